Background: an optimization exercise with open tools, aiming at small area. Do not read the settings as production practice. RTL that was checked went through simulation tests only; none was proved equivalent to the original. The runs stand in the order in which they began. Some may have run side by side, so a run need not build on the results above it, and the first need not be the original design. Some runs may be left out. An edit can pass the tests and still lose a function that they never use. Function not checked in run 1: the RTL went through the layout flow alone. No driver is modelled on the clock port, so clock power and skew are understated where the tree is cut down; a real chip needs a root buffer or a tree. Power is estimated from default activity; no workload was simulated.

$ cat flow/run.sh
#!/bin/bash
# synth_recipe.tcl (not shown) runs the flow's synth.tcl, then flattens the netlist and writes it again
# the make line also repeats each setting of config.mk as NAME=value (left out here)
make -C /OpenROAD-flow-scripts/flow DESIGN_CONFIG=/design/flow/config.mk WORK_HOME=/design/flow/orfs CLKGATE_MAP_FILE= SYNTH_SCRIPT=/design/flow/synth_recipe.tcl finish
$ cat flow/config.mk
export PLATFORM = sky130hd
export DESIGN_NAME = lab4_2
export DESIGN_NICKNAME = lab4_2
export VERILOG_FILES = /design/flow/design.v
export SDC_FILE = /design/flow/constraint.sdc
export NUM_CORES = 4
export LEC_CHECK = 0
export CAP_MARGIN = 20
export CORE_MARGIN = 2
export CORE_UTILIZATION = 40
export SLEW_MARGIN = 20
$ cat flow/constraint.sdc
create_clock -name core_clock -period 15.0 [get_ports {CLK}]
set_input_delay 3.0000 -clock core_clock [delete_from_list [all_inputs] [get_ports {CLK}]]
set_output_delay 3.0000 -clock core_clock [all_outputs]
set_load 0.01 [all_outputs]
$ cat flow/design.v
`timescale 1ns / 1ps
module lab4_2(
	input[3:0] userID, 
	input CLK, 
	input rst,
	input team,
	input [1:0] mode,
	output reg  [7:0] numPlyLP,
	output reg  [7:0] numPlyCF,
	output reg  teamWng,
	output reg capWngLP,
	output reg capWngCF,
	output reg findRes,
	output reg [3:0] listOut,
	output reg  listMode
    );
reg [3:0] logicPlayers [4:0]; 
reg [3:0] cengPlayers [4:0]; 
integer i; 
integer j;	 
integer flag;
integer index;
integer countLP;
integer countCF;
always@(posedge CLK)
begin
if(rst)
begin
	for(i=0;i<=4;i=i+1)
	begin
		logicPlayers[i]=4'b0000;
		cengPlayers[i]=4'b0000;
	end
	numPlyLP = 0;
	numPlyCF = 0;
	capWngLP = 1;
	capWngCF = 1;
	j = 0;
	listOut=0;
	countLP=0;
	countCF=0;
	findRes = 0;
	teamWng = 0;
	listMode = 0;
end
else
begin
index = -1;
flag = 0;
findRes = 0;	
teamWng = 0;
listMode=0;
numPlyLP=countLP;
numPlyCF=countCF;
	if(mode==2'b00)  
	begin
		j=0; 
		if(team == 0)  
		begin
			for(i = 0; i <= 4; i = i + 1) 
			begin
				if(logicPlayers[i] == userID && userID != 4'b0000) 
				begin
					logicPlayers[i] = 4'b0000;
					countLP = countLP- 1; 
					if(countLP == 0) 
					begin
						capWngLP = 1;
					end
				end
			end
		end
		else  
		begin
			for(i = 0; i <= 4; i = i + 1) 
			begin
				if(cengPlayers[i] == userID && userID != 4'b0000) 
				begin
					cengPlayers[i] = 4'b0000;
					countCF = countCF - 1; 
					if(countCF == 0) 
					begin
						capWngCF = 1;
					end
				end
			end
		end
	end
	else if(mode==2'b01)  
	begin
		j=0; 
		if(team != userID[3])  
		begin
			teamWng = 1;
		end
		else
		begin
			if(team == 0)  
			begin
				for(i = 0; i < 5; i = i + 1) 
				begin
					if(logicPlayers[i] == 4'b0000) 
					begin
						index = (index >= 0) ? index : i;
					end
				end
				for(i = 0; i < 5; i = i + 1) 
				begin
					if(logicPlayers[i] == userID)
					begin
						flag = 1;  
					end
				end
				if((flag == 0) && (index >= 0))  
				begin
					logicPlayers[index] = userID;
					countLP = countLP + 1;
					if((countLP == 5) || (countLP == 0))
					begin
						capWngLP = 1;
					end
					else if((countLP < 5) && (countLP > 0))
					begin
						capWngLP = 0;
					end
				end
			end
			else  
			begin
				for(i = 0; i <= 4; i = i + 1)
				begin
					if(cengPlayers[i] == 4'b0000)
					begin
						index = (index >= 0) ? index : i;
					end
				end
				for(i = 0; i <= 4; i = i + 1)
				begin
					if(cengPlayers[i] == userID)
					begin
						flag = 1;  
					end
				end
				if((flag == 0) && (index >= 0))  
				begin
					cengPlayers[index] = userID;
					countCF = countCF + 1;
					if((countCF == 5) || (countCF == 0))
					begin
						capWngCF = 1;
					end
					else if((countCF < 5) && (countCF > 0))
					begin
						capWngCF = 0;
					end
				end
			end
		end
	end
	else if(mode==2'b10)  
	begin
		j=0; 
		if(team==0)
		begin
			for(i=0;i<=4;i=i+1)
			begin
				if(logicPlayers[i]==userID)  
				begin
					findRes=1;
				end
			end
		end
		else
		begin
			for(i=0;i<=4;i=i+1)
			begin
				if(cengPlayers[i]==userID)  
				begin
					findRes=1;
				end
			end
		end
	end
	else if(mode == 2'b11)  
	begin
		listMode=1;
		if(team==0) 
		begin
			listOut = logicPlayers[j];
			j = (j == 4) ? 0: j + 1;
		end
		else 
		begin
			listOut = cengPlayers[j];
			j = (j == 4) ? 0: j + 1;
		end
	end
end
end
endmodule
==> summary.txt, run 1 <==
CTS Root Cell clkbuf_16; Static Leak 0.008524 uW; TNS Setup 0 ns; CTS Buffer Depth 2; Most used DFF post-synth dfxtp_1; starting density of the core 40.18%; DR vias/cell 6.575; number of setup violations in the final report 0; Die Width 249.5 um; top cell type's share of synthesized area 13.37%; initial detailed-routing violation count 3491; maximum capacitance violations 0; postcts setup bufs 0; first-pass GRT wire length 144200 um; Async SR Flop Fraction 0%; vias in the first global route 24690; CTS Sinks 161; DP Wirelength 71880 um; synthesized cell area 0.02411 mm^2; GRT Total Usage 28.71%; Max-slew headroom 27.41%; Avg WL per Cell 22.01 um; FF+latch area 0.003223 mm^2; largest net degree at the start of global routing 97; EDFF count, synth 0; Post-CTS Hold Buffers 0; R2R Setup Slk 6.51 ns; Buffers on Ports 33; Worst Setup End Kind register; GRT overflow 0; First-pass DRT Iterations 6; post-synth cell types 104; Synth warnings 3; antenna violation net count after detailed routing 0; Total Power 2034 uW; Critical Path AT 11.74 ns; total CTS buffers 17; Area Overhead vs Synth 5.355%; worst hold slack 0.5109 ns; Filler Cells Inserted 6372; layout cells sized above 1 5.231%; cells after synthesis 3552; Final Hold Viols 0; gpl congestion 0.9979; critical path class in -> reg; Worst Tran Pin Value 1.080 ns; Clock Latency Late Sink 0.48 ns; CTS clk-pin slew, worst paths 0.08 ns; Synth area leaders dfxtp_1, xnor2_1, nor2_1, xor2_1, nand2_1; nets 3452; Site Rows 90; area of the multi-input gates 0.01979 mm^2; worst-path fanout max 19; io pins 34; required time of the critical path 15.40 ns; Slew Viols, Final 0; Fmax 0.08819 GHz; # diodes 0; via count 27640; outcome timing/DRC/antenna clean; CTS tree done; Routed WL 92530 um; Worst Skew 0.01865 ns; Syn Area/Cell 6.789 um^2; die height 249.5 um; Max H-tree Level 4; Final period util 75.59%; final worst path period need 11.34 ns; register bit total from synthesis 161; Startpoint Class input port; Max VDD drop 0.09215 mV; core area 0.06002 mm^2; Yosys top cell by area dfxtp_1; sequential area share after synthesis 13.37%; DRC Markers 0; post-CTS sizing 0; unrepaired setup endpoints after global routing false; total power per unit cell area 80.06 mW/mm^2; Min-Delay Path Class reg -> reg; DIE AREA 0.06226 mm^2; initial antenna violation count 0
## final timing paths
check                                  startpoint  endpoint  cells after the start
worst max-delay path                    userID[0]  capWngCF                     24
worst min-delay path                        j[15]     j[15]                      2
worst max register to register  cengPlayers[0][0]  capWngCF                     22
worst min register to register              j[15]     j[15]                      2
## layout by cell type (no fill, tap or decap), types with 45 or more instances in the layout
| cell type | Yosys | layout |
|---|---|---|
| nor2_1 | 434 | 432 |
| xnor2_1 | 290 | 290 |
| nand2_1 | 257 | 257 |
| nand3_1 | 192 | 192 |
| nor3_1 | 181 | 180 |
| a21oi_1 | 177 | 177 |
| o21ai_0 | 165 | 165 |
| dfxtp_1 | 161 | 161 |
| nand4_1 | 141 | 141 |
| xor2_1 | 139 | 139 |
| nor4_1 | 122 | 122 |
| and3_1 | 69 | 69 |
| a31oi_1 | 59 | 59 |
| or3_1 | 56 | 56 |
| and2_1 | 53 | 53 |
| or4_1 | 51 | 51 |
| a22oi_1 | 46 | 46 |
| inv_1 | 46 | 45 |
## layout make-up
| type | count | area share [%] |
|---|---|---|
| Multi-Input combinational cell | 3106 | 77.88 |
| Sequential cell | 161 | 12.69 |
| Tap cell | 782 | 3.851 |
| Timing Repair Buffer | 74 | 2.502 |
| Clock buffer | 17 | 1.675 |
| Inverter | 49 | 0.7240 |
| Clock inverter | 15 | 0.6797 |
## sequential cells by signal (all words and copies together) (netlist names), 4 cells and up
register	count
cengPlayers	20
countCF	32
countLP	32
j	32
listOut	4
logicPlayers	20
numPlyCF	8
numPlyLP	8
## cells in the mapped netlist (26+ instances only)
cell / instances
a211oi_1: 32
a21oi_1: 177
a22oi_1: 46
a31oi_1: 59
and2_1: 53
and3_1: 69
and4_1: 32
clkbuf_1: 200
dfxtp_1: 161
ha_1: 34
inv_1: 46
mux2i_1: 38
nand2_1: 257
nand3_1: 192
nand4_1: 141
nor2_1: 434
nor2b_1: 26
nor3_1: 181
nor4_1: 122
o21ai_0: 165
o31ai_1: 35
or3_1: 56
or4_1: 51
xnor2_1: 290
xor2_1: 139
## metrics by stage
step                instance area [um^2]  utilization, %  std cells  setup slack (ns)
global placement                   24800           41.32       4172             3.667
floorplan                          24110               -       3552             5.062
detailed placement                 24800           41.32       4172             3.330
CTS                                25400           42.32       4204             3.848
finish                             25400           42.33       4204             3.661
global route                       25400           42.33       4204             2.940
## power by group
| group | switching (uW) | internal (uW) | leakage [uW] |
|---|---|---|---|
| logic | 763 | 366 | 0.00694 |
| clock network | 218 | 237 | 0.000289 |
| registers | 16.2 | 434 | 0.00130 |
| total | 997 | 1040 | 0.00852 |
## critical path: stages
cell and delay, ns:
clkdlybuf4s50_1 0.45, buf_4 0.29, xnor2_1 0.18, and4_1 0.68, a21oi_1 0.20, nor2_1 0.24, ha_1 0.29, inv_1 0.09
nor3_1 0.61, o21ai_0 0.37, o32ai_1 0.34, nor2_1 0.19, o211ai_1 0.37, nand4_1 0.40, or3_1 0.64, or4_1 0.59
a211oi_2 0.44, nand3_1 0.22, xnor2_1 0.19, a2111oi_0 0.85, nand4_1 0.16, a2111oi_0 0.50, o2111ai_1 0.19, o31ai_1 0.21
## per-layer routing
layer	track usage (%)	part of all wire [%]
met1	40.87	45
met5	0	0
met3	4.297	8.7
met2	43.40	43
met4	10.90	3.8
## kinds of logic (layout without fill, tap and decap cells)
kind of cell    after synthesis  count (layout)  synth area share, %
compound gates              808             808                22.78
mux                          47              47                1.998
xor+xnor                    436             436                16.21
buf+inv                     285             155                4.748
fa+ha+maj                    34              34                1.764
simple gates               1781            1781                39.13
flops                       161             161                13.37
==> inputs of run 2 (changes only) <==
==> flow/design.v (replaced) <==
`timescale 1ns / 1ps
module lab4_2(
	input [3:0] userID,
	input CLK,
	input rst,
	input team,
	input [1:0] mode,
	output reg [7:0] numPlyLP,
	output reg [7:0] numPlyCF,
	output reg teamWng,
	output reg capWngLP,
	output reg capWngCF,
	output reg findRes,
	output reg [3:0] listOut,
	output reg listMode
    );
reg [2:0] a [0:4];	 
reg [3:0] b [0:4];	 
reg [2:0] pos;		 
reg [2:0] cntA, cntB;	 
wire logout = (mode == 2'd0);
wire login  = (mode == 2'd1);
wire find   = (mode == 2'd2);
wire list   = (mode == 2'd3);
integer i;
reg [4:0] fullA, fullB, eqA, eqB, wrA, wrB;
reg [2:0] popA, popB;
reg anyA, anyB, freeA, freeB;
always @* begin
	for (i = 0; i < 5; i = i + 1) begin
		fullA[i] = |a[i];
		fullB[i] = b[i][3];
		eqA[i] = (a[i] == userID[2:0]) & ~userID[3];
		eqB[i] = (b[i] == userID);
	end
	anyA = |eqA;
	anyB = |eqB;
	freeA = ~&fullA;
	freeB = ~&fullB;
	popA = fullA[0] + fullA[1] + fullA[2] + fullA[3] + fullA[4];
	popB = fullB[0] + fullB[1] + fullB[2] + fullB[3] + fullB[4];
	wrA = ~fullA & {&fullA[3:0], &fullA[2:0], &fullA[1:0], fullA[0], 1'b1};
	wrB = ~fullB & {&fullB[3:0], &fullB[2:0], &fullB[1:0], fullB[0], 1'b1};
end
wire tOK   = (team == userID[3]);
wire addA  = login & tOK & ~team & ~anyA & freeA;
wire addB  = login & tOK &  team & ~anyB & freeB;
wire delA  = logout & ~team & (userID != 4'd0);
wire delB  = logout &  team & (userID != 4'd0);
reg [3:0] sel;
always @* begin
	sel = team ? b[0] : {1'b0, a[0]};
	case (pos)
		3'd1: sel = team ? b[1] : {1'b0, a[1]};
		3'd2: sel = team ? b[2] : {1'b0, a[2]};
		3'd3: sel = team ? b[3] : {1'b0, a[3]};
		3'd4: sel = team ? b[4] : {1'b0, a[4]};
		default: ;
	endcase
end
always @(posedge CLK) begin
	if (rst) begin
		for (i = 0; i < 5; i = i + 1) begin
			a[i] <= 3'd0;
			b[i] <= 4'd0;
		end
		pos <= 3'd0;
		cntA <= 3'd0;
		cntB <= 3'd0;
		capWngLP <= 1'b1;
		capWngCF <= 1'b1;
		listOut <= 4'd0;
		teamWng <= 1'b0;
		findRes <= 1'b0;
		listMode <= 1'b0;
	end else begin
		cntA <= popA;
		cntB <= popB;
		teamWng <= login & ~tOK;
		findRes <= find & (team ? anyB : anyA);
		listMode <= list;
		pos <= (list && pos != 3'd4) ? pos + 3'd1 : 3'd0;
		if (list)
			listOut <= sel;
		for (i = 0; i < 5; i = i + 1) begin
			if (addA & wrA[i])
				a[i] <= userID[2:0];
			else if (delA & eqA[i])
				a[i] <= 3'd0;
			if (addB & wrB[i])
				b[i] <= userID;
			else if (delB & eqB[i])
				b[i] <= 4'd0;
		end
		if (addA)
			capWngLP <= (popA == 3'd4);
		else if (delA & anyA & (popA == 3'd1))
			capWngLP <= 1'b1;
		if (addB)
			capWngCF <= (popB == 3'd4);
		else if (delB & anyB & (popB == 3'd1))
			capWngCF <= 1'b1;
	end
end
always @* begin
	numPlyLP = {5'd0, cntA};
	numPlyCF = {5'd0, cntB};
end
endmodule
==> run 2 against run 1 <==
Against the previous run: still clean on timing, DRC and antenna; synthesized cell count shrank 90%; maximum frequency grew 110%; clock-buffer cell count shrank 12; power shrank 87%; final area shrank 86%; combinational power shrank 97%; area after synthesis shrank 87%; non-clock buffer count shrank 50; sequential share of layout area grew 17 points; largest cell class unchanged.
==> summary.txt, run 2 <==
outcome timing/DRC/antenna clean; cells after synthesis 346 (-90%); Synth area leaders dfxtp_1, xor2_1, mux2i_1, ha_1, nand2_1; RR Startpoint a[0][0]; Most used DFF post-synth dfxtp_1; largest family of logic cells by synthesized area simple AND/OR/NAND/NOR gates; Startpoint Class input port; DP Wirelength 5804 um (-92%); starting density of the core 41.41% (+1.2 points); Static Leak 0.001438 uW (-83%); Met3 Wirelength 335 um (-96%); met2 WL post-DR 3837 um (-90%); Critical Path AT 5.65 ns (-6.09 ns); total power per unit cell area 72.35 mW/mm^2 (-9.6%); Max H-tree Level 2 (-2); unrepaired setup endpoints after global routing false; first-pass GRT wire length 12770 um (-91%); Worst Setup End Kind register; CTS Root Cell clkbuf_8; Buffers on Ports 23 (-30%); sequential area share after synthesis 32.98% (+20 points); Clock Latency Late Sink 0.31 ns (-0.17 ns); reg2reg path depth 11 (-50%); post-synth cell types 54 (-48%); required time of the critical path 15.18 ns (-0.22 ns); R2R Setup Slk 12.29 ns (+5.78 ns); Die Width 93.68 um (-62%); antenna violation net count after detailed routing 0 (unchanged); maximum capacitance violations 0 (unchanged); Area Overhead vs Synth 9.646%; Yosys top cell by area dfxtp_1; worst hold slack 0.4652 ns (-0.04571 ns); commonest non-fill, non-tap cell in the layout dfxtp_1; Largest register FFs 20; CTS tree done; CTS Sinks 53 (-67%); via count 2531 (-91%); layout cells sized above 1 7.778% (+2.5 points); xor/xnor share of the synthesized area 10.04% (-6.2 points); Filler Cells Inserted 769 (-88%); Commonest cells post-synth dfxtp_1, nand2_1, xor2_1, mux2i_1; critical path class in -> reg; fin util 45.41% (+3.1 points); largest net degree at the start of global routing 36 (-63%); DR vias/cell 5.478 (-17%); DIE AREA 0.008775 mm^2 (-86%); Site Rows 32 (-64%); CTS clk-pin slew, worst paths 0.09 ns (about the same); EDFF count, synth 0 (unchanged); FF+latch area 0.001061 mm^2 (-67%); Max VDD drop 0.03014 mV (-67%); nets 385 (-89%); Max Used Layer met4; hold path depth 2 (unchanged); GRT Total Usage 18.81% (-9.9 points); First-pass DRT Iterations 4 (-2); DRC Markers 0 (unchanged); final worst path period need 5.467 ns (-5.871 ns); mux cell area share after synthesis 8.868% (+6.9 points); Avg WL per Cell 16.83 um (-24%); worst-path fanout max 20 (+1); Routed WL 7776 um (-92%); die height 93.68 um (-62%); Hold Crit Start listOut[3]; TNS Setup 0 ns (unchanged); number of setup violations in the final report 0 (unchanged); Adder-Cell Fraction of Synth Area 6.768% (+5.0 points); Synth Area in Simple Gates 23.14% (-16 points); Synth warnings 3 (unchanged); Async SR Flop Fraction 0% (unchanged); Worst Tran Pin Value 0.9308 ns (-0.1488 ns); Max-slew headroom 37.43% (+10 points); met1 WL 3536 um (-92%); CTS Buffer Depth 2 (unchanged); worst hold endpoint listOut[3]; Post-CTS Hold Buffers 0 (unchanged); Largest Register b; Fmax 0.1829 GHz (+110%); total CTS buffers 5 (-12); top cell type's share of synthesized area 32.98% (+20 points); Syn Area/Cell 9.297 um^2 (+37%); # diodes 0 (unchanged); Min-Delay Path Class reg -> reg; vias in the first global route 2456 (-90%); Placed Instances 456 (-89%); postcts setup bufs 0 (unchanged); most frequent cells in the layout dfxtp_1, nand2_1, xor2_1; core area 0.007767 mm^2 (-87%); R2R Path End capWngLP; complex-gate fraction of the synthesized area 11.86% (-11 points); Final Hold Viols 0 (unchanged); Final period util 36.45% (-39 points); Post-DP Area 0.003453 mm^2 (-86%); initial antenna violation count 0 (unchanged); post-CTS sizing 0 (unchanged); area of all placed cells without fillers 0.003527 mm^2 (-86%); area of the multi-input gates 0.001989 mm^2 (-90%); register bit total from synthesis 53 (-67%); gpl congestion 0.7900 (-21%); io pins 34 (unchanged); synthesized cell area 0.003217 mm^2 (-87%); Slew Viols, Final 0 (unchanged); fin cells 462 (-89%); most frequent cell after synthesis dfxtp_1; Worst Skew 0.006585 ns (-0.01206 ns); GRT overflow 0 (unchanged); initial detailed-routing violation count 149 (-96%)
## run 2: cell types whose count changed after synthesis, sizes merged, moves of 117 or more
cell	delta
nor2	-416
xnor2	-283
nand2	-224
clkbuf	-193
nand3	-187
o21ai	-172
nor3	-167
a21oi	-157
nand4	-137
nor4	-117
## run 2: report_power, final
part	leakage, uW	total, uW	switching (uW)	internal [uW]
clock network	0.0000399	76.9	46.0	30.9
logic	0.000970	34.7	22.2	12.5
registers	0.000428	144	1.32	142
total	0.00144	255	69.5	186
## run 2: worst max path at each step
stage                     startpoint       end  slack, ns  cells past startpoint
after floorplan              mode[0]  capWngCF      10.59                      6
after global placement          team   b[2][2]       9.32                      6
after detailed placement        team   b[2][0]       9.16                      6
after CTS                       team   b[2][0]       9.51                      6
after global routing            team   b[2][2]       9.24                      6
final                           team   b[2][0]       9.53                      6
## run 2: cells by family (layout without fill, tap and decap cells)
group                    count (synthesis)  in the layout
other                                    1             10
flip-flops                              53             53
adder cells (fa/ha/maj)                 15             15
XOR/XNOR                                36             36
AO/OA/AOI/OAI                           53             53
buffers and inverters                   35             40
multiplexers                            28             28
AND/OR/NAND/NOR                        125            125
## run 2: area by class of cell
type                       instances  share of cell area (%)
clock buffer                       5                   1.951
clock inverter                     1                  0.1419
inverter                          10                   1.064
multi-input combinational        267                   56.40
sequential                        53                   30.08
tap                              102                   3.618
timing repair buffer              24                   6.740
## run 2: routing by layer
| metal | vias up | track usage [%] |
|---|---|---|
| met5 | - | 0 |
| met4 | 0 | 4.348 |
| met3 | 7 | 3.130 |
| met2 | 50 | 31.89 |
| met1 | 1238 | 25.14 |
| li1 | 1236 | - |
## run 2: worst max-delay path, cell delays in order
cell and delay [ns]:
clkdlybuf4s50_1 1.00, inv_1 0.27, nor4_2 0.88, a21oi_1 0.27, nand2_1 0.13, mux2i_1 0.08
## run 2: per-stage QoR
step                      setup WS [ns]  total power, uW
final                             9.533            255.2
after global routing              9.236            265.2
after CTS                         9.508            256.3
after detailed placement          9.164            181.5
after global placement            9.316            181.0
after floorplan                   10.59            173.4
==> inputs of run 3 (changes only) <==
==> flow/design.v (replaced) <==
`timescale 1ns / 1ps
module lab4_2(
	input [3:0] userID,
	input CLK,
	input rst,
	input team,
	input [1:0] mode,
	output reg [7:0] numPlyLP,
	output reg [7:0] numPlyCF,
	output reg teamWng,
	output reg capWngLP,
	output reg capWngCF,
	output reg findRes,
	output reg [3:0] listOut,
	output reg listMode
    );
reg [2:0] a [0:4];	 
reg [3:0] b [0:4];	 
reg [2:0] pos;		 
reg [3:0] lst;		 
reg capA, capB;		 
reg [1:0] cmd_mode;	 
reg cmd_team;
reg [3:0] cmd_id;
wire logout = (cmd_mode == 2'd0);
wire login  = (cmd_mode == 2'd1);
wire find   = (cmd_mode == 2'd2);
wire list   = (cmd_mode == 2'd3);
wire tOK    = (cmd_team == cmd_id[3]);
wire nz     = |cmd_id[2:0];
function [2:0] pop5(input [4:0] x);
	reg s1, c1, s2, c2;
	begin
		s1 = x[0] ^ x[1] ^ x[2];
		c1 = (x[0] & x[1]) | (x[0] & x[2]) | (x[1] & x[2]);
		s2 = x[3] ^ x[4] ^ s1;
		c2 = (x[3] & x[4]) | (x[3] & s1) | (x[4] & s1);
		pop5 = {c1 & c2, c1 ^ c2, s2};
	end
endfunction
integer i;
reg [2:0] m [0:4];	 
reg [4:0] occA, occB, hit, feA, feB;
reg [2:0] popA, popB, sel;
always @* begin
	for (i = 0; i < 5; i = i + 1) begin
		occA[i] = |a[i];
		occB[i] = b[i][3];
		m[i] = cmd_team ? b[i][2:0] : a[i];
		hit[i] = (m[i] == cmd_id[2:0]) & (cmd_team ? b[i][3] : 1'b1);
	end
	popA = pop5(occA);
	popB = pop5(occB);
	feA = ~occA & {&occA[3:0], &occA[2:0], &occA[1:0], occA[0], 1'b1};
	feB = ~occB & {&occB[3:0], &occB[2:0], &occB[1:0], occB[0], 1'b1};
	case (pos)
		3'd1: sel = m[1];
		3'd2: sel = m[2];
		3'd3: sel = m[3];
		3'd4: sel = m[4];
		default: sel = m[0];
	endcase
end
wire anyHit = tOK & |hit;		 
wire freeA  = ~&occA;
wire freeB  = ~&occB;
wire addA   = login & tOK & ~cmd_team & nz & ~anyHit & freeA;
wire addB   = login & tOK &  cmd_team & ~anyHit & freeB;
wire delA   = logout & tOK & ~cmd_team & nz;
wire delB   = logout & tOK &  cmd_team;
wire bit3   = cmd_team & b[pos][3];
wire [4:0] wrA   = {5{addA & ~rst}} & feA;
wire [4:0] wrB   = {5{addB & ~rst}} & feB;
wire [4:0] keepA = ~({5{delA}} & hit | {5{rst}});
wire [4:0] keepB = ~({5{delB}} & hit | {5{rst}});
always @* begin
	numPlyLP = {5'd0, popA};
	numPlyCF = {5'd0, popB};
	teamWng  = login & ~tOK;
	findRes  = find & (anyHit | (~tOK & cmd_team & ~nz & freeB));
	listMode = list;
	listOut  = list ? {bit3, sel} : lst;
	capWngLP = addA ? (popA == 3'd4) : (capA | (delA & anyHit & (popA == 3'd1)));
	capWngCF = addB ? (popB == 3'd4) : (capB | (delB & anyHit & (popB == 3'd1)));
end
always @(posedge CLK) begin
	cmd_team <= team;
	cmd_id <= userID;
	for (i = 0; i < 5; i = i + 1) begin
		a[i] <= ({3{wrA[i]}} & cmd_id[2:0]) | ({3{keepA[i]}} & a[i]);
		b[i] <= ({4{wrB[i]}} & cmd_id) | ({4{keepB[i]}} & b[i]);
	end
	if (rst) begin
		pos <= 3'd0;
		lst <= 4'd0;
		capA <= 1'b1;
		capB <= 1'b1;
		cmd_mode <= 2'd0;
	end else begin
		cmd_mode <= mode;
		pos <= (list && pos != 3'd4) ? pos + 3'd1 : 3'd0;
		lst <= listOut;
		capA <= capWngLP;
		capB <= capWngCF;
	end
end
endmodule
==> run 3 against run 2 <==
Against the previous run: still clean on timing, DRC and antenna; critical path type is now reg -> out; clock-buffer cell count increased by 3; area after synthesis decreased by 7.8%; first-iteration DRC count increased by 29%; sequential power about the same; global-route usage increased by 0.51 points; critical path depth increased by 2; maximum frequency decreased by 16%; critical endpoint is now capWngLP; combinational power decreased by 22%.
==> summary.txt, run 3 <==
first-pass GRT wire length 12630 um (-1.1%); Critical Path AT 3.49 ns (-2.16 ns); EDFF count, synth 0 (unchanged); register bit total from synthesis 51 (-3.8%); area of all placed cells without fillers 0.003314 mm^2 (-6.0%); vias in the first global route 2480 (+0.98%); total CTS buffers 5 (unchanged); commonest non-fill, non-tap cell in the layout nand2_1; Total Power 254.8 uW (-0.15%); Sw Ratio 25.77% (-1.5 points); total power per unit cell area 76.87 mW/mm^2 (+6.3%); critical path class reg -> out; maximum capacitance violations 0 (unchanged); cells after synthesis 351 (+1.4%); antenna violation net count after detailed routing 0 (unchanged); mux cell area share after synthesis 6.073% (-2.8 points); core area 0.007214 mm^2 (-7.1%); CTS Buffer Depth 2 (unchanged); Startpoint Class register; complex-gate fraction of the synthesized area 17.84% (+6.0 points); Int Pwr 189.1 uW (+1.9%); Max VDD drop 0.03318 mV (+10%); Async SR Flop Fraction 0% (unchanged); DR vias/cell 5.483 (about the same); Seq pwr share 55.2% (-1.1 points); postcts setup bufs 0 (unchanged); Worst Setup End Kind primary output; initial antenna violation count 0 (unchanged); Final Hold Viols 0 (unchanged); most frequent cells in the layout nand2_1, dfxtp_1, clkdlybuf4s50_1; Min-Delay Path Class reg -> reg; First-pass DRT Iterations 5 (+1); xor/xnor share of the synthesized area 5.314% (-4.7 points); Routed WL 7746 um (-0.39%); DP Wirelength 5714 um (-1.5%); post-synth cell types 53 (-1.9%); TNS Setup 0 ns (unchanged); DRC Markers 0 (unchanged); sequential area share after synthesis 34.42% (+1.4 points); Final period util 43.27% (+6.8 points); Syn Area/Cell 8.452 um^2 (-9.1%); GRT overflow 0 (unchanged); initial detailed-routing violation count 192 (+29%); Synth warnings 4 (+1); Static Leak 0.001267 uW (-12%); Synth Area in Simple Gates 20.58% (-2.6 points); largest net degree at the start of global routing 33 (-8.3%); io pins 34 (unchanged); Site Rows 31 (-3.1%); Worst Tran Pin Value 0.8450 ns (-0.08579 ns); synthesized cell area 0.002967 mm^2 (-7.8%); DIE AREA 0.008122 mm^2 (-7.4%); Avg WL per Cell 16.62 um (-1.2%); CTS clk-pin slew, worst paths 0.09 ns (about the same); gpl congestion 0.8085 (+2.3%); Filler Cells Inserted 717 (-6.8%); Synth area leaders dfxtp_1, nand2_1, mux2i_1, ha_1, xor2_1; Adder-Cell Fraction of Synth Area 7.760% (+0.99 points); fin util 45.94% (+0.53 points); FF+latch area 0.001021 mm^2 (-3.8%); Most used DFF post-synth dfxtp_1; Max H-tree Level 2 (unchanged); Comb power frac 10.6% (-3.0 points); most frequent cell after synthesis nand2_1; top cell type's share of synthesized area 34.42% (+1.4 points); switching pwr 65.65 uW (-5.5%); number of setup violations in the final report 0 (unchanged); CTS Root Cell clkbuf_8; largest family of logic cells by synthesized area simple AND/OR/NAND/NOR gates; post-CTS sizing 0 (unchanged); GRT Total Usage 19.33% (+0.51 points); final worst path period need 6.490 ns (+1.023 ns); worst-path fanout max 6 (-70%); Buffers on Ports 23 (unchanged); Slew Viols, Final 0 (unchanged); Worst Skew 0.01315 ns (+0.006569 ns); Largest register FFs 20 (unchanged); starting density of the core 41.12% (-0.29 points); die height 90.12 um (-3.8%); layout cells sized above 1 4.905% (-2.9 points); area of the multi-input gates 0.001753 mm^2 (-12%); Largest Register b; Post-DP Area 0.003214 mm^2 (-6.9%); CTS Sinks 51 (-3.8%); nets 391 (+1.6%); Area Overhead vs Synth 11.73%; Clk pwr share 34.1% (+4.0 points); CTS tree done; Commonest cells post-synth nand2_1, dfxtp_1, o21ai_0, mux2i_1, inv_1; Post-CTS Hold Buffers 0 (unchanged); Max-slew headroom 43.54% (+6.1 points); Fmax 0.1541 GHz (-16%); via count 2555 (+0.95%); required time of the critical path 12.00 ns (-3.18 ns); Clock Latency Late Sink 0.30 ns (about the same); unrepaired setup endpoints after global routing false; outcome timing/DRC/antenna clean; Yosys top cell by area dfxtp_1; Die Width 90.12 um (-3.8%); # diodes 0 (unchanged)
==> run 3: cell types whose count changed after synthesis, sizes merged, moves of 6 or more <==
cell and change:
a22o -12, inv +7, mux2i -6, nand2 +29, nor2 -10, nor3 -11
nor4 -16, o21ai +20, o22ai +9, o41ai +15, xor2 -13
==> run 3: logic make-up (layout without fill, tap and decap cells) <==
| family | count (synthesis) | in the layout |
|---|---|---|
| AO/OA/AOI/OAI | 80 | 80 |
| XOR/XNOR | 18 | 18 |
| adder cells (fa/ha/maj) | 16 | 16 |
| buffers and inverters | 44 | 51 |
| flip-flops | 51 | 51 |
| multiplexers | 18 | 18 |
| other | 1 | 10 |
| AND/OR/NAND/NOR | 123 | 123 |
==> run 3: power by group through the flow <==
stage / sequential (uW) / combinational, uW / clock, uW
floorplan: 141 / 22.8 / 0
global placement: 144 / 26.4 / 0
detailed placement: 144 / 26.7 / 0
CTS: 141 / 26.9 / 89.2
global route: 141 / 29.5 / 95.6
finish: 141 / 27.1 / 87.0
==> run 3: worst paths after layout <==
path / start / end / slack, ns / cells past startpoint
setup / recovery: a[0][2] / capWngLP / 8.51 / 8
hold / removal: lst[0] / lst[0] / 0.46 / 2
setup reg to reg: cmd_id[3] / b[4][3] / 12.14 / 6
hold reg to reg: lst[0] / lst[0] / 0.46 / 2
==> run 3: layout make-up <==
| cell class | count | share of cell area (%) |
|---|---|---|
| clock buffers | 8 | 3.020 |
| multi-input cells | 265 | 52.89 |
| flip-flops and latches | 51 | 30.80 |
| inverters | 17 | 1.925 |
| repair buffers | 26 | 7.626 |
| well taps | 99 | 3.737 |
==> run 3: critical path: stages (launching register included) <==
cell	delay (ns)
dfxtp_1	0.35
or3_1	0.51
fa_1	0.52
fa_1	0.38
ha_1	0.31
nor4b_1	0.31
a21oi_1	0.10
mux2i_1	0.15
clkdlybuf4s50_1	0.56
==> run 3: through the flow <==
step	hold slack [ns]	instances	setup slack (ns)
2_1_floorplan	0.4248	360	9.381
3_3_place_gp	0.4476	458	8.889
3_5_place_dp	0.4509	458	8.845
4_1_cts	0.4665	466	8.487
5_1_grt	0.4993	466	8.269
6_report	0.4649	466	8.510
==> run 3: per-layer routing <==
metal	part of all wire [%]	track usage [%]	up-vias	routed length, um
met2	45	31.64	82	3487
met3	5.3	3.521	13	413
li1	-	-	1249	-
met1	48	25.85	1211	3685
met4	2.1	6.154	0	159
met5	0	0	-	0
==> inputs of run 4 (changes only) <==
==> flow/flow/run.sh (new file) <==
#!/bin/bash
# The standard layout (standard.sh, whole), with the port buffers
# that ORFS inserts made the smallest buffer cell instead of the one the
# resizer picks by default. The make output goes to flow_make.log here.
set -euo pipefail
cd "$(dirname "$0")/.."
bash standard.sh "BUFFER_PORTS_ARGS=-buffer_cell sky130_fd_sc_hd__buf_1" finish > flow_make.log 2>&1
==> flow/standard.sh (new file) <==
#!/bin/bash
# synth_recipe.tcl (not shown) runs the flow's synth.tcl, then flattens the netlist and writes it again
# the make line also repeats each setting of config.mk as NAME=value (left out here)
make -C /OpenROAD-flow-scripts/flow DESIGN_CONFIG=/design/flow/config.mk WORK_HOME=/design/flow/orfs CLKGATE_MAP_FILE= SYNTH_SCRIPT=/design/flow/synth_recipe.tcl "${@:-finish}"
removed: flow/run.sh
==> run 4 against run 3 <==
Against the previous run: clock-buffer cell count decreased by 3; worst setup slack better by 0.41 ns; synthesized cell count stayed put; non-clock buffer count grew 1; clock power shrank 8.0%; register-to-register slack better by 0.05 ns; power fell by 3.8%; sequential share of layout area grew 1.4 points; global-route usage decreased by 0.30 points; clock skew down 0.0073 ns; critical path type unchanged; critical endpoint unchanged; largest cell class unchanged.
==> summary.txt, run 4 <==
outcome timing/DRC/antenna clean; largest net degree at the start of global routing 33 (unchanged); Clock Latency Late Sink 0.31 ns (about the same); initial detailed-routing violation count 188 (-2.1%); cells after synthesis 351 (unchanged); Commonest cells post-synth nand2_1, dfxtp_1, o21ai_0, mux2i_1, inv_1; pre-CTS setup slack 9.223 ns (+0.3785 ns); Fmax 0.1645 GHz (+6.8%); postcts setup bufs 0 (unchanged); sequential area share after synthesis 34.42% (unchanged); critical path class reg -> out; register bit total from synthesis 51 (unchanged); Synth area leaders dfxtp_1, nand2_1, mux2i_1, ha_1, xor2_1; Worst Skew 0.005851 ns (-0.007303 ns); GRT Total Usage 19.02% (-0.30 points); CTS Buffer Depth 2 (unchanged); FF+latch area 0.001021 mm^2 (unchanged); DRC Markers 0 (unchanged); Min-Delay Path Class reg -> reg; Static Leak 0.001204 uW (-5.0%); CTS Sinks 51 (unchanged); Synth warnings 4 (unchanged); Yosys top cell by area dfxtp_1; gpl congestion 0.8371 (+3.5%); final worst path period need 6.078 ns (-0.4124 ns); io pins 34 (unchanged); Area Overhead vs Synth 6.748%; vias in the first global route 2368 (-4.5%); DR vias/cell 5.381 (-1.9%); GRT overflow 0 (unchanged); via count 2513 (-1.6%); Critical Path AT 3.08 ns (-0.41 ns); Die Width 90.12 um (unchanged); final worst slack 8.922 ns (+0.4124 ns); worst-path fanout max 6 (unchanged); Startpoint Class register; initial antenna violation count 0 (unchanged); nets 392 (+0.26%); total power per unit cell area 77.43 mW/mm^2 (+0.72%); Post-CTS Hold Buffers 0 (unchanged); antenna violation net count after detailed routing 0 (unchanged); CTS clk-pin slew, worst paths 0.09 ns (about the same); starting density of the core 41.12% (unchanged); # diodes 0 (unchanged); first-pass GRT wire length 12430 um (-1.6%); post-synth cell types 53 (unchanged); number of setup violations in the final report 0 (unchanged); Syn Area/Cell 8.452 um^2 (unchanged); Largest Register b; synthesized cell area 0.002967 mm^2 (unchanged); post-CTS sizing 0 (unchanged); Routed WL 7426 um (-4.1%); required time of the critical path 12.00 ns (about the same); unrepaired setup endpoints after global routing false; Final Hold Viols 0 (unchanged); CTS tree done; Worst Setup End Kind primary output; Final period util 40.52% (-2.7 points); DIE AREA 0.008122 mm^2 (unchanged); Avg WL per Cell 15.90 um (-4.3%); Max VDD drop 0.02730 mV (-18%); DP Wirelength 5499 um (-3.8%); commonest non-fill, non-tap cell in the layout nand2_1; top cell type's share of synthesized area 34.42% (unchanged); most frequent cell after synthesis nand2_1; Site Rows 31 (unchanged); TNS Setup 0 ns (unchanged); Most used DFF post-synth dfxtp_1; maximum capacitance violations 0 (unchanged); CTS Root Cell clkbuf_8; core area 0.007214 mm^2 (unchanged); Buffers on Ports 23 (unchanged); Async SR Flop Fraction 0% (unchanged); EDFF count, synth 0 (unchanged); die height 90.12 um (unchanged); Max H-tree Level 2 (unchanged); First-pass DRT Iterations 4 (-1); total CTS buffers 5 (unchanged); layout cells sized above 1 5.435% (+0.53 points); Slew Viols, Final 0 (unchanged); Worst Tran Pin Value 0.8728 ns (+0.02773 ns); Filler Cells Inserted 741 (+3.3%); fin util 43.90% (-2.0 points); area of the multi-input gates 0.001753 mm^2 (unchanged); Largest register FFs 20 (unchanged); worst hold slack 0.4668 ns (+0.001984 ns); Max-slew headroom 41.69% (-1.9 points); most frequent cells in the layout nand2_1, dfxtp_1, buf_1
-- run 4: cell counts after synthesis --
No cell type changed its count.
-- run 4: path summary, 6_finish.rpt --
path	slack, ns	from	to	cells after the start
worst max-delay path	8.92	a[0][2]	capWngLP	8
worst min-delay path	0.47	lst[0]	lst[0]	2
worst max register to register	12.19	cmd_team	b[4][3]	6
worst min register to register	0.47	lst[0]	lst[0]	2
-- run 4: final cells by class --
cell class                 instances  share of cell area, %
tap                               99                  3.912
sequential                        51                  32.24
multi-input combinational        265                  55.35
timing repair buffer              27                  3.674
inverter                          17                  2.015
clock inverter                     3                 0.6322
clock buffer                       5                  2.173
-- run 4: report_power, final --
group | internal [uW] | total (uW) | switching [uW]
Clock | 32.5 | 80.0 | 47.5
Combinational | 7.87 | 24.5 | 16.7
Sequential | 137 | 141 | 3.76
Total | 177 | 245 | 67.9
-- run 4: cells by family after synthesis --
kind of cell	synth area share, %
AOI/OAI and AO/OA	17.84
xor gates and xnor gates	5.314
adders and majority gates	7.760
buffers and inverters	7.887
DFF	34.42
muxes	6.073
other	0.1264
and+or+nand+nor	20.58
-- run 4: per-stage QoR --
step,total power (uW),instances,instance area (um^2)
floorplan,164.0,360,3000
global placement,168.0,459,3078
detailed placement,168.1,459,3078
CTS,247.1,467,3167
global route,256.9,467,3167
finish,245.2,467,3167
-- run 4: per-layer routing --
layer	track usage [%]	vias to the layer above	share of wire [%]
met3	2.850	12	4.5
met5	0	-	0
li1	-	1247	-
met1	26.24	1185	48
met4	8.205	0	2.7
met2	29.57	69	44
-- run 4: worst max-delay path: stages, from the launching register on --
cell,delay (ns)
dfxtp_1,0.35
or3_1,0.50
fa_1,0.52
fa_1,0.38
ha_1,0.31
nor4b_1,0.31
a21oi_1,0.10
mux2i_1,0.13
buf_1,0.17
==> inputs of run 5 (changes only) <==
==> flow/flow/run.sh (replaced) <==
#!/bin/bash
# Own layout flow: the standard flow, with two changes.
#  1. After the standard synthesis (standard.sh, unchanged), the combinational
#     logic of its netlist is mapped again by ABC with an area-oriented script
#     (flow/area.abc); the registers (and their names), the full-adder cells
#     and the tie cell are kept as the standard synthesis made them.
#  2. The port buffers that ORFS inserts use the smallest buffer cell.
# Each tool's output goes to a log file of its own in the work folder.
set -euo pipefail
cd "$(dirname "$0")/.."
W=$PWD
R=$W/orfs/results/sky130hd/lab4_2/base
LIB=$FLOW_HOME/platforms/sky130hd/lib/sky130_fd_sc_hd__tt_025C_1v80.lib
YOSYS=$FLOW_HOME/../tools/install/yosys/bin/yosys
[ -x "$YOSYS" ] || YOSYS=yosys

bash standard.sh synth > make_synth.log 2>&1
cp $R/1_2_yosys.v $W/standard_synth.v

cat > $W/remap.ys <<EOS
read_liberty -ignore_miss_func $LIB
blackbox sky130_fd_sc_hd__dfxtp_1 sky130_fd_sc_hd__fa_1 sky130_fd_sc_hd__conb_1
read_verilog $W/standard_synth.v
hierarchy -top $FLOW_TOP
flatten
rename -hide w:*.*
opt_clean -purge
abc -script $W/flow/area.abc -liberty $LIB -dont_use *probe* -dont_use *lpflow*
opt_clean -purge
stat -liberty $LIB
write_verilog -noattr -nohex -nodec $W/remapped.v
EOS
$YOSYS -l $W/remap_yosys.log -s $W/remap.ys > /dev/null 2>&1

# the remapped netlist replaces the synthesis result; make then rebuilds
# 1_synth.odb from it and runs the rest of the flow
cp $W/remapped.v $R/1_2_yosys.v
touch $R/1_2_yosys.v
bash standard.sh "BUFFER_PORTS_ARGS=-buffer_cell sky130_fd_sc_hd__buf_1" finish > make_finish.log 2>&1
==> flow/flow/area.abc (new file) <==
strash
dch
amap
strash
dch
amap
strash
dch
amap
==> run 5 against run 4 <==
Against the previous run: still clean; non-clock buffer count fell by 3; final area down 13%; wire length is 9.5% lower; cell count fell by 8.6%; clock power increased by 25%; worst setup slack lost 1.4 ns; critical path depth is 5 higher; critical path type unchanged.
==> summary.txt, run 5 <==
outcome timing/DRC/antenna clean; Post-CTS Hold Buffers 0 (unchanged); Static Leak 0.0009245 uW (-23%); Critical Path AT 4.47 ns (+1.39 ns); FF+latch area 0.001021 mm^2 (unchanged); # diodes 0 (unchanged); reg2reg path depth 11 (+5); worst hold slack 0.4687 ns (+0.001887 ns); Max-slew headroom 41.47% (-0.22 points); Avg WL per Cell 15.73 um (-1.1%); Final period util 49.83% (+9.3 points); Synth warnings 4 (unchanged); Worst Setup End Kind primary output; initial antenna violation count 0 (unchanged); DIE AREA 0.006672 mm^2 (-18%); First-pass DRT Iterations 4 (unchanged); total power per unit cell area 97.17 mW/mm^2 (+25%); commonest non-fill, non-tap cell in the layout dfxtp_1; Max VDD drop 0.06220 mV (+130%); Die Width 81.68 um (-9.4%); vias in the first global route 2151 (-9.2%); worst hold endpoint b[0][1]; Total Power 267.5 uW (+9.1%); R2R Setup Slk 10.83 ns (-1.36 ns); Site Rows 28 (-9.7%); die height 81.68 um (-9.4%); Max H-tree Level 2 (unchanged); Largest register FFs 20 (unchanged); cell family with most CP delay simple AND/OR/NAND/NOR gates; Clock Latency Late Sink 0.31 ns (about the same); Largest Register b; Filler Cells Inserted 626 (-16%); hold path depth 2 (unchanged); layout cells sized above 1 2.557% (-2.9 points); required time of the critical path 12.00 ns (about the same); Hold Crit Start b[0][1]; nets 364 (-7.1%); maximum capacitance violations 0 (unchanged); postcts setup bufs 0 (unchanged); critical path class reg -> out; Min-Delay Path Class reg -> reg; RR Startpoint cmd_team; fin util 46.77% (+2.9 points); most frequent cells in the layout dfxtp_1, clkinv_1, nor2_1; Buffers on Ports 23 (unchanged); initial detailed-routing violation count 182 (-3.2%); CTS clk-pin slew, worst paths 0.10 ns (about the same); Fmax 0.1338 GHz (-19%); Syn Area/Cell 7.761 um^2 (-8.2%); GRT overflow 0 (unchanged); Routed WL 6717 um (-9.5%); Worst Skew 0.01063 ns (+0.004782 ns); DRC Markers 0 (unchanged); Slew Viols, Final 0 (unchanged); number of setup violations in the final report 0 (unchanged); via count 2407 (-4.2%); gpl congestion 0.9275 (+11%); DP Wirelength 5085 um (-7.5%); post-CTS sizing 0 (unchanged); unrepaired setup endpoints after global routing false; CTS Root Cell clkbuf_8; antenna violation net count after detailed routing 0 (unchanged); CTS Sinks 51 (unchanged); TNS Setup 0 ns (unchanged); Buffers & Inverters on Critical Path 3 (+2); Area Overhead vs Synth 14.05%; area of the multi-input gates 0.001242 mm^2 (-29%); GRT Total Usage 21.26% (+2.2 points); starting density of the core 41.01% (-0.11 points); crit path cell chain clkinv_1 > o22ai_1 > a22oi_1 > o21ai_0 > a2111oi_0 > nor3_1 > nand2_1 > nor4_1 > clkinv_1 > nor3_1 > a41oi_1 > o21ai_0 > buf_1; largest net degree at the start of global routing 23 (-30%); Worst Tran Pin Value 0.8747 ns (+0.001900 ns); CP max stage cell dfxtp_1; io pins 34 (unchanged); cells after synthesis 311 (-11%); DR vias/cell 5.637 (+4.8%); final worst path period need 7.474 ns (+1.396 ns); Max stage delay on crit path 0.82 ns (+0.30 ns); CTS Buffer Depth 2 (unchanged); Startpoint Class register; total CTS buffers 5 (unchanged); Final Hold Viols 0 (unchanged); first-pass GRT wire length 10740 um (-14%); synthesized cell area 0.002414 mm^2 (-19%); CTS tree done; core area 0.005886 mm^2 (-18%); worst-path fanout max 22 (+16); R2R Path End a[3][0]
## run 5: worst register-to-register path: stages, from the launching register on
cell       delay [ns]
dfxtp_1          0.82
clkinv_1         0.72
o22ai_1          0.39
a22oi_1          0.13
o21ai_0          0.09
a2111oi_0        0.10
nor3_1           0.24
nand2_1          0.19
nor4_1           0.55
clkinv_1         0.31
or3_1            0.40
o22ai_1          0.16
## run 5: worst max-delay path by stage
stage / from / to / slack, ns / cells after the start
final: cmd_team / capWngLP / 7.53 / 13
after global routing: cmd_team / capWngLP / 7.06 / 13
after CTS: cmd_team / capWngLP / 7.61 / 13
after detailed placement: cmd_team / capWngLP / 7.98 / 13
after global placement: cmd_team / capWngLP / 8.31 / 13
after floorplan: cmd_team / capWngLP / 8.98 / 12
## run 5: metal layers
metal  vias to the layer above  global-route usage [%]  wire, um
met4                         0                   7.167       126
met3                        14                   4.505       461
li1                       1191                       -         -
met5                         -                       0         0
met1                      1092                   29.18      3162
met2                       110                   33.28      2965
## run 5: final cells by class
| type | instances | share of cell area [%] |
|---|---|---|
| Clock buffer | 6 | 3.000 |
| Clock inverter | 2 | 1.273 |
| Inverter | 49 | 6.682 |
| Multi-Input combinational cell | 220 | 45.14 |
| Sequential cell | 51 | 37.09 |
| Tap cell | 75 | 3.409 |
| Timing Repair Buffer | 24 | 3.409 |
## run 5: report_power, final
group	internal, uW	total [uW]	leakage, uW	switching, uW
clock network	54.0	99.9	0.0000612	45.9
logic	8.09	26.8	0.000450	18.7
registers	137	141	0.000414	3.27
## run 5: per-stage QoR
step	cells	setup slack (ns)	instance area (um^2)
floorplan	320	8.983	2447
global placement	419	8.307	2635
detailed placement	419	7.980	2635
CTS	427	7.608	2753
global route	427	7.059	2753
finish	427	7.526	2753
==> inputs of run 6 (changes only) <==
--- a/flow/design.v
+++ b/flow/design.v
@@ -17,5 +17,5 @@
 reg [2:0] a [0:4];	 
 reg [3:0] b [0:4];	 
-reg [2:0] pos;		 
+reg [4:1] pos;		 
 reg [3:0] lst;		 
 reg capA, capB;		 
@@ -43,4 +43,5 @@
 reg [4:0] occA, occB, hit, feA, feB;
 reg [2:0] popA, popB, sel;
+wire pos0 = ~|pos;
 always @* begin
 	for (i = 0; i < 5; i = i + 1) begin
@@ -54,11 +55,7 @@
 	feA = ~occA & {&occA[3:0], &occA[2:0], &occA[1:0], occA[0], 1'b1};
 	feB = ~occB & {&occB[3:0], &occB[2:0], &occB[1:0], occB[0], 1'b1};
-	case (pos)
-		3'd1: sel = m[1];
-		3'd2: sel = m[2];
-		3'd3: sel = m[3];
-		3'd4: sel = m[4];
-		default: sel = m[0];
-	endcase
+	sel = {3{pos0}} & m[0];
+	for (i = 1; i < 5; i = i + 1)
+		sel = sel | ({3{pos[i]}} & m[i]);
 end
 wire anyHit = tOK & |hit;		 
@@ -69,5 +66,5 @@
 wire delA   = logout & tOK & ~cmd_team & nz;
 wire delB   = logout & tOK &  cmd_team;
-wire bit3   = cmd_team & b[pos][3];
+wire bit3   = cmd_team & |({pos, pos0} & occB);
 wire [4:0] wrA   = {5{addA & ~rst}} & feA;
 wire [4:0] wrB   = {5{addB & ~rst}} & feB;
@@ -92,5 +89,5 @@
 	end
 	if (rst) begin
-		pos <= 3'd0;
+		pos <= 4'd0;
 		lst <= 4'd0;
 		capA <= 1'b1;
@@ -99,5 +96,5 @@
 	end else begin
 		cmd_mode <= mode;
-		pos <= (list && pos != 3'd4) ? pos + 3'd1 : 3'd0;
+		pos <= list ? {pos[3:1], pos0} : 4'd0;
 		lst <= listOut;
 		capA <= capWngLP;
--- a/flow/flow/run.sh
+++ b/flow/flow/run.sh
@@ -6,4 +6,6 @@
 #     and the tie cell are kept as the standard synthesis made them.
 #  2. The port buffers that ORFS inserts use the smallest buffer cell.
+#  3. Clock tree synthesis uses clkbuf_8 cells and no dummy loads.
+#  4. The constant outputs share one tie cell.
 # Each tool's output goes to a log file of its own in the work folder.
 set -euo pipefail
@@ -37,3 +39,5 @@
 cp $W/remapped.v $R/1_2_yosys.v
 touch $R/1_2_yosys.v
-bash standard.sh "BUFFER_PORTS_ARGS=-buffer_cell sky130_fd_sc_hd__buf_1" finish > make_finish.log 2>&1
+bash standard.sh "BUFFER_PORTS_ARGS=-buffer_cell sky130_fd_sc_hd__buf_1" \
+  "CTS_ARGS=-sink_clustering_enable -repair_clock_nets -dont_use_dummy_load -buf_list sky130_fd_sc_hd__clkbuf_8" \
+  SKIP_REPAIR_TIE_FANOUT=1 finish > make_finish.log 2>&1
==> flow/flow/area.abc (replaced) <==
strash
dch
amap
strash
dch
amap
strash
dch
amap
strash
dch
amap
strash
dch
amap
strash
dch
amap
==> run 6 against run 5 <==
Against the previous run: core utilization is 1.4 points lower; first-iteration DRC count is 9.9% lower; worst hold slack better by 0.0048 ns; maximum frequency is 4.6% higher; clock power is 28% lower; wire length is 2.3% lower; area after synthesis is 0.73% lower; cell count is 3.7% lower; register-to-register slack worse by 0.26 ns; critical endpoint is now capWngCF; largest cell class unchanged; largest power group unchanged.
==> summary.txt, run 6 <==
maximum capacitance violations 0 (unchanged); Buffers on Ports 23 (unchanged); CTS Sinks 52 (+2.0%); DIE AREA 0.006625 mm^2 (-0.70%); First-pass DRT Iterations 4 (unchanged); largest net degree at the start of global routing 25 (+8.7%); Post-DP Area 0.002584 mm^2 (-1.9%); TNS Setup 0 ns (unchanged); initial antenna violation count 0 (unchanged); io pins 34 (unchanged); DR vias/cell 5.586 (-0.90%); Syn Area/Cell 7.805 um^2 (+0.57%); cells after synthesis 307 (-1.3%); Routed WL 6561 um (-2.3%); Avg WL per Cell 15.96 um (+1.5%); Final Hold Viols 0 (unchanged); Largest Register b; nets 351 (-3.6%); Max H-tree Level 2 (unchanged); CTS Buffer Depth 2 (unchanged); outcome timing/DRC/antenna clean; Worst Setup End Kind primary output; most frequent cells in the layout clkinv_1, o22ai_1, dfxtp_1; starting density of the core 40.95% (-0.054 points); GRT Total Usage 21.79% (+0.52 points); required time of the critical path 12.00 ns (about the same); total CTS buffers 5 (unchanged); CTS clk-pin slew, worst paths 0.10 ns (about the same); Largest register FFs 20 (unchanged); Die Width 81.40 um (-0.35%); post-CTS sizing 0 (unchanged); Clock Latency Late Sink 0.32 ns (about the same); die height 81.40 um (-0.35%); Max VDD drop 0.04742 mV (-24%); Area Overhead vs Synth 10.70%; Worst Skew 0.02121 ns (+0.01057 ns); total power per unit cell area 91.62 mW/mm^2 (-5.7%); fin util 45.34% (-1.4 points); Slew Viols, Final 0 (unchanged); synthesized cell area 0.002396 mm^2 (-0.73%); Site Rows 28 (unchanged); core area 0.005851 mm^2 (-0.60%); area of all placed cells without fillers 0.002653 mm^2 (-3.6%); Post-CTS Hold Buffers 0 (unchanged); Critical Path AT 4.15 ns (-0.32 ns); antenna violation net count after detailed routing 0 (unchanged); critical path class reg -> out; pre-CTS setup slack 8.258 ns (+0.2789 ns); Synth warnings 4 (unchanged); Startpoint Class register; # diodes 0 (unchanged); unrepaired setup endpoints after global routing false; commonest non-fill, non-tap cell in the layout clkinv_1; postcts setup bufs 0 (unchanged); Final period util 47.64% (-2.2 points); Static Leak 0.0008651 uW (-6.4%); gpl congestion 0.9242 (-0.36%); Max-slew headroom 48.49% (+7.0 points); number of setup violations in the final report 0 (unchanged); Total Power 243.0 uW (-9.1%); layout cells sized above 1 1.786% (-0.77 points); Worst Tran Pin Value 0.7531 ns (-0.1216 ns); DRC Markers 0 (unchanged); worst-path fanout max 24 (+9.1%); final worst slack 7.855 ns (+0.3288 ns); GRT overflow 0 (unchanged); via count 2296 (-4.6%); vias in the first global route 2181 (+1.4%); Min-Delay Path Class reg -> reg; DP Wirelength 5079 um (-0.12%); Fmax 0.1400 GHz (+4.6%); CTS tree done; first-pass GRT wire length 10700 um (-0.38%); initial detailed-routing violation count 164 (-9.9%); final worst path period need 7.145 ns (-0.3288 ns); CTS Root Cell clkbuf_8
## run 6: cell type report
| type | count | area, um^2 |
|---|---|---|
| clock buffers | 5 | 68.82 |
| fillers | 599 | 3198 |
| inverters | 59 | 221.5 |
| multi-input cells | 196 | 1134 |
| flip-flops and latches | 52 | 1041 |
| well taps | 75 | 93.84 |
| repair buffers | 24 | 93.84 |
## run 6: final timing paths
path	start	endpoint	slack, ns	depth (start not counted)
setup / recovery	cmd_team	capWngCF	7.85	13
hold reg to reg	b[3][0]	b[3][0]	0.47	2
setup reg to reg	cmd_team	b[3][0]	10.57	12
hold / removal	b[3][0]	b[3][0]	0.47	2
## run 6: layer usage
metal,vias to the layer above,GRT usage [%],share of wire [%]
li1,1160,-,-
met1,1051,28.45,46
met2,66,34.92,47
met3,19,4.333,4.5
met4,0,9.322,2.7
met5,-,0,0
## run 6: where the power goes
part | total [uW] | switching, uW | internal [uW]
Combinational | 27.0 | 18.5 | 8.44
Clock | 72.4 | 42.2 | 30.2
Sequential | 144 | 3.45 | 140
Total | 243 | 64.2 | 179
## run 6: per-stage QoR
stage,hold WS [ns],std cells
3_3_place_gp,0.4585,406
2_1_floorplan,0.4361,307
3_5_place_dp,0.4603,406
6_report,0.4735,411
4_1_cts,0.4720,411
5_1_grt,0.5030,411
## run 6: worst max-delay path: stages (launching register included)
cell and delay (ns):
dfxtp_1 0.74, clkinv_1 0.70, o22ai_1 0.44, clkinv_1 0.13, o22ai_1 0.15, a2111oi_0 0.11
nor3_1 0.25, nand2_1 0.17, nor4_1 0.38, clkinv_1 0.23, nor3_1 0.22, a21oi_1 0.05
o21ai_0 0.09, buf_1 0.17
==> inputs of run 7 (changes only) <==
--- a/flow/design.v
+++ b/flow/design.v
@@ -17,6 +17,5 @@
 reg [2:0] a [0:4];	 
 reg [3:0] b [0:4];	 
-reg [4:1] pos;		 
-reg [3:0] lst;		 
+reg [3:0] rp;		 
 reg capA, capB;		 
 reg [1:0] cmd_mode;	 
@@ -43,5 +42,6 @@
 reg [4:0] occA, occB, hit, feA, feB;
 reg [2:0] popA, popB, sel;
-wire pos0 = ~|pos;
+wire pos0 = ~|rp;
+wire [4:0] pdec = {rp, pos0};	 
 always @* begin
 	for (i = 0; i < 5; i = i + 1) begin
@@ -55,7 +55,7 @@
 	feA = ~occA & {&occA[3:0], &occA[2:0], &occA[1:0], occA[0], 1'b1};
 	feB = ~occB & {&occB[3:0], &occB[2:0], &occB[1:0], occB[0], 1'b1};
-	sel = {3{pos0}} & m[0];
-	for (i = 1; i < 5; i = i + 1)
-		sel = sel | ({3{pos[i]}} & m[i]);
+	sel = 3'd0;
+	for (i = 0; i < 5; i = i + 1)
+		sel = sel | ({3{pdec[i]}} & m[i]);
 end
 wire anyHit = tOK & |hit;		 
@@ -66,5 +66,5 @@
 wire delA   = logout & tOK & ~cmd_team & nz;
 wire delB   = logout & tOK &  cmd_team;
-wire bit3   = cmd_team & |({pos, pos0} & occB);
+wire bit3   = cmd_team & |(pdec & occB);
 wire [4:0] wrA   = {5{addA & ~rst}} & feA;
 wire [4:0] wrB   = {5{addB & ~rst}} & feB;
@@ -77,5 +77,5 @@
 	findRes  = find & (anyHit | (~tOK & cmd_team & ~nz & freeB));
 	listMode = list;
-	listOut  = list ? {bit3, sel} : lst;
+	listOut  = list ? {bit3, sel} : rp;
 	capWngLP = addA ? (popA == 3'd4) : (capA | (delA & anyHit & (popA == 3'd1)));
 	capWngCF = addB ? (popB == 3'd4) : (capB | (delB & anyHit & (popB == 3'd1)));
@@ -89,6 +89,5 @@
 	end
 	if (rst) begin
-		pos <= 4'd0;
-		lst <= 4'd0;
+		rp <= 4'd0;
 		capA <= 1'b1;
 		capB <= 1'b1;
@@ -96,6 +95,5 @@
 	end else begin
 		cmd_mode <= mode;
-		pos <= list ? {pos[3:1], pos0} : 4'd0;
-		lst <= listOut;
+		rp <= (mode == 2'd3) ? ({4{list}} & {rp[2:0], pos0}) : listOut;
 		capA <= capWngLP;
 		capB <= capWngCF;
==> flow/flow/run.sh (replaced) <==
#!/bin/bash
# Own layout flow: the standard flow, with these changes.
#  1. After the standard synthesis (standard.sh synth, unchanged), the
#     combinational logic of its netlist is mapped again by ABC with several
#     area-oriented scripts (flow/abc_*.script), and the smallest result is
#     used; the registers (and their names), the full-adder cells and the tie
#     cell stay as the standard synthesis made them.
#  2. The port buffers that ORFS inserts use the smallest buffer cell.
#  3. Clock tree synthesis uses clkbuf_8 cells and no dummy loads.
#  4. The constant outputs share one tie cell.
# Each tool's output goes to a log file of its own in the work folder.
set -euo pipefail
cd "$(dirname "$0")/.."
W=$PWD
R=$W/orfs/results/sky130hd/lab4_2/base
LIB=$FLOW_HOME/platforms/sky130hd/lib/sky130_fd_sc_hd__tt_025C_1v80.lib
YOSYS=$FLOW_HOME/../tools/install/yosys/bin/yosys
[ -x "$YOSYS" ] || YOSYS=yosys

bash standard.sh synth > make_synth.log 2>&1
cp $R/1_2_yosys.v $W/standard_synth.v

best=""
bestarea=""
for s in $W/flow/abc_*.script; do
  k=$(basename $s .script)
  cat > $W/remap_$k.ys <<EOS
read_liberty -ignore_miss_func $LIB
blackbox sky130_fd_sc_hd__dfxtp_1 sky130_fd_sc_hd__fa_1 sky130_fd_sc_hd__conb_1
read_verilog $W/standard_synth.v
hierarchy -top $FLOW_TOP
flatten
rename -hide w:*.*
opt_clean -purge
abc -script $s -liberty $LIB -dont_use *probe* -dont_use *lpflow*
opt_clean -purge
stat -liberty $LIB
write_verilog -noattr -nohex -nodec $W/remapped_$k.v
EOS
  if $YOSYS -l $W/remap_$k.log -s $W/remap_$k.ys > /dev/null 2>&1; then
    area=$(grep "Chip area" $W/remap_$k.log | tail -1 | awk '{print $NF}')
    echo "$k $area" >> $W/remap_areas.txt
    if [ -z "$bestarea" ] || awk "BEGIN{exit !($area < $bestarea)}"; then
      best=$k; bestarea=$area
    fi
  fi
done
echo "chosen $best $bestarea" >> $W/remap_areas.txt

# the remapped netlist replaces the synthesis result; make then rebuilds
# 1_synth.odb from it and runs the rest of the flow
if [ -n "$best" ]; then
  cp $W/remapped_$best.v $R/1_2_yosys.v
  touch $R/1_2_yosys.v
fi
bash standard.sh "BUFFER_PORTS_ARGS=-buffer_cell sky130_fd_sc_hd__buf_1" \
  "CTS_ARGS=-sink_clustering_enable -repair_clock_nets -dont_use_dummy_load -buf_list sky130_fd_sc_hd__clkbuf_8" \
  SKIP_REPAIR_TIE_FANOUT=1 finish > make_finish.log 2>&1
==> flow/flow/abc_a4.script (new file) <==
strash
dch
amap
strash
dch
amap
strash
dch
amap
strash
dch
amap
strash
dch
amap
strash
dch
amap
==> flow/flow/abc_a8.script (new file) <==
strash
dch
amap
strash
dch
amap
strash
dch
amap
strash
dch
amap
strash
dch
amap
strash
dch
amap
strash
dch
amap
strash
dch
amap
strash
dch
amap
strash
dch
amap
==> flow/flow/abc_df.script (new file) <==
strash
dch -f
amap
strash
dch -f
amap
strash
dch -f
amap
strash
dch -f
amap
==> flow/flow/abc_g3.script (new file) <==
strash
dch
amap
strash
dch
amap
strash
dch
amap
==> flow/flow/abc_m1.script (new file) <==
strash
dch
amap
strash
dch
map -a
strash
dch
amap
strash
dch
amap
removed: flow/flow/area.abc
==> run 7 against run 6 <==
Against the previous run: still clean; worst setup slack better by 0.014 ns; wire length is 3.9% lower; core utilization rose by 0.72 points; final area fell by 4.4%; area after synthesis down 4.4%; sequential power fell by 8%; sequential share of layout area decreased by 1.4 points; non-clock buffer count fell by 1; die area is 4.2% lower; largest cell class unchanged.
==> summary.txt, run 7 <==
outcome timing/DRC/antenna clean; largest net degree at the start of global routing 25 (unchanged); Syn Area/Cell 7.511 um^2 (-3.8%); reg2reg path depth 12 (unchanged); DP Wirelength 4853 um (-4.5%); commonest non-fill, non-tap cell in the layout clkinv_1; cells after synthesis 305 (-0.65%); worst-path fanout max 24 (unchanged); Setup crit start cmd_team; DR vias/cell 5.617 (+0.55%); Worst Tran Pin Value 0.8535 ns (+0.1004 ns); CTS tree done; nets 348 (-0.85%); Filler Cells Inserted 576 (-3.8%); maximum capacitance violations 0 (unchanged); starting density of the core 41.60% (+0.65 points); Post-CTS Hold Buffers 0 (unchanged); Buffers on Ports 23 (unchanged); postcts setup bufs 0 (unchanged); Final period util 47.54% (-0.094 points); Synth warnings 4 (unchanged); post-CTS sizing 0 (unchanged); Clock Latency Late Sink 0.29 ns (-0.03 ns); GRT Total Usage 21.96% (+0.17 points); # diodes 0 (unchanged); DIE AREA 0.006349 mm^2 (-4.2%); core area 0.005507 mm^2 (-5.9%); gpl congestion 0.9510 (+2.9%); crit path to capWngCF; CTS Root Cell clkbuf_8; DRC Markers 0 (unchanged); antenna violation net count after detailed routing 0 (unchanged); via count 2275 (-0.91%); Fmax 0.1402 GHz (+0.20%); number of setup violations in the final report 0 (unchanged); Max VDD drop 0.04468 mV (-5.8%); Routed WL 6303 um (-3.9%); total power per unit cell area 88.33 mW/mm^2 (-3.6%); area of the multi-input gates 0.001120 mm^2 (-1.2%); required time of the critical path 12.00 ns (about the same); Final Hold Viols 0 (unchanged); die height 79.68 um (-2.1%); Min-Delay Path Class reg -> reg; first-pass GRT wire length 10740 um (+0.45%); First-pass DRT Iterations 5 (+1); GRT overflow 0 (unchanged); worst hold slack 0.4709 ns (-0.002574 ns); Largest register FFs 20 (unchanged); io pins 34 (unchanged); initial detailed-routing violation count 145 (-12%); Largest Register b; Startpoint Class register; final worst path period need 7.131 ns (-0.01411 ns); Static Leak 0.0008315 uW (-3.9%); RR Startpoint cmd_team; R2R Setup Slk 10.63 ns (+0.06 ns); R2R Path End b[2][1]; Avg WL per Cell 15.56 um (-2.5%); CTS clk-pin slew, worst paths 0.08 ns (-0.02 ns); unrepaired setup endpoints after global routing false; initial antenna violation count 0 (unchanged); Slew Viols, Final 0 (unchanged); Area Overhead vs Synth 10.70% (about the same); Site Rows 27 (-3.6%); Max H-tree Level 2 (unchanged); CTS Buffer Depth 2 (unchanged); CTS Sinks 48 (-7.7%); FF+latch area 960.9 um^2 (-7.7%); Die Width 79.68 um (-2.1%); vias in the first global route 2167 (-0.64%); Critical Path AT 4.13 ns (-0.02 ns); most frequent cells in the layout clkinv_1, nor2_1, o22ai_1; layout cells sized above 1 1.502% (-0.28 points); Worst Setup End Kind primary output; hold path depth 2 (unchanged); Worst Skew 0.008955 ns (-0.01225 ns); Max-slew headroom 43.10% (-5.4 points); critical path class reg -> out; synthesized cell area 0.002291 mm^2 (-4.4%); TNS Setup 0 ns (unchanged); total CTS buffers 5 (unchanged)
==> run 7: cell count changes in the layout (fill, tap and decap cells not counted), moves of 2 or more <==
cell      change
dfxtp_1       -4
clkinv_1      -3
o22ai_1       -5
a211oi_1      +2
o221ai_1      -5
o21ai_0      +11
nor2_1        +2
a21oi_1       +6
nand2_1       +3
a221oi_1      +3
or3_1         +4
or2_0         -6
a31oi_1       -2
==> run 7: final cells by class <==
type / count / share of cell area (%)
clock buffers: 5 / 2.713
inverters: 56 / 8.288
multi-input cells: 201 / 44.15
flip-flops and latches: 48 / 37.89
well taps: 72 / 3.552
repair buffers: 23 / 3.404
==> run 7: through the flow <==
| step | power, uW | std cells | cell area, um^2 | worst slack, ns | utilization (%) |
|---|---|---|---|---|---|
| 6_report | 224.0 | 405 | 2536 | 7.869 | 46.06 |
| 5_1_grt | 233.6 | 405 | 2536 | 7.463 | 46.06 |
| 4_1_cts | 225.4 | 405 | 2536 | 7.921 | 46.06 |
| 3_5_place_dp | 157.9 | 400 | 2467 | 8.249 | 44.81 |
| 3_3_place_gp | 157.8 | 400 | 2467 | 8.391 | 44.81 |
| 2_1_floorplan | 150.4 | 305 | 2291 | 8.846 | - |
==> run 7: power by group <==
group | switching (uW) | total (uW) | internal [uW] | leakage, uW
sequential | 3.29 | 133 | 129 | 0.000389
clock | 38.6 | 68.7 | 30.1 | 0.0000359
combinational | 16.0 | 22.7 | 6.76 | 0.000406
==> run 7: layer usage <==
metal | track usage (%) | share of wire [%]
met3 | 3.959 | 6.1
met4 | 8.103 | 2.0
met2 | 35.80 | 45
met1 | 28.97 | 47
met5 | 0 | 0
==> run 7: how the worst min path moves through the flow <==
stage	start	endpoint	slack (ns)
2_1_floorplan	b[4][1]	b[4][1]	0.44
3_3_place_gp	b[4][2]	b[4][2]	0.45
3_5_place_dp	b[4][2]	b[4][2]	0.45
4_1_cts	b[4][2]	b[4][2]	0.46
5_1_grt	b[4][2]	b[4][2]	0.48
6_report	b[3][1]	b[3][1]	0.47
==> run 7: critical path, cell delays in order (launching register included) <==
cell	delay [ns]
dfxtp_1	0.86
clkinv_1	0.69
o22ai_1	0.44
nor2_1	0.07
a21oi_1	0.13
a221o_1	0.12
a2111oi_0	0.07
nor3_1	0.21
nand2_1	0.14
or4_1	0.49
o311ai_0	0.41
buf_1	0.19
==> inputs of run 8 (changes only) <==
--- a/flow/flow/run.sh
+++ b/flow/flow/run.sh
@@ -9,4 +9,5 @@
 #  3. Clock tree synthesis uses clkbuf_8 cells and no dummy loads.
 #  4. The constant outputs share one tie cell.
+#  5. After CTS the clock root buffer is made clkbuf_2 (flow/post_cts.tcl).
 # Each tool's output goes to a log file of its own in the work folder.
 set -euo pipefail
@@ -56,3 +57,3 @@
 bash standard.sh "BUFFER_PORTS_ARGS=-buffer_cell sky130_fd_sc_hd__buf_1" \
   "CTS_ARGS=-sink_clustering_enable -repair_clock_nets -dont_use_dummy_load -buf_list sky130_fd_sc_hd__clkbuf_8" \
-  SKIP_REPAIR_TIE_FANOUT=1 finish > make_finish.log 2>&1
+  SKIP_REPAIR_TIE_FANOUT=1 "POST_CTS_TCL=$W/flow/post_cts.tcl" finish > make_finish.log 2>&1
==> flow/flow/abc_DGGGGG.script (new file) <==
strash
dc2
dch
amap
strash
dch
amap
strash
dch
amap
strash
dch
amap
strash
dch
amap
strash
dch
amap
==> flow/flow/abc_FAGGAAA.script (new file) <==
strash
dch -f
amap
strash
dch
amap -m
strash
dch
amap
strash
dch
amap
strash
dch
amap -m
strash
dch
amap -m
strash
dch
amap -m
==> flow/flow/abc_GGDMA.script (new file) <==
strash
dch
amap
strash
dch
amap
strash
dc2
dch
amap
strash
dch
map -a
strash
dch
amap -m
==> flow/flow/abc_GGMAMD.script (new file) <==
strash
dch
amap
strash
dch
amap
strash
dch
map -a
strash
dch
amap -m
strash
dch
map -a
strash
dc2
dch
amap
==> flow/flow/abc_GGMDGMF.script (new file) <==
strash
dch
amap
strash
dch
amap
strash
dch
map -a
strash
dc2
dch
amap
strash
dch
amap
strash
dch
map -a
strash
dch -f
amap
==> flow/flow/abc_GMGDGG.script (new file) <==
strash
dch
amap
strash
dch
map -a
strash
dch
amap
strash
dc2
dch
amap
strash
dch
amap
strash
dch
amap
==> flow/flow/abc_x2.script (new file) <==
strash
dch
amap
strash
dch
map -a
strash
dch
amap
strash
dch
map -a
strash
dch
amap
==> flow/flow/abc_x3.script (new file) <==
strash
dch
amap
strash
dch
amap
strash
dch
map -a
strash
dch
amap
strash
dch
amap
==> flow/flow/post_cts.tcl (new file) <==
# The clock root buffer drives only the few leaf buffers of the tree, so the
# smallest clock buffer serves; the leaves keep the buffers CTS chose.
set root [[ord::get_db_block] findInst clkbuf_0_CLK]
if { $root != "NULL" } {
  replace_cell clkbuf_0_CLK sky130_fd_sc_hd__clkbuf_2
  detailed_placement
  estimate_parasitics -placement
}
removed: flow/flow/abc_g3.script
==> run 8 against run 7 <==
Against the previous run: critical path depth rose by 1; register-to-register slack improved by 0.07 ns; core utilization shrank 0.38 points; maximum frequency is 1.1% lower; critical endpoint is now capWngLP.
==> summary.txt, run 8 <==
Synth warnings 4 (unchanged); total power per unit cell area 88.48 mW/mm^2 (+0.17%); antenna violation net count after detailed routing 0 (unchanged); Clock Latency Late Sink 0.39 ns (+0.10 ns); Setup crit start cmd_team; Worst Setup End Kind primary output; Static Leak 0.0008072 uW (-2.9%); CTS clk-pin slew, worst paths 0.09 ns (about the same); synthesized cell area 0.002263 mm^2 (-1.2%); maximum capacitance violations 0 (unchanged); Max stage delay on crit path 0.81 ns (-0.05 ns); Total Power 221.2 uW (-1.3%); Max VDD drop 0.03430 mV (-23%); outcome timing/DRC/antenna clean; Fmax 0.1386 GHz (-1.1%); Final period util 48.09% (+0.54 points); number of setup violations in the final report 0 (unchanged); Post-DP Area 0.002440 mm^2 (-1.1%); RR Startpoint cmd_team; initial detailed-routing violation count 158 (+9.0%); nets 337 (-3.2%); Area Overhead vs Synth 10.45%; crit path cell chain clkinv_1 > o22ai_1 > clkinv_1 > o22ai_1 > a2111oi_0 > nor3_1 > nand2_1 > or4_1 > nor3_1 > a21oi_1 > o21ai_0 > buf_1; critical path class reg -> out; Startpoint Class register; R2R Path End b[2][1]; vias in the first global route 2078 (-4.1%); Largest register FFs 20 (unchanged); final worst slack 7.787 ns (-0.08167 ns); First-pass DRT Iterations 4 (-1); CP max stage cell dfxtp_1; starting density of the core 41.36% (-0.25 points); Syn Area/Cell 7.699 um^2 (+2.5%); via count 2219 (-2.5%); GRT Total Usage 21.41% (-0.54 points); Die Width 79.23 um (-0.57%); unrepaired setup endpoints after global routing false; die height 79.23 um (-0.57%); crit path to capWngLP; final worst path period need 7.213 ns (+0.08167 ns); Placed Instances 389 (-2.8%); Avg WL per Cell 15.81 um (+1.6%); R2R Setup Slk 10.70 ns (+0.07 ns); cells after synthesis 294 (-3.6%); worst-path fanout max 22 (-8.3%); most frequent cells in the layout clkinv_1, o22ai_1, dfxtp_1; initial antenna violation count 0 (unchanged); GRT overflow 0 (unchanged); reg2reg path depth 12 (unchanged); layout cells sized above 1 1.553% (+0.051 points); # diodes 0 (unchanged); area of all placed cells without fillers 0.002500 mm^2 (-1.4%); fin cells 394 (-2.7%); largest net degree at the start of global routing 23 (-8.0%); Critical Path AT 4.21 ns (+0.08 ns); Slew Viols, Final 0 (unchanged); io pins 34 (unchanged); Largest Register b; DR vias/cell 5.632 (+0.26%); CTS Sinks 48 (unchanged); first-pass GRT wire length 10320 um (-4.0%); DP Wirelength 4776 um (-1.6%); core area 0.005473 mm^2 (-0.61%); commonest non-fill, non-tap cell in the layout clkinv_1; TNS Setup 0 ns (unchanged); Min-Delay Path Class reg -> reg; pre-CTS setup slack 8.300 ns (+0.05081 ns); DRC Markers 0 (unchanged); Max-slew headroom 41.47% (-1.6 points); CTS tree done; Worst Tran Pin Value 0.8780 ns (+0.02447 ns); gpl congestion 0.8696 (-8.6%); required time of the critical path 12.00 ns (about the same); Routed WL 6230 um (-1.2%); Final Hold Viols 0 (unchanged); Buffers on Ports 23 (unchanged); Site Rows 27 (unchanged); Worst Skew 0.01420 ns (+0.005246 ns); DIE AREA 0.006277 mm^2 (-1.1%)
[run 8: layer usage]
layer,vias up,global-route usage (%),routed length [um]
met3,8,3.750,453
met1,1021,28.81,2749
met4,0,7.414,106
met2,73,34.66,2921
li1,1117,-,-
met5,-,0,0
[run 8: worst min-delay path by stage]
| stage | slack (ns) | start | cells after the start | to |
|---|---|---|---|---|
| after global placement | 0.46 | b[3][1] | 2 | b[3][1] |
| final | 0.48 | b[4][1] | 2 | b[4][1] |
| after global routing | 0.49 | b[1][2] | 2 | b[1][2] |
| after detailed placement | 0.46 | b[4][1] | 2 | b[4][1] |
| after floorplan | 0.45 | b[3][0] | 2 | b[3][0] |
[run 8: area by class of cell]
type                    count  area [um^2]
clock buffers               5        60.06
fillers                   591         2973
inverters                  57        214.0
multi-input cells         189         1089
flip-flops and latches     48        960.9
well taps                  72        90.09
repair buffers             23        86.33
[run 8: metrics by stage]
stage,hold WS [ns],util (%)
2_1_floorplan,0.4466,-
3_3_place_gp,0.4592,44.58
3_5_place_dp,0.4605,44.58
5_1_grt,0.4949,45.68
6_report,0.4751,45.68
[run 8: critical path: cells and delay by family (launching register included)]
kind                   cells  cell delay [ns]
AOI/OAI and AO/OA          5             0.82
buffers and inverters      3             1.00
DFF                        1             0.81
and+or+nand+nor            4             1.19
[run 8: report_power, final]
group          switching, uW  internal, uW  total (uW)
Combinational           16.8          7.31        24.1
Clock                   39.3          25.5        64.8
Sequential              2.98           129         132
Total                   59.1           162         221
==> inputs of run 9 (changes only) <==
==> flow/flow/run.sh (replaced) <==
#!/bin/bash
# Own layout flow: the standard flow, with these changes.
#  2. The port buffers that ORFS inserts use the smallest buffer cell.
#  3. Clock tree synthesis uses clkbuf_8 cells and no dummy loads.
#  4. The constant outputs share one tie cell.
#  5. After CTS the clock root buffer is made clkbuf_2 (flow/post_cts.tcl).
# Each tool's output goes to a log file of its own in the work folder.
set -euo pipefail
cd "$(dirname "$0")/.."
W=$PWD
R=$W/orfs/results/sky130hd/lab4_2/base
LIB=$FLOW_HOME/platforms/sky130hd/lib/sky130_fd_sc_hd__tt_025C_1v80.lib
YOSYS=$FLOW_HOME/../tools/install/yosys/bin/yosys
[ -x "$YOSYS" ] || YOSYS=yosys

bash standard.sh synth > make_synth.log 2>&1
cp $R/1_2_yosys.v $W/standard_synth.v

mkdir -p $W/remap
remap_one() {
  local k=$1 s=$W/remap/$1.script
  : > $s
  for ((i = 0; i < ${#k}; i++)); do
    case ${k:i:1} in
      G) printf 'strash\ndch\namap\n' >> $s ;;
      M) printf 'strash\ndch\nmap -a\n' >> $s ;;
      F) printf 'strash\ndch -f\namap\n' >> $s ;;
      D) printf 'strash\ndc2\ndch\namap\n' >> $s ;;
      A) printf 'strash\ndch\namap -m\n' >> $s ;;
      N) printf 'strash\ndch -f\nmap -a\n' >> $s ;;
    esac
  done
  cat > $W/remap/$k.ys <<EOS
read_liberty -ignore_miss_func $LIB
blackbox sky130_fd_sc_hd__dfxtp_1 sky130_fd_sc_hd__fa_1 sky130_fd_sc_hd__conb_1
read_verilog $W/standard_synth.v
hierarchy -top $FLOW_TOP
flatten
rename -hide w:*.*
opt_clean -purge
abc -script $s -liberty $LIB -dont_use *probe* -dont_use *lpflow*
opt_clean -purge
stat -liberty $LIB
write_verilog -noattr -nohex -nodec $W/remap/$k.v
EOS
  if $YOSYS -l $W/remap/$k.log -s $W/remap/$k.ys > /dev/null 2>&1; then
    echo "$k $(grep 'Chip area' $W/remap/$k.log | tail -1 | awk '{print $NF}')" > $W/remap/$k.area
  fi
}
for k in $(cat $W/flow/abc_sequences.txt); do
  remap_one $k &
  while [ $(jobs -r | wc -l) -ge ${NUM_CORES:-4} ]; do sleep 0.2; done
done
wait
cat $W/remap/*.area | sort -k2 -g > $W/remap_areas.txt
best=$(head -1 $W/remap_areas.txt | awk '{print $1}')
echo "chosen $best" >> $W/remap_areas.txt

# the remapped netlist replaces the synthesis result; make then rebuilds
# 1_synth.odb from it and runs the rest of the flow
if [ -n "$best" ]; then
  cp $W/remap/$best.v $R/1_2_yosys.v
  touch $R/1_2_yosys.v
fi
bash standard.sh "BUFFER_PORTS_ARGS=-buffer_cell sky130_fd_sc_hd__buf_1" \
  "CTS_ARGS=-sink_clustering_enable -repair_clock_nets -dont_use_dummy_load -buf_list sky130_fd_sc_hd__clkbuf_8" \
  SKIP_REPAIR_TIE_FANOUT=1 "POST_CTS_TCL=$W/flow/post_cts.tcl" finish > make_finish.log 2>&1
==> flow/flow/abc_sequences.txt (new file) <==
AAGGM
AANGFMG
ADDANM
ADNG
AFGGMAM
AGAAGM
AGAF
AGGADM
AGMMMA
AGN
AMGGD
AMGMMDMG
ANAMDM
ANGNGGDM
ANNGMM
DDM
DFAAFMM
DFF
DFGD
DGADGM
DGFGDNGN
DGGGGG
DMDF
DMG
DMGMMGNM
DNGNGA
FAFF
FAGGAAA
FFAD
FFFF
FFNGNGGG
FGAD
FGDDMG
FGG
FMFN
FMMMDMM
GADD
GAFGG
GAGM
GAMDAM
GDAGGMMM
GDG
GDGGG
GDGM
GDGMGDN
GDM
GFF
GFFGFFMG
GGDFF
GGDMA
GGF
GGGD
GGGDA
GGGGAM
GGGGGG
GGGGGGGGGG
GGM
GGMAMD
GGMDGMF
GGMF
GGMFGG
GGMGG
GGMMG
GGMMNM
GGNGF
GMD
GMDDMMF
GMFMFNDD
GMG
GMGDGG
GMGG
GMGGD
GMGMG
GMM
GMMG
GMMGMD
GNMMMG
MAG
MAGGGM
MFG
MFGGGMA
MFMAGA
MGAMFDNG
MGFGG
MGGDM
MGGGFM
MGGGGM
MGGGMM
MGGMMFGM
MGGNGDGM
MGM
MGMA
MGMFGFM
MGNMMF
MGNMMND
MMFMMFMN
MNDMGGMN
MNM
NDNG
NGDM
NGGFD
NGGMGDM
NMAMMD
NMGMG
NNGGGM
--- a/flow/config.mk
+++ b/flow/config.mk
@@ -6,4 +6,5 @@
 export NUM_CORES = 4
 export LEC_CHECK = 0
+export ABC_AREA = 1
 export CAP_MARGIN = 20
 export CORE_MARGIN = 2
removed: flow/flow/abc_DGGGGG.script
removed: flow/flow/abc_FAGGAAA.script
removed: flow/flow/abc_GGDMA.script
removed: flow/flow/abc_GGMAMD.script
removed: flow/flow/abc_GGMDGMF.script
removed: flow/flow/abc_GMGDGG.script
removed: flow/flow/abc_a4.script
removed: flow/flow/abc_a8.script
removed: flow/flow/abc_df.script
removed: flow/flow/abc_m1.script
removed: flow/flow/abc_x2.script
removed: flow/flow/abc_x3.script
==> run 9 against run 8 <==
Against the previous run: still clean on timing, DRC and antenna; register-to-register slack better by 0.05 ns; worst hold slack barely moved; via count up 2.6%; clock power shrank 2%; final area shrank 0.60%; critical path depth up 1; wire length up 1.6%; critical endpoint is now capWngCF.
==> summary.txt, run 9 <==
Sw Ratio 25.44% (-1.3 points); gpl congestion 0.9470 (+8.9%); total power per unit cell area 86.47 mW/mm^2 (-2.3%); Fmax 0.1338 GHz (-3.5%); worst-path fanout max 22 (unchanged); Critical Path AT 4.47 ns (+0.26 ns); io pins 34 (unchanged); Largest Register b; Max stage delay on crit path 0.82 ns (about the same); Min-Delay Path Class reg -> reg; outcome timing/DRC/antenna clean; First-pass DRT Iterations 8 (+4); Largest register FFs 20 (unchanged); CTS Sinks 48 (unchanged); Slew Viols, Final 0 (unchanged); Site Rows 27 (unchanged); Hold Crit Start b[4][0]; starting density of the core 41.08% (-0.27 points); Comb power frac 9.3% (-1.6 points); TNS Setup 0 ns (unchanged); die height 78.98 um (-0.32%); Max-slew headroom 49.45% (+8.0 points); Static Leak 0.0007807 uW (-3.3%); worst hold endpoint b[4][0]; commonest non-fill, non-tap cell in the layout clkinv_1; reg2reg path depth 13 (+1); Clock Latency Late Sink 0.39 ns (about the same); most frequent CP cell clkinv_1; Final Hold Viols 0 (unchanged); Buffers & Inverters on Critical Path 3 (unchanged); Worst Setup End Kind primary output; initial detailed-routing violation count 275 (+74%); Avg WL per Cell 16.35 um (+3.4%); fin util 45.40% (-0.27 points); R2R Path End b[2][3]; maximum capacitance violations 0 (unchanged); unrepaired setup endpoints after global routing false; cell family with most CP delay compound AO/OA/AOI/OAI gates; antenna violation net count after detailed routing 0 (unchanged); final worst path period need 7.473 ns (+0.2597 ns); GRT Total Usage 21.24% (-0.17 points); layout cells sized above 1 1.587% (+0.035 points); CTS clk-pin slew, worst paths 0.08 ns (about the same); largest net degree at the start of global routing 23 (unchanged); vias in the first global route 2089 (+0.53%); first-pass GRT wire length 10170 um (-1.4%); Routed WL 6328 um (+1.6%); nets 330 (-2.1%); Area Overhead vs Synth 10.52% (about the same); initial antenna violation count 0 (unchanged); number of setup violations in the final report 0 (unchanged); R2R Setup Slk 10.75 ns (+0.05 ns); switching pwr 54.65 uW (-7.5%); Synth warnings 4 (unchanged); critical path class reg -> out; # diodes 0 (unchanged); CP max stage cell dfxtp_1; cells after synthesis 287 (-2.4%); Int Pwr 160.2 uW (-1.2%); Buffers on Ports 23 (unchanged); required time of the critical path 12.00 ns (about the same); DR vias/cell 5.881 (+4.4%); DRC Markers 0 (unchanged); Worst Tran Pin Value 0.7572 ns (-0.1208 ns); DIE AREA 0.006237 mm^2 (-0.63%); Startpoint Class register; Max VDD drop 0.04996 mV (+46%); crit path cell chain clkinv_1 > o22ai_1 > a222oi_1 > o211ai_1 > a21oi_1 > o21ai_0 > nand2_1 > nor2_1 > nand4_1 > nor3_1 > clkinv_1 > o32ai_1 > buf_1; Syn Area/Cell 7.834 um^2 (+1.8%); via count 2276 (+2.6%); Final period util 49.82% (+1.7 points); synthesized cell area 0.002248 mm^2 (-0.66%); most frequent cells in the layout clkinv_1, o22ai_1, dfxtp_1; core area 0.005473 mm^2 (unchanged); CTS tree done; RR Startpoint cmd_team; Seq pwr share 61.3% (+1.5 points); Worst Skew 0.02172 ns (+0.007515 ns); GRT overflow 0 (unchanged); hold path depth 2 (unchanged); Clk pwr share 29.4% (about the same); DP Wirelength 4725 um (-1.1%); Die Width 78.98 um (-0.32%)
==> run 9: worst max path at each step <==
| stage | start | to | slack (ns) | cells after the start |
|---|---|---|---|---|
| after detailed placement | cmd_team | capWngCF | 8.08 | 13 |
| after floorplan | cmd_team | capWngCF | 8.90 | 12 |
| after global placement | cmd_team | capWngCF | 8.29 | 13 |
| final | cmd_team | capWngCF | 7.53 | 13 |
| after global routing | cmd_team | capWngCF | 7.10 | 13 |
==> run 9: routing by layer <==
metal  GRT usage, %  share of wire, %
met5              0                 0
met4          9.138               3.1
met3          4.091               6.9
met2          32.54                45
met1          29.21                45
==> run 9: final cells by class <==
type                            instances  area, um^2
Sequential cell                        48       960.9
Tap cell                               72       90.09
Timing Repair Buffer                   23       86.33
Multi-Input combinational cell        180        1066
Inverter                               59       221.5
Clock buffer                            5       60.06
Fill cell                             566        2988
==> run 9: worst min-delay path: cells and delay by family (launching register included) <==
| kind | cells | cell delay, ns |
|---|---|---|
| AO/OA/AOI/OAI | 1 | 0.07 |
| flip-flops | 1 | 0.32 |
| buffers and inverters | 1 | 0.04 |
==> run 9: stage by stage <==
step           total power [uW]  setup slack (ns)  hold slack (ns)  instances  instance area (um^2)
5_1_grt                   223.8             7.099           0.4843        387                  2485
6_report                  214.9             7.527           0.4747        387                  2485
3_3_place_gp              153.8             8.290           0.4536        382                  2425
2_1_floorplan             147.5             8.900           0.4366        287                  2248
3_5_place_dp              153.9             8.079           0.4571        382                  2425
==> run 9: power groups by stage <==
stage               registers (uW)  clock network (uW)  logic [uW]
floorplan                      134                   0        13.8
global placement               135                   0        19.3
detailed placement             135                   0        19.3
global route                   132                69.9        22.0
finish                         132                63.3        19.9
==> inputs of run 10 (changes only) <==
--- a/flow/flow/run.sh
+++ b/flow/flow/run.sh
@@ -4,5 +4,6 @@
 #  3. Clock tree synthesis uses clkbuf_8 cells and no dummy loads.
 #  4. The constant outputs share one tie cell.
-#  5. After CTS the clock root buffer is made clkbuf_2 (flow/post_cts.tcl).
+#  5. After CTS the two smallest clock leaves are merged and the root buffer
+#     is made clkbuf_2 (flow/post_cts.tcl).
 # Each tool's output goes to a log file of its own in the work folder.
 set -euo pipefail
==> flow/flow/post_cts.tcl (replaced) <==
# Trim the small clock tree CTS built (a root buffer and four leaf buffers):
# the two leaves with the fewest registers are merged into one, and the root
# buffer, which then drives only three leaf buffers, is made clkbuf_2.
set block [ord::get_db_block]
set root [$block findInst clkbuf_0_CLK]
if { $root != "NULL" } {
  set leaves {}
  foreach inst [$block getInsts] {
    set name [$inst getName]
    if { [string match "clkbuf_*_CLK" $name] && $name != "clkbuf_0_CLK" } {
      set net [[$inst findITerm X] getNet]
      lappend leaves [list [expr {[llength [$net getITerms]] - 1}] $name]
    }
  }
  set leaves [lsort -integer -index 0 $leaves]
  if { [llength $leaves] >= 4 } {
    set gone [$block findInst [lindex [lindex $leaves 0] 1]]
    set keep [$block findInst [lindex [lindex $leaves 1] 1]]
    set gonenet [[$gone findITerm X] getNet]
    set keepnet [[$keep findITerm X] getNet]
    set sx 0; set sy 0; set n 0
    foreach it [concat [$gonenet getITerms] [$keepnet getITerms]] {
      set sink [$it getInst]
      if { $sink == $gone || $sink == $keep } { continue }
      set loc [$sink getLocation]
      set sx [expr {$sx + [lindex $loc 0]}]
      set sy [expr {$sy + [lindex $loc 1]}]
      incr n
    }
    foreach it [$gonenet getITerms] {
      if { [$it getInst] == $gone } { continue }
      $it disconnect
      $it connect $keepnet
    }
    [$gone findITerm A] disconnect
    [$gone findITerm X] disconnect
    odb::dbInst_destroy $gone
    odb::dbNet_destroy $gonenet
    $keep setLocation [expr {$sx / $n}] [expr {$sy / $n}]
    $keep setPlacementStatus PLACED
  }
  replace_cell clkbuf_0_CLK sky130_fd_sc_hd__clkbuf_2
  detailed_placement
  estimate_parasitics -placement
  report_clock_skew
}
==> run 10 against run 9 <==
Against the previous run: first-iteration DRC count rose by 12%; flip-flop and latch count stayed put; core utilization shrank 0.25 points; highest routed layer unchanged; still clean on timing, DRC and antenna; largest power group unchanged; clock-buffer cell count is 1 lower; largest cell class unchanged; worst setup slack gained 0.10 ns; sequential share of layout area grew 0.22 points; die area is the same; sequential power hardly changed; maximum frequency increased by 1.4%; non-clock buffer count did not move.
==> summary.txt, run 10 <==
outcome timing/DRC/antenna clean; met1 WL 2713 um (-4.5%); Max VDD drop 0.05015 mV (+0.39%); initial detailed-routing violation count 307 (+12%); required time of the critical path 12.00 ns (about the same); most frequent cells in the layout clkinv_1, o22ai_1, dfxtp_1; gpl congestion 0.9470 (unchanged); area of the multi-input gates 0.001066 mm^2 (unchanged); Worst Setup End Kind primary output; First-pass DRT Iterations 5 (-3); # diodes 0 (unchanged); TNS Setup 0 ns (unchanged); layout cells sized above 1 1.274% (-0.31 points); Site Rows 27 (unchanged); CTS Sinks 48 (unchanged); Static Leak 0.0007735 uW (-0.92%); Final Hold Viols 0 (unchanged); Largest Register b; first-pass GRT wire length 10160 um (-0.14%); Synth warnings 4 (unchanged); number of setup violations in the final report 0 (unchanged); cells after synthesis 287 (unchanged); synthesized cell area 0.002248 mm^2 (unchanged); Buffers on Ports 23 (unchanged); critical path class reg -> out; vias in the first global route 2092 (+0.14%); Max Used Layer met4; Syn Area/Cell 7.834 um^2 (unchanged); Worst Tran Pin Value 0.7413 ns (-0.01590 ns); antenna violation net count after detailed routing 0 (unchanged); CTS clk-pin slew, worst paths 0.08 ns (about the same); Routed WL 6213 um (-1.8%); core area 0.005473 mm^2 (unchanged); pre-CTS setup slack 8.079 ns (unchanged); final worst path period need 7.372 ns (-0.1007 ns); Placed Instances 382 (unchanged); Fmax 0.1357 GHz (+1.4%); Max-slew headroom 50.51% (+1.1 points); commonest non-fill, non-tap cell in the layout clkinv_1; Critical Path AT 4.37 ns (-0.10 ns); Die Width 78.98 um (unchanged); Filler Cells Inserted 571 (+0.88%); worst-path fanout max 22 (unchanged); GRT Total Usage 21.03% (-0.22 points); met2 WL post-DR 2851 um (about the same); via count 2263 (-0.57%); io pins 34 (unchanged); total power per unit cell area 83.96 mW/mm^2 (-2.9%); DR vias/cell 5.863 (-0.31%); Largest register FFs 20 (unchanged); Final period util 49.15% (-0.67 points); die height 78.98 um (unchanged); Clock Latency Late Sink 0.37 ns (-0.02 ns); Startpoint Class register; unrepaired setup endpoints after global routing false; DP Wirelength 4725 um (unchanged); GRT overflow 0 (unchanged); FF+latch area 960.9 um^2 (unchanged); starting density of the core 41.08% (unchanged); Area Overhead vs Synth 9.905%; Met3 Wirelength 473 um (+8.5%); largest net degree at the start of global routing 23 (unchanged); initial antenna violation count 0 (unchanged); Slew Viols, Final 0 (unchanged); Worst Skew 0.03214 ns (+0.01043 ns); final worst slack 7.628 ns (+0.1007 ns); Avg WL per Cell 16.10 um (-1.6%); DRC Markers 0 (unchanged); Min-Delay Path Class reg -> reg; fin cells 386 (-0.26%); DIE AREA 0.006237 mm^2 (unchanged); maximum capacitance violations 0 (unchanged); worst hold slack 0.4742 ns (-0.0004860 ns); nets 329 (-0.30%)
run 10: area by class of cell:
class | count | area share [%]
inverters | 59 | 8.962
multi-input cells | 180 | 43.14
flip-flops and latches | 48 | 38.89
clock buffers | 4 | 1.873
repair buffers | 23 | 3.494
well taps | 72 | 3.646
run 10: path summary, 6_finish.rpt:
check | to | slack (ns) | cells past startpoint | startpoint
hold / removal | b[4][0] | 0.47 | 2 | b[4][0]
setup / recovery | capWngCF | 7.63 | 13 | cmd_team
setup reg to reg | b[4][2] | 10.83 | 13 | cmd_team
hold reg to reg | b[4][0] | 0.47 | 2 | b[4][0]
run 10: per-layer routing:
layer / vias to the layer above / global-route usage, %
li1: 1099 / -
met1: 1028 / 29.49
met2: 118 / 32.46
met3: 18 / 3.068
met4: 0 / 8.621
met5: - / 0
run 10: report_power, final:
part	total (uW)	internal (uW)	switching, uW
Clock	56.0	19.9	36.1
Sequential	132	129	2.65
Combinational	19.8	5.79	14.0
run 10: worst max-delay path, cell delays in order, from the launching register on:
cell,delay [ns]
dfxtp_1,0.81
clkinv_1,0.72
o22ai_1,0.47
a222oi_1,0.14
o211ai_1,0.11
a21oi_1,0.05
o21ai_0,0.16
nand2_1,0.12
nor2_1,0.11
nand4_1,0.12
nor3_1,0.49
clkinv_1,0.17
o32ai_1,0.37
buf_1,0.19
run 10: metrics by stage:
step                      instance area (um^2)  power (uW)  utilization [%]
final                                     2471       207.5            45.15
after global routing                      2471       216.4            45.15
after detailed placement                  2425       153.9            44.31
after global placement                    2425       153.8            44.31
after floorplan                           2248       147.5                -
==> inputs of run 11 (changes only) <==
--- a/flow/design.v
+++ b/flow/design.v
@@ -62,7 +62,7 @@
 wire freeA  = ~&occA;
 wire freeB  = ~&occB;
-wire addA   = login & tOK & ~cmd_team & nz & ~anyHit & freeA;
+wire addA   = login & tOK & ~cmd_team & ~anyHit & freeA;	 
 wire addB   = login & tOK &  cmd_team & ~anyHit & freeB;
-wire delA   = logout & tOK & ~cmd_team & nz;
+wire delA   = logout & tOK & ~cmd_team;	 
 wire delB   = logout & tOK &  cmd_team;
 wire bit3   = cmd_team & |(pdec & occB);
@@ -78,5 +78,5 @@
 	listMode = list;
 	listOut  = list ? {bit3, sel} : rp;
-	capWngLP = addA ? (popA == 3'd4) : (capA | (delA & anyHit & (popA == 3'd1)));
+	capWngLP = addA ? (popA == 3'd4) : (capA | (delA & nz & anyHit & (popA == 3'd1)));
 	capWngCF = addB ? (popB == 3'd4) : (capB | (delB & anyHit & (popB == 3'd1)));
 end
==> run 11 against run 10 <==
Against the previous run: still clean; worst hold slack worse by 0.00098 ns; first-iteration DRC count shrank 33%; wire length up 2.3%; combinational power up 2%; cell count grew 0.26%; clock-buffer cell count unchanged; core utilization barely moved; sequential share of layout area about the same; clock power up 1%; die area is essentially flat; clock skew increased by 0.0077 ns; non-clock buffer count unchanged; largest cell class unchanged; highest routed layer unchanged.
==> summary.txt, run 11 <==
outcome timing/DRC/antenna clean; Worst Setup End Kind primary output; Final Hold Viols 0 (unchanged); Comb power frac 9.7% (about the same); Fmax 0.1434 GHz (+5.7%); most frequent cells in the layout clkinv_1, o22ai_1, dfxtp_1; unrepaired setup endpoints after global routing false; Seq pwr share 63.1% (-0.4 points); Die Width 78.95 um (about the same); starting density of the core 41.06% (about the same); TNS Setup 0 ns (unchanged); worst-path fanout max 21 (-4.5%); final worst path period need 6.974 ns (-0.3981 ns); Synth warnings 4 (unchanged); Clock Latency Late Sink 0.39 ns (+0.02 ns); Syn Area/Cell 7.803 um^2 (-0.40%); required time of the critical path 12.00 ns (about the same); Buffers on Ports 23 (unchanged); synthesized cell area 0.002247 mm^2 (about the same); Worst Skew 0.03982 ns (+0.007678 ns); GRT Total Usage 22.16% (+1.1 points); Final period util 46.49% (-2.7 points); DR vias/cell 5.762 (-1.7%); gpl congestion 0.9340 (-1.4%); Largest register FFs 20 (unchanged); Area Overhead vs Synth 9.911% (about the same); Int Pwr 154.7 uW (about the same); Site Rows 27 (unchanged); Largest Register b; CTS Sinks 48 (unchanged); commonest non-fill, non-tap cell in the layout clkinv_1; largest net degree at the start of global routing 22 (-4.3%); nets 330 (+0.30%); number of setup violations in the final report 0 (unchanged); layout cells sized above 1 1.270% (-0.0040 points); critical path class reg -> out; vias in the first global route 2071 (-1.0%); fin util 45.13% (about the same); via count 2230 (-1.5%); total power per unit cell area 84.52 mW/mm^2 (+0.66%); io pins 34 (unchanged); Max VDD drop 0.06147 mV (+23%); DRC Markers 0 (unchanged); maximum capacitance violations 0 (unchanged); Max-slew headroom 51.46% (+0.95 points); switching pwr 54.06 uW (+2.4%); Critical Path AT 3.97 ns (-0.40 ns); Routed WL 6359 um (+2.3%); DIE AREA 0.006233 mm^2 (about the same); First-pass DRT Iterations 5 (unchanged); GRT overflow 0 (unchanged); DP Wirelength 4919 um (+4.1%); Avg WL per Cell 16.43 um (+2.1%); cells after synthesis 288 (+0.35%); first-pass GRT wire length 10500 um (+3.4%); CTS clk-pin slew, worst paths 0.09 ns (about the same); Min-Delay Path Class reg -> reg; initial antenna violation count 0 (unchanged); # diodes 0 (unchanged); Static Leak 0.0007842 uW (+1.4%); antenna violation net count after detailed routing 0 (unchanged); Slew Viols, Final 0 (unchanged); Startpoint Class register; Worst Tran Pin Value 0.7271 ns (-0.01423 ns); Clk pwr share 27.2% (+0.2 points); die height 78.95 um (about the same); Sw Ratio 25.90% (+0.45 points); core area 0.005473 mm^2 (unchanged); initial detailed-routing violation count 206 (-33%)
## run 11: power groups by stage
stage          registers [uW]  clock network (uW)  logic [uW]
2_1_floorplan             134                   0        14.2
3_3_place_gp              135                   0        19.9
3_5_place_dp              135                   0        19.7
5_1_grt                   132                64.2        22.8
6_report                  132                56.8        20.2
## run 11: area by class of cell
| class | instances | area [um^2] |
|---|---|---|
| Clock buffer | 4 | 46.29 |
| Tap cell | 72 | 90.09 |
| Sequential cell | 48 | 960.9 |
| Fill cell | 585 | 3003 |
| Inverter | 60 | 225.2 |
| Multi-Input combinational cell | 180 | 1061 |
| Timing Repair Buffer | 23 | 86.33 |
## run 11: per-stage QoR
| stage | area (um^2) | std cells | total power (uW) | hold slack, ns | worst slack, ns |
|---|---|---|---|---|---|
| floorplan | 2247 | 288 | 147.9 | 0.4469 | 9.212 |
| global placement | 2424 | 383 | 154.5 | 0.4597 | 8.687 |
| detailed placement | 2424 | 383 | 154.3 | 0.4634 | 8.525 |
| global route | 2470 | 387 | 219.1 | 0.4975 | 7.582 |
| finish | 2470 | 387 | 208.7 | 0.4732 | 8.026 |
## run 11: worst max-delay path, cell delays in order (launching register included)
cell and delay [ns]:
dfxtp_1 0.80, clkinv_1 0.68, o22ai_1 0.46, a22oi_1 0.14, o2111ai_1 0.21, nand3_1 0.12
nor2_1 0.15, clkinv_1 0.10, nor2_1 0.15, o311ai_0 0.21, o32ai_1 0.39, buf_1 0.19
## run 11: routing by layer
metal | track usage [%] | vias up | wire length, um
li1 | - | 1098 | -
met2 | 33.59 | 102 | 2817
met5 | 0 | - | 0
met4 | 6.552 | 0 | 96
met1 | 29.74 | 1016 | 2843
met3 | 7.955 | 14 | 601
## run 11: path summary, 6_finish.rpt
path / start / to / slack [ns] / cells past startpoint
setup reg to reg: cmd_team / a[2][2] / 10.98 / 13
hold reg to reg: b[2][1] / b[2][1] / 0.47 / 2
setup / recovery: cmd_team / capWngLP / 8.03 / 11
hold / removal: b[2][1] / b[2][1] / 0.47 / 2

==> afterwards: timing with drivers on the ports <==
In the flow no input, the clock included, has a driving cell. The finished layouts below were timed again as built, in two steps.
Step 1 sets driving cells, clkbuf_16 on the clock port and buf_2 on the other inputs (assumed; they add their load-dependent delay and slew).
Step 2 times the ports against the registers' clock, not the clock port: input delays grow and output delays shrink by t, the midpoint of the rising clock arrivals with the driver on.
Slacks: no drivers / after step 1 / after step 2; pairs: no drivers / after step 1.
run | t, ns | slack for setup (ns) | latest minus earliest clock arrival (ns)
run 1 | 0.522 | 3.661 / 3.691 / 3.169 | 0.018 / 0.019
run 2 | 0.336 | 9.533 / 9.539 / 9.203 | 0.008 / 0.007
run 3 | 0.329 | 8.510 / 8.478 / 8.807 | 0.013 / 0.013
run 4 | 0.341 | 8.922 / 8.891 / 9.232 | 0.006 / 0.006
run 5 | 0.328 | 7.526 / 7.499 / 7.827 | 0.010 / 0.010
run 6 | 0.333 | 7.855 / 7.826 / 8.159 | 0.021 / 0.022
run 7 | 0.320 | 7.869 / 7.839 / 8.158 | 0.009 / 0.009
run 8 | 0.414 | 7.787 / 7.760 / 8.174 | 0.015 / 0.014
run 9 | 0.407 | 7.527 / 7.501 / 7.908 | 0.022 / 0.022
run 10 | 0.378 | 7.628 / 7.601 / 7.979 | 0.032 / 0.032
run 11 | 0.398 | 8.026 / 8.001 / 8.399 | 0.039 / 0.040
After both steps every run listed still meets setup and hold. The setup slack of run 1, which loses most, moves by +0.030 ns with the drivers and by -0.492 ns with both steps.
